Source: an optimization exercise on an open RTL-to-GDS flow (aim: small area and a short achievable clock period). Production flows keep margins and buffers that such runs may drop. The RTL was checked by simulation tests, not by an equivalence proof against the original design. Order is by start time. A run may have started before the one above it ended, and the first run may already hold edits. Some runs may be left out. An edit can pass the tests and still lose a function that they never use. The clock cells of runs 4 to 8 come from the design's own scripts or RTL, not from TritonCTS. The clock port is modelled as an ideal driver, which makes a skipped or thinned clock tree look cheaper than it is; a real chip needs a root buffer or a tree. Power is estimated from default activity; no workload was simulated.

[flow/design.v]
module module_regfile (
    input logic            clk_i,  
    input logic            rst_i,  
    input logic            we3_i,  
    input logic   [4 : 0]  a1_i,   
    input logic   [4 : 0]  a2_i,   
    input logic   [4 : 0]  a3_i,   
    input logic   [31 : 0] wd3_i,  
    output logic  [31 : 0] rd1_o,  
    output logic  [31 : 0] rd2_o   
);
    typedef logic [31 : 0] register; 
    register      [31 : 0] rf_r;   
    always_ff @ (negedge clk_i) begin
        if (!rst_i)
            rf_r <= '0;
        else if (we3_i) 
            rf_r[a3_i] <= wd3_i;
        else
            rf_r[a3_i] <= rf_r[a3_i];
    end
    assign rd1_o = (a1_i != 0) ? rf_r[a1_i] : 0;  
    assign rd2_o = (a2_i != 0) ? rf_r[a2_i] : 0;  
endmodule
[flow/run.sh]
#!/bin/bash
# synth_recipe.tcl (not shown) runs the flow's synth.tcl, then flattens the netlist and writes it again
# the make line also repeats each setting of config.mk as NAME=value (left out here)
make -C /OpenROAD-flow-scripts/flow DESIGN_CONFIG=/design/flow/config.mk WORK_HOME=/design/flow/orfs CLKGATE_MAP_FILE= SYNTH_SCRIPT=/design/flow/synth_recipe.tcl finish
[flow/config.mk]
export PLATFORM = sky130hd
export DESIGN_NAME = module_regfile
export DESIGN_NICKNAME = module_regfile
export VERILOG_FILES = /design/flow/design.v
export SDC_FILE = /design/flow/constraint.sdc
export NUM_CORES = 4
export LEC_CHECK = 0
export CAP_MARGIN = 20
export CORE_MARGIN = 2
export CORE_UTILIZATION = 40
export SLEW_MARGIN = 20
[flow/constraint.sdc]
create_clock -name core_clock -period 12.0 [get_ports {clk_i}]
set_input_delay 2.4000 -clock core_clock [delete_from_list [all_inputs] [get_ports {clk_i}]]
set_output_delay 2.4000 -clock core_clock [all_outputs]
set_load 0.01 [all_outputs]
==> summary.md, run 1 <==
| Metric | Value |
|---|---|
| WL final | 253 mm |
| Vias per cell | 6.69 |
| Nets | 6329 |
| Seq/Total Area, Yosys | 36.0% |
| Distinct cells, synth | 51 |
| Setup violators final | 0 |
| Async SR Flop Fraction | 0% |
| DR iter-0 viols | 9120 |
| Syn-to-layout area delta | 20.9% |
| Yosys Warn Count | 1 |
| Place WS | 0.589 ns |
| Tightest Pin Transition | 1.23 ns |
| Antenna cells | 0 |
| Top reg by flops | rf_r |
| Maximum buffer depth of the clock tree | 3 |
| Max incr delay on CP | 0.73 ns |
| Share of post-route cells with drive strength above 1 | 23.0% |
| CTS tree | done |
| CP Class | flop to output port |
| Final HPWL DP | 146 mm |
| CP most frequent cell | mux4_2 |
| Routed Antenna Nets | 0 |
| Pin count of the biggest net entering global routing | 138 |
| Max FFs per register | 1024 |
| Vias in the first global route | 54784 |
| Register-to-Register Path Depth | 6 |
| Crit-path slowest cell | mux2i_1 |
| Ys flop type | dfxtp_1 |
| Die Ht | 381 µm |
| Clock latency on the worst-skew pair | 0.75 ns |
| TritonRoute pass-1 iters | 8 |
| Max H-tree Level | 3 |
| Crit-path max FO | 4 |
| Synthesized flop and latch total | 1024 |
| RSZ-0062 raised after global routing | no |
| Area of the core | 0.141 mm² |
| Rel. slew slack | 16.8% |
| Setup_tns | 0 ns |
| I/O pins | 114 |
| Global-route wire length before repair | 362 mm |
| Lkg Pwr | 27.1 nW |
| Clock transition at the registers of the reported paths | 0.04 ns |
| Status | complete, no violations |
| Cells after Synth | 5396 |
| Buffers on Ports | 113 |
| Worst setup EP type | output port |
| DRC viols | 0 |
| WL per Instance | 30.7 µm |
| Most frequent cells in the layout | inv_1 (1057), dfxtp_1 (1024), nand2_1 (838) |
| Worst path top cell family by delay | multiplexers |
| GRT Util Overall | 33.8% |
| Part of the power in registers | 36.1% |
| Worst vdd ir | 0.143 mV |
| Worst R2R End | rf_r[41] |
| CP cell instances | mux4_2 > mux4_2 > mux2i_1 > nor2_1 > clkdlybuf4s50_1 |
| Pint | 6.46 mW |
| Clock power frac | 52.1% |
| Combinational Power Share | 11.8% |
| Post-synthesis net count | 5451 |
| Setup Skew | 0.0311 ns |
| Sw Ratio | 33.9% |
| Grt ovf | 0 |
| Initial Utilization | 40.3% |
| CTS buffer count | 113 |
| PwrDens | 142 mW/mm² |
| Initial antenna violation count | 6 |
| Postcts setup bufs | 0 |
| PostCTS Resize Cnt | 0 |
| Largest registers | rf_r (1024) |
| Post-synth EDFFs | 0 |
| Hold violation count in the final report | 0 |
| Avg Cell Area, Syn | 10.6 µm² |
| CP bufs+invs | 1 |
| R2R setup slack | 9.55 ns |
| Arr. time, crit path | 9.46 ns |
| Max-slew violation count | 0 |
| Max cap viols | 0 |
| Routability Congestion | 0.935 |
| Most common cell after layout, fill and taps aside | inv_1 |
| Critical Path RT | 9.60 ns |
| Worst hold path type | flop to flop |
| Worst Setup Start Kind | flop |
| Synth Cell Area | 0.0570 mm² |
| Die X | 381 µm |
| Hold-fix buffers, CTS | 0 |
| Die area | 0.145 mm² |
| Total number of vias | 55259 |
| Row count | 138 |
| PnR worst setup slack | 0.135 ns |
| Worst hold path depth | 2 |
| RR Startpoint | rf_r[265] |
| Sw Pwr | 3.31 mW |
| Hold EP | rf_r[913] |
| TritonCTS Sinks | 1024 |
| Root Buffer | clkbuf_16 |
| Hold_sp | rf_r[913] |
-- tightest hold or removal path: stages (launching register included) --
cell,delay (ns)
dfxtp_1,0.31
nand2_1,0.05
o21ai_1,0.05
-- per-stage QoR --
step	instance area, µm²	hold WS [ns]	util (%)	instances	power, mW
finish	68900	0.470	48.7	8254	9.77
global route	68900	0.495	48.7	8254	10.3
CTS	68800	0.474	48.7	8252	9.79
detailed placement	61200	0.468	43.3	7024	5.18
global placement	61200	0.460	43.2	7024	5.18
floorplan	57000	0.447	-	5396	4.68
-- cells in the mapped netlist (2+ instances only) --
| cell | number | share of area, % |
|---|---|---|
| a31oi_1 | 17 | 0.19 |
| buf_4 | 11 | 0.14 |
| a41oi_1 | 10 | 0.15 |
| a221oi_1 | 31 | 0.48 |
| o2bb2ai_1 | 288 | 4.4 |
| o221ai_1 | 57 | 0.88 |
| nand2_1 | 845 | 5.6 |
| nor4_1 | 32 | 0.35 |
| nor3_1 | 59 | 0.52 |
| nand2b_1 | 4 | 0.044 |
| mux2_2 | 202 | 4.0 |
| o31ai_1 | 32 | 0.42 |
| nor2_1 | 83 | 0.55 |
| and3_1 | 8 | 0.088 |
| and2_1 | 4 | 0.044 |
| clkbuf_1 | 431 | 2.8 |
| mux4_2 | 684 | 27 |
| inv_1 | 10 | 0.066 |
| a211oi_1 | 104 | 1.4 |
| a21oi_2 | 2 | 0.031 |
| buf_6 | 8 | 0.16 |
| nor2b_1 | 98 | 1.1 |
| dfxtp_1 | 1024 | 36 |
| a21oi_1 | 109 | 0.96 |
| buf_2 | 159 | 1.4 |
| buf_1 | 26 | 0.17 |
| ha_1 | 5 | 0.11 |
| nand3_2 | 7 | 0.12 |
| nand3_1 | 18 | 0.16 |
| mux2i_1 | 117 | 2.1 |
| or4_1 | 2 | 0.026 |
| a211o_1 | 11 | 0.17 |
| inv_2 | 3 | 0.020 |
| o21ai_1 | 71 | 0.62 |
| o21ai_0 | 665 | 5.8 |
| o22ai_1 | 113 | 1.2 |
| o41ai_1 | 32 | 0.49 |
-- cell type report --
class | count | area [µm²]
fill | 12976 | 72500
clock buffer | 115 | 2880
timing repair buffer | 375 | 3660
tap | 1890 | 2360
clock inverter | 1114 | 4800
multi-input combinational | 3723 | 34600
sequential | 1024 | 20500
inverter | 13 | 56.3
-- cells by family after synthesis --
group	after synthesis	share of synthesized area, %
AO/OA/AOI/OAI	1546	17.4
AND/OR/NAND/NOR	1167	8.63
flip-flops	1024	36.0
multiplexers	1003	33.1
buffers and inverters	649	4.80
adder cells (fa/ha/maj)	5	0.110
XOR/XNOR	2	0.0439
-- layer usage --
layer / routed length, µm / global-route usage, % / up-vias
li1: - / - / 22525
met1: 90700 / 42.1 / 27113
met2: 105000 / 46.9 / 4643
met3: 37100 / 13.3 / 972
met4: 20100 / 25.5 / 6
met5: 42 / 0 / -
-- power groups by stage --
stage	combinational, mW	clock, mW	sequential (mW)
2_1_floorplan	0.614	0.514	3.56
3_3_place_gp	1.09	0.514	3.57
3_5_place_dp	1.10	0.514	3.57
4_1_cts	1.10	5.16	3.53
5_1_grt	1.16	5.57	3.53
6_report	1.15	5.09	3.53
-- worst max-delay path by stage --
stage,cells past startpoint,from,slack [ns],end
2_1_floorplan,19,a3_i[0],0.33,rf_r[544]
4_1_cts,5,rf_r[426],0.24,rd1_o[10]
6_report,5,rf_r[426],0.14,rd1_o[10]
5_1_grt,5,rf_r[426],0.1,rd1_o[10]
3_3_place_gp,7,a3_i[0],0.63,rf_r[539]
3_5_place_dp,8,a3_i[2],0.59,rf_r[370]
==> inputs of run 2 (changes only) <==
==> flow/design.v (replaced) <==
module rf_nand2 (input logic a, b, output logic y);
    assign y = ~(a & b);
endmodule
module rf_nand3 (input logic a, b, c, output logic y);
    assign y = ~(a & b & c);
endmodule
module rf_nand4 (input logic a, b, c, d, output logic y);
    assign y = ~(a & b & c & d);
endmodule
module rf_or3 (input logic a, b, c, output logic y);
    assign y = a | b | c;
endmodule
module rf_o21ai (input logic a1, a2, b1, output logic y);
    assign y = ~((a1 | a2) & b1);
endmodule
module rf_a222oi (input logic a1, a2, b1, b2, c1, c2, output logic y);
    assign y = ~((a1 & a2) | (b1 & b2) | (c1 & c2));
endmodule
module rf_rdbit (input logic [31 : 1] q, s, output logic y);
    logic [10 : 0] p;
    logic [2 : 0]  t;
    genvar g;
    generate
        for (g = 0; g < 10; g++) begin : grp
            rf_a222oi u (.a1(q[3*g+1]), .a2(s[3*g+1]), .b1(q[3*g+2]), .b2(s[3*g+2]),
                         .c1(q[3*g+3]), .c2(s[3*g+3]), .y(p[g]));
        end
    endgenerate
    rf_nand2 u31 (.a(q[31]), .b(s[31]), .y(p[10]));
    rf_nand4 un0 (.a(p[0]), .b(p[1]), .c(p[2]),  .d(p[3]), .y(t[0]));
    rf_nand4 un1 (.a(p[4]), .b(p[5]), .c(p[6]),  .d(p[7]), .y(t[1]));
    rf_nand3 un2 (.a(p[8]), .b(p[9]), .c(p[10]), .y(t[2]));
    rf_or3   uo  (.a(t[0]), .b(t[1]), .c(t[2]), .y(y));
endmodule
module module_regfile (
    input logic            clk_i,  
    input logic            rst_i,  
    input logic            we3_i,  
    input logic   [4 : 0]  a1_i,   
    input logic   [4 : 0]  a2_i,   
    input logic   [4 : 0]  a3_i,   
    input logic   [31 : 0] wd3_i,  
    output logic  [31 : 0] rd1_o,  
    output logic  [31 : 0] rd2_o   
);
    logic [31 : 0] rf_r [1 : 31];
    logic [31 : 0] rf_d [1 : 31];
    logic [31 : 1] hold;
    logic [31 : 0] wdn;
    assign wdn = ~(wd3_i & {32{rst_i}});
    always_comb begin
        for (int i = 1; i < 32; i++)
            hold[i] = rst_i && !(we3_i && (a3_i == i[4:0]));
    end
    logic [31 : 1] s1, s2;
    always_comb begin
        for (int i = 1; i < 32; i++) begin
            s1[i] = (a1_i == i[4:0]);
            s2[i] = (a2_i == i[4:0]);
        end
    end
    genvar r, b;
    generate
        for (r = 1; r < 32; r++) begin : row
            for (b = 0; b < 32; b++) begin : col
                logic n;
                rf_nand2  un (.a(rf_r[r][b]), .b(hold[r]), .y(n));
                rf_o21ai  uo (.a1(wdn[b]), .a2(hold[r]), .b1(n), .y(rf_d[r][b]));
            end
        end
        for (b = 0; b < 32; b++) begin : rdcol
            logic [31 : 1] q;
            for (r = 1; r < 32; r++) begin : rq
                assign q[r] = rf_r[r][b];
            end
            rf_rdbit u1 (.q(q), .s(s1), .y(rd1_o[b]));
            rf_rdbit u2 (.q(q), .s(s2), .y(rd2_o[b]));
        end
    endgenerate
    always_ff @ (negedge clk_i) begin
        for (int i = 1; i < 32; i++)
            rf_r[i] <= rf_d[i];
    end
endmodule
--- a/flow/config.mk
+++ b/flow/config.mk
@@ -11 +11,3 @@
 export SLEW_MARGIN = 20
+export SYNTH_HIERARCHICAL = 1
+export SYNTH_MINIMUM_KEEP_SIZE = 0
==> run 2 against run 1 <==
Compared with the run above: global-route usage up 1.1 points; hold slack about the same; still clean on timing, DRC and antenna; clock-buffer cell count is 6 lower; critical endpoint is now rd1_o[18]; largest power group unchanged; total power down 5.3%; critical path type unchanged; area after synthesis decreased by 34%; combinational power fell by about 30%.
==> summary.md, run 2 <==
| Metric | Value |
|---|---|
| Status | complete, no violations |
| Post-synth EDFFs | 0 |
| Most frequent cell after synthesis | nand2_1 |
| Share of post-route cells with drive strength above 1 | 7.11% |
| CTS tree | done |
| Routability Congestion | 0.909 |
| PostCTS Resize Cnt | 0 |
| Initial Utilization | 40.4% |
| Commonest cells post-synth | nand2_1 (1093), dfxtp_1 (992), o21ai_1 (992), a222oi_1 (640), nand4_1 (129) |
| Final HPWL DP | 99.9 mm |
| Max H-tree Level | 3 |
| Seq/Total Area, Yosys | 52.7% |
| GRT Util Overall | 35.0% |
| Rel. slew slack | 7.53% |
| Worst hold path type | flop to flop |
| Hold-fix buffers, CTS | 0 |
| Hold WS | 0.470 ns |
| Synthesized flop and latch total | 992 |
| CTS buffer count | 108 |
| Buffers on Ports | 113 |
| M3 GR Usage | 15.5% |
| Worst vdd ir | 0.134 mV |
| Initial antenna violation count | 12 |
| Vias per cell | 6.39 |
| Top reg by flops | rf_r |
| DR iter-0 viols | 9449 |
| Synth top area share | 52.7% |
| Worst path top cell family by delay | simple AND/OR/NAND/NOR gates |
| Ys flop type | dfxtp_1 |
| Max FFs per register | 992 |
| Yosys Warn Count | 10 |
| Setup Skew | 0 ns |
| Most frequent cells in the layout | nand2_1 (1091), inv_1 (1015), o21ai_1 (992), dfxtp_1 (992), a222oi_1 (640) |
| Max incr delay on CP | 0.86 ns |
| CP cell instances | a222oi_1 > nand4_1 > or3_1 > clkdlybuf4s50_1 |
| Worst setup EP type | output port |
| Cells after Synth | 4118 |
| Crit-path slowest cell | a222oi_1 |
| Max cap viols | 0 |
| Hold violation count in the final report | 0 |
| Root Buffer | clkbuf_16 |
| Tightest Pin Transition | 1.38 ns |
| PwrDens | 187 mW/mm² |
| Clock transition at the registers of the reported paths | 0.04 ns |
| Row count | 112 |
| Pin count of the biggest net entering global routing | 65 |
| Avg Cell Area, Syn | 9.15 µm² |
| Nets | 5498 |
| Postcts setup bufs | 0 |
| Die Ht | 311 µm |
| Global-route wire length before repair | 255 mm |
| Post-layout util | 52.9% |
| Worst Setup Start Kind | flop |
| WL per Instance | 26.4 µm |
| CP Class | flop to output port |
| GRT Max-Usage Layer | met2 |
| Area of the core | 0.0933 mm² |
| Grt met1 use | 42.0% |
| Met2 usage | 51.0% |
| I/O pins | 114 |
| Total power | 9.26 mW |
| Lkg Pwr | 21.6 nW |
| Largest registers | rf_r (992) |
| Most common cell after layout, fill and taps aside | nand2_1 |
| RSZ-0062 raised after global routing | no |
| DRC viols | 0 |
| Post-synthesis net count | 4168 |
| Die X | 311 µm |
| Crit-path max FO | 3 |
| Arr. time, crit path | 9.36 ns |
| Total number of vias | 43393 |
| Setup violators final | 0 |
| Area contributors post-synth | dfxtp_1 (53%), a222oi_1 (17%), o21ai_1 (13%), nand2_1 (11%), nand4_1 (2.1%) |
| Distinct cells, synth | 24 |
| CP bufs+invs | 1 |
| Routed Antenna Nets | 0 |
| Synth Cell Area | 0.0377 mm² |
| Clock latency on the worst-skew pair | 0.71 ns |
| Vias in the first global route | 41614 |
| Die area | 0.0967 mm² |
| Max-slew violation count | 0 |
| TritonCTS Sinks | 992 |
| Cell taking the most area after synthesis | dfxtp_1 |
| WL final | 179 mm |
| TritonRoute pass-1 iters | 17 |
| Async SR Flop Fraction | 0% |
| Syn-to-layout area delta | 31.1% |
| Grt ovf | 0 |
| Maximum buffer depth of the clock tree | 3 |
| Critical Path RT | 9.60 ns |
[run 2: changes by cell type after synthesis, sizes merged, moves of 248 or more]
cell | previous run | this run
mux4 | 684 | 0
a222oi | 0 | 640
clkbuf | 431 | 8
o2bb2ai | 288 | 0
o21ai | 736 | 992
nand2 | 845 | 1093
[run 2: metrics by stage]
| step | setup WS (ns) | std cells | cell area [µm²] | setup TNS, ns |
|---|---|---|---|---|
| 3_5_place_dp | 0.952 | 5598 | 42200 | 0 |
| 4_1_cts | 0.571 | 6775 | 49300 | 0 |
| 3_3_place_gp | 0.958 | 5591 | 42000 | 0 |
| 5_1_grt | 0.196 | 6780 | 49400 | 0 |
| 2_1_floorplan | -0.580 | 4118 | 37700 | -230.18 |
| 6_report | 0.239 | 6787 | 49400 | 0 |
[run 2: path summary, 6_finish.rpt]
kind                              startpoint  cells past startpoint  slack (ns)           end
worst max-delay path             rf_r[1][18]                      4        0.24     rd1_o[18]
worst min register to register    rf_r[3][4]                      2        0.47    rf_r[3][4]
worst min-delay path              rf_r[3][4]                      2        0.47    rf_r[3][4]
worst max register to register  rf_r[22][28]                      2       11.34  rf_r[22][28]
[run 2: layout make-up]
class	count	area, µm²
fill	9070	43900
antenna	9	22.5
timing repair buffer	244	2350
clock inverter	1069	4440
tap	1254	1570
clock buffer	109	2730
sequential	992	19900
multi-input combinational	3110	18400
[run 2: logic make-up after synthesis]
family	count (synthesis)	share of synthesized area, %
flip-flops	992	52.7
buffers and inverters	16	0.183
AND/OR/NAND/NOR	1447	16.3
AO/OA/AOI/OAI	1663	30.8
[run 2: power breakdown]
| part | switching (mW) | internal (mW) | total [mW] |
|---|---|---|---|
| Sequential | 0.222 | 3.61 | 3.83 |
| Combinational | 0.531 | 0.269 | 0.800 |
| Clock | 2.30 | 2.32 | 4.62 |
[run 2: Yosys stat by module, one instance, submodules excluded, excerpt]
module | times used | cells
module_regfile | 1 | 1174
rf_a222oi | 640 | 1
rf_nand4 | 128 | 1
rf_or3 | 64 | 1
rf_nand3 | 64 | 1
rf_o21ai | 992 | 1
rf_nand2 | 1056 | 1
[run 2: worst min-delay path: cells and delay by family (launching register included)]
kind / cells / cell delay, ns
simple gates: 1 / 0.06
flops: 1 / 0.31
compound gates: 1 / 0.05
[run 2: layer usage]
layer	routed length, µm	up-vias	share of wire [%]
met2	76000	3193	42
met4	9830	8	5.5
li1	-	19300	-
met5	197	-	0.11
met3	26200	602	15
met1	67200	20290	37
==> inputs of run 3 (changes only) <==
==> flow/flow/run.sh (new file) <==
#!/bin/bash
# The standard layout, with one change: the clock inverter that feeds the
# negative-edge registers is kept as one cell at the root of the clock tree
# (see pre_cts.tcl), instead of a copy next to every register.
set -euo pipefail
W=$PWD
bash standard.sh PRE_CTS_TCL=$W/flow/pre_cts.tcl finish > $W/standard.log 2>&1
==> flow/flow/pre_cts.tcl (new file) <==
# The negative-edge registers share one clock inverter at the root of the
# clock tree: do not clone it next to every register.
proc repair_clock_inverters {args} {
  puts "pre_cts.tcl: repair_clock_inverters skipped"
}
==> flow/standard.sh (new file) <==
#!/bin/bash
# synth_recipe.tcl (not shown) runs the flow's synth.tcl, then flattens the netlist and writes it again
# the make line also repeats each setting of config.mk as NAME=value (left out here)
make -C /OpenROAD-flow-scripts/flow DESIGN_CONFIG=/design/flow/config.mk WORK_HOME=/design/flow/orfs CLKGATE_MAP_FILE= SYNTH_SCRIPT=/design/flow/synth_recipe.tcl "${@:-finish}"
removed: flow/run.sh
==> run 3 against run 2 <==
Compared with the run above: clock-buffer cell count up 32; flip-flop and latch count unchanged; combinational power down 0.9%; final area down 7.3%; routed wire length down 4.0%; via count down 10%; highest routed layer unchanged.
==> summary.md, run 3 <==
| Metric | Value |
|---|---|
| Setup violators final | 0 |
| Status | complete, no violations |
| Tightest Pin Transition | 1.31 ns |
| Max-slew violation count | 0 |
| Share of post-route cells with drive strength above 1 | 8.94% |
| Initial Utilization | 40.4% |
| Distinct cells, synth | 24 |
| Die area | 0.0967 mm² |
| Clock latency on the worst-skew pair | 1.04 ns |
| Area contributors post-synth | dfxtp_1 (53%), a222oi_1 (17%), o21ai_1 (13%), nand2_1 (11%), nand4_1 (2.1%) |
| Grt ovf | 0 |
| Sw Ratio | 27.4% |
| Sw Pwr | 2.19 mW |
| WL per Instance | 29.7 µm |
| Row count | 112 |
| Syn-to-layout area delta | 21.6% |
| Clock transition at the registers of the reported paths | 0.06 ns |
| Most common cell after layout, fill and taps aside | nand2_1 |
| Top reg by flops | rf_r |
| Vias in the first global route | 35043 |
| CTS tree | done |
| Post-synthesis net count | 4168 |
| Crit-path max FO | 3 |
| Ys flop type | dfxtp_1 |
| Place WS | 0.952 ns |
| TritonCTS Sinks | 992 |
| Die Ht | 311 µm |
| PostCTS Resize Cnt | 0 |
| DRC viols | 0 |
| Part of the power in registers | 47.6% |
| Synth Cell Area | 0.0377 mm² |
| Largest registers | rf_r (992) |
| Routability Congestion | 0.909 |
| Worst setup EP type | output port |
| Vias per cell | 6.71 |
| Setup Skew | 0 ns |
| Postcts setup bufs | 0 |
| Final HPWL DP | 99.9 mm |
| Routed Antenna Nets | 0 |
| Avg Cell Area, Syn | 9.15 µm² |
| CTS buffer count | 105 |
| Seq/Total Area, Yosys | 52.7% |
| Most frequent cells in the layout | nand2_1 (1091), o21ai_1 (992), dfxtp_1 (992) |
| GRT Util Overall | 33.6% |
| CP Class | flop to output port |
| Lkg Pwr | 16.4 nW |
| CP Launch Point | rf_r[7][18] |
| RR Startpoint | rf_r[6][24] |
| Arr. time, crit path | 9.49 ns |
| Yosys Warn Count | 10 |
| Max cap viols | 0 |
| Synth top area share | 52.7% |
| Die X | 311 µm |
| Hold WS | 0.473 ns |
| Worst vdd ir | 0.122 mV |
| Cells after Synth | 4118 |
| TritonRoute pass-1 iters | 13 |
| Most frequent cell after synthesis | nand2_1 |
| Async SR Flop Fraction | 0% |
| Pint | 5.80 mW |
| Synthesized flop and latch total | 992 |
| Placed instance count | 5598 |
| # fillers | 8988 |
| RSZ-0062 raised after global routing | no |
| Hold violation count in the final report | 0 |
| Buffers on Ports | 113 |
| PwrDens | 174 mW/mm² |
| Global-route wire length before repair | 242 mm |
| Nets | 4504 |
| Worst Setup Start Kind | flop |
| I/O pins | 114 |
| Post-synth EDFFs | 0 |
| Pin count of the biggest net entering global routing | 65 |
| DR iter-0 viols | 9277 |
| Critical Path RT | 9.60 ns |
| Worst hold path type | flop to flop |
| PnR worst setup slack | 0.111 ns |
| Area of the core | 0.0933 mm² |
| Initial antenna violation count | 15 |
| Hold_sp | rf_r[3][4] |
| Combinational Power Share | 9.9% |
| Cell taking the most area after synthesis | dfxtp_1 |
| Rel. slew slack | 12.1% |
| Max FFs per register | 992 |
| Total number of vias | 38927 |
| Fin cells | 5805 |
| Commonest cells post-synth | nand2_1 (1093), dfxtp_1 (992), o21ai_1 (992), a222oi_1 (640), nand4_1 (129) |
| Clock power frac | 42.5% |
| WL final | 172 mm |
[run 3: cells by family after synthesis]
| family | count (synthesis) | synth area share [%] |
|---|---|---|
| compound gates | 1663 | 30.8 |
| simple gates | 1447 | 16.3 |
| buf+inv | 16 | 0.183 |
| flops | 992 | 52.7 |
[run 3: layout make-up]
class / instances / area [µm²] / share of cell area (%)
Multi-Input combinational cell: 3110 / 18400 / 40.2
Timing Repair Buffer: 244 / 2340 / 5.11
Tap cell: 1254 / 1570 / 3.42
Clock inverter: 52 / 627 / 1.37
Antenna cell: 11 / 27.5 / 0.0601
Clock buffer: 141 / 2950 / 6.44
Sequential cell: 992 / 19900 / 43.3
Inverter: 1 / 3.75 / 0.00819
[run 3: critical path, stage by stage, from the launching register on]
cell and delay (ns):
dfxtp_1 0.32, a222oi_1 0.72, nand4_1 0.40, or3_1 0.46, clkdlybuf4s50_1 0.53
[run 3: routing by layer]
metal / part of all wire (%) / vias to the layer above / GRT usage, %
met5: 0.26 / - / 2.27
met4: 5.0 / 17 / 16.3
met3: 14 / 510 / 11.0
met2: 42 / 2753 / 50.3
met1: 39 / 18324 / 43.2
li1: - / 17323 / -
[run 3: what timing repair did]
action,in CTS,in global routing
setup endpoints to repair,0,1
endpoints found under the hold margin,0,0
hold buffers,0,0
[run 3: stage by stage]
step | cell area (µm²) | utilization, % | power (mW) | TNS, ns
6_report | 45800 | 49.1 | 7.99 | 0
5_1_grt | 45800 | 49.1 | 8.23 | 0
4_1_cts | 45700 | 49.0 | 7.98 | 0
3_5_place_dp | 42200 | 45.2 | 5.12 | 0
3_3_place_gp | 42000 | 45.0 | 5.10 | 0
2_1_floorplan | 37700 | - | 4.72 | -230.18
[run 3: power groups by stage]
stage	Sequential (mW)	Combinational (mW)	Clock, mW
floorplan	3.80	0.416	0.498
global placement	3.85	0.750	0.498
detailed placement	3.85	0.766	0.498
CTS	3.79	0.769	3.42
global route	3.83	0.838	3.56
finish	3.80	0.793	3.39
[run 3: worst paths after layout]
check | end | slack [ns] | cells past startpoint
max | rd1_o[18] | 0.11 | 4
min | rf_r[3][4] | 0.47 | 2
max reg2reg | rf_r[6][24] | 11.33 | 2
min reg2reg | rf_r[3][4] | 0.47 | 2
[run 3: Yosys stat by module, one instance, submodules excluded, excerpt]
module,cells inside,cell area (µm²),times used,flops+latches
rf_nand4,1,6.26,128,0
rf_a222oi,1,10.0,640,0
module_regfile,1174,20800,1,992
rf_nand3,1,5.00,64,0
rf_o21ai,1,5.00,992,0
rf_or3,1,6.26,64,0
==> inputs of run 4 (changes only) <==
--- a/flow/design.v
+++ b/flow/design.v
@@ -6,7 +6,7 @@
 endmodule
-module rf_nand4 (input logic a, b, c, d, output logic y);
-    assign y = ~(a & b & c & d);
+module rf_and3 (input logic a, b, c, output logic y);
+    assign y = a & b & c;
 endmodule
-module rf_or3 (input logic a, b, c, output logic y);
-    assign y = a | b | c;
+module rf_and4 (input logic a, b, c, d, output logic y);
+    assign y = a & b & c & d;
 endmodule
@@ -29,6 +29,6 @@
     rf_nand2 u31 (.a(q[31]), .b(s[31]), .y(p[10]));
-    rf_nand4 un0 (.a(p[0]), .b(p[1]), .c(p[2]),  .d(p[3]), .y(t[0]));
-    rf_nand4 un1 (.a(p[4]), .b(p[5]), .c(p[6]),  .d(p[7]), .y(t[1]));
-    rf_nand3 un2 (.a(p[8]), .b(p[9]), .c(p[10]), .y(t[2]));
-    rf_or3   uo  (.a(t[0]), .b(t[1]), .c(t[2]), .y(y));
+    rf_and4  ua0 (.a(p[0]), .b(p[1]), .c(p[2]),  .d(p[3]), .y(t[0]));
+    rf_and4  ua1 (.a(p[4]), .b(p[5]), .c(p[6]),  .d(p[7]), .y(t[1]));
+    rf_and3  ua2 (.a(p[8]), .b(p[9]), .c(p[10]), .y(t[2]));
+    rf_nand3 uo  (.a(t[0]), .b(t[1]), .c(t[2]), .y(y));
 endmodule
==> flow/flow/run.sh (replaced) <==
#!/bin/bash
# The standard layout (standard.sh, all steps), with these changes:
# - clock tree: clock_tree.tcl builds it in place of TritonCTS (it is
#   sourced as the PRE_CTS hook and replaces clock_tree_synthesis). The clock
#   port drives 4 buf_16 roots, each root 16 inv_8 leaves, each leaf a
#   cluster of about 15 nearby negative-edge registers. The clock inverter
#   that synthesis makes is not cloned next to every register.
# - ports are buffered with buf_2 cells.
# The make output goes to standard.log; ORFS writes each step's log under
# orfs/logs.
set -euo pipefail
W=$PWD
bash standard.sh PRE_CTS_TCL=$W/flow/clock_tree.tcl \
  CTREE_LEAVES=64 CTREE_LEAF=sky130_fd_sc_hd__inv_8 CTREE_ROOT=sky130_fd_sc_hd__buf_16 CTREE_ROOTS=4 \
  "BUFFER_PORTS_ARGS=-buffer_cell sky130_fd_sc_hd__buf_2" \
  finish > $W/standard.log 2>&1
==> flow/flow/clock_tree.tcl (new file) <==
# Clock tree for the negative-edge registers, built here in place of
# TritonCTS (see run.sh). The clock port drives a few root cells; each root
# drives a set of leaf cells; each leaf drives a cluster of nearby registers
# of about the same size (recursive bisection of the placed registers), so
# that every register has the same path from the clock port and a similar
# load. The one clock
# inverter that synthesis makes is replaced by the tree: with the default
# cells the roots are buffers and the leaves inverters.

proc repair_clock_inverters {args} {
  puts "clock tree: repair_clock_inverters skipped"
}

proc ctree_env {name default} {
  if {[info exists ::env($name)] && $::env($name) ne ""} { return $::env($name) }
  return $default
}

proc ctree_inverts {master} {
  return [string match "*inv*" [$master getName]]
}

proc ctree_out {inst} {
  foreach it [$inst getITerms] {
    if {[$it getIoType] eq "OUTPUT"} { return $it }
  }
}

proc ctree_in {inst} {
  foreach it [$inst getITerms] {
    if {[$it getIoType] eq "INPUT" && [$it isInputSignal]} { return $it }
  }
}

# split items {obj x y} into k groups of about equal count and compact shape:
# cut across the longer side of their bounding box, recursively
proc ctree_bisect {items k} {
  if {$k <= 1} { return [list $items] }
  set xs [lsort -integer [lmap s $items {lindex $s 1}]]
  set ys [lsort -integer [lmap s $items {lindex $s 2}]]
  set idx [expr {([lindex $xs end] - [lindex $xs 0]) >= ([lindex $ys end] - [lindex $ys 0]) ? 1 : 2}]
  set items [lsort -integer -index $idx $items]
  set k1 [expr {$k / 2}]
  set m [expr {[llength $items] * $k1 / $k}]
  return [concat [ctree_bisect [lrange $items 0 [expr {$m - 1}]] $k1] \
                 [ctree_bisect [lrange $items $m end] [expr {$k - $k1}]]]
}

proc ctree_center {items} {
  set sx 0; set sy 0
  foreach s $items { incr sx [lindex $s 1]; incr sy [lindex $s 2] }
  set n [llength $items]
  return [list [expr {$sx / $n}] [expr {$sy / $n}]]
}

proc ctree_place {inst xy} {
  $inst setLocation [lindex $xy 0] [lindex $xy 1]
  $inst setPlacementStatus PLACED
}

proc clock_tree_synthesis {args} {
  set db [ord::get_db]
  set block [ord::get_db_block]
  set nleaves [ctree_env CTREE_LEAVES 48]
  set nroots [ctree_env CTREE_ROOTS 4]
  set leafm [$db findMaster [ctree_env CTREE_LEAF sky130_fd_sc_hd__inv_8]]
  set rootm [$db findMaster [ctree_env CTREE_ROOT sky130_fd_sc_hd__clkbuf_16]]

  # the synthesized clock inverter between clk_i and the registers
  set cnet [$block findNet clk_i]
  set loads {}
  foreach it [$cnet getITerms] { lappend loads $it }
  if {[llength $loads] != 1} { error "clock tree: clk_i drives [llength $loads] pins, expected 1" }
  set inv [[lindex $loads 0] getInst]
  if {![ctree_inverts [$inv getMaster]]} { error "clock tree: [$inv getName] is not an inverter" }
  set onet [[ctree_out $inv] getNet]
  set sinks {}
  foreach it [$onet getITerms] {
    if {[$it getIoType] ne "INPUT"} { continue }
    set bb [[$it getInst] getBBox]
    lappend sinks [list $it [expr {([$bb xMin] + [$bb xMax]) / 2}] [expr {([$bb yMin] + [$bb yMax]) / 2}]]
  }
  if {[ctree_inverts $leafm] == [ctree_inverts $rootm]} {
    error "clock tree: exactly one of root and leaf must invert"
  }
  puts "clock tree: [llength $sinks] sinks, $nleaves leaves ([$leafm getName]), $nroots roots ([$rootm getName])"
  foreach it [$inv getITerms] { $it disconnect }
  odb::dbInst_destroy $inv
  odb::dbNet_destroy $onet

  # leaves
  set leaves {}
  set k 0
  foreach grp [ctree_bisect $sinks $nleaves] {
    if {1} {
      if {[llength $grp] == 0} { continue }
      set b [odb::dbInst_create $block $leafm "ctree_leaf_$k"]
      set n [odb::dbNet_create $block "ctree_leaf_net_$k"]
      $n setSigType CLOCK
      [ctree_out $b] connect $n
      foreach s $grp {
        set it [lindex $s 0]
        $it disconnect
        $it connect $n
      }
      set xy [ctree_center $grp]
      ctree_place $b $xy
      lappend leaves [list $b {*}$xy]
      incr k
    }
  }
  # roots: the leaves split the same way into nroots groups
  set groups [ctree_bisect $leaves $nroots]
  set r 0
  foreach grp $groups {
    set b [odb::dbInst_create $block $rootm "ctree_root_$r"]
    set n [odb::dbNet_create $block "ctree_root_net_$r"]
    $n setSigType CLOCK
    [ctree_in $b] connect $cnet
    [ctree_out $b] connect $n
    foreach l $grp { [ctree_in [lindex $l 0]] connect $n }
    ctree_place $b [ctree_center $grp]
    incr r
  }
  $cnet setSigType CLOCK
  puts "clock tree: inserted $k leaves and $r roots"
  global_connect
  set_propagated_clock [all_clocks]
  estimate_parasitics -placement
  report_clock_latency
}
--- a/flow/config.mk
+++ b/flow/config.mk
@@ -9,3 +9,3 @@
 export CORE_MARGIN = 2
-export CORE_UTILIZATION = 40
+export CORE_UTILIZATION = 55
 export SLEW_MARGIN = 20
removed: flow/flow/pre_cts.tcl
==> run 4 against run 3 <==
Compared with the run above: clock power down 55%; flip-flop and latch count unchanged; clock skew unchanged; via count up 0.45%; first-iteration DRC count up 0.40%; utilization up 13 points; area after synthesis up 0.85%; die area down 26%; critical path depth unchanged; total power down 24%; final area down 7.8%; critical endpoint is now rd1_o[30].
==> summary.md, run 4 <==
| Metric | Value |
|---|---|
| Grt met1 use | 57.2% |
| Buffers on Ports | 113 |
| Synthesized flop and latch total | 992 |
| Worst Setup Start Kind | flop |
| WL per Instance | 31.9 µm |
| Routability Congestion | 0.908 |
| Most frequent cell after synthesis | nand2_1 |
| Ys flop type | dfxtp_1 |
| Avg Cell Area, Syn | 9.23 µm² |
| I/O pins | 114 |
| Nets | 4478 |
| RSZ-0062 raised after global routing | no |
| DRC viols | 0 |
| Die area | 0.0712 mm² |
| Status | complete, no violations |
| Yosys Warn Count | 10 |
| Hold violation count in the final report | 0 |
| Rel. slew slack | 12.8% |
| Max FFs per register | 992 |
| Post-synth EDFFs | 0 |
| Clock latency on the worst-skew pair | 0.41 ns |
| Seq/Total Area, Yosys | 52.2% |
| DR iter-0 viols | 9314 |
| Clock transition at the registers of the reported paths | 0.10 ns |
| Row count | 96 |
| Largest registers | rf_r (992) |
| Tightest Pin Transition | 1.31 ns |
| GRT Util Overall | 44.9% |
| Total number of vias | 39101 |
| Crit-path max FO | 3 |
| CP Class | flop to output port |
| TritonRoute pass-1 iters | 17 |
| Syn-to-layout area delta | 11.1% |
| Met2 usage | 67.1% |
| Worst vdd ir | 0.196 mV |
| Top reg by flops | rf_r |
| Most frequent cells in the layout | nand2_1 (1092), o21ai_1 (992), dfxtp_1 (992) |
| Max cap viols | 0 |
| WL final | 169 mm |
| CP cell instances | a222oi_1 > and4_1 > nand3_1 > buf_2 |
| Post-synthesis net count | 4168 |
| Cells after Synth | 4118 |
| Critical Path RT | 9.60 ns |
| Pin count of the biggest net entering global routing | 65 |
| Grt ovf | 0 |
| Vias per cell | 7.36 |
| Async SR Flop Fraction | 0% |
| Most common cell after layout, fill and taps aside | nand2_1 |
| Vias in the first global route | 34879 |
| # fillers | 6276 |
| Setup Skew | 0 ns |
| PwrDens | 144 mW/mm² |
| Worst path top cell family by delay | simple AND/OR/NAND/NOR gates |
| Post-layout util | 61.7% |
| M3 GR Usage | 12.6% |
| Total power | 6.09 mW |
| Routed Antenna Nets | 0 |
| Setup violators final | 0 |
| Die X | 267 µm |
| Synth Cell Area | 0.0380 mm² |
| Max incr delay on CP | 0.51 ns |
| Lkg Pwr | 14.3 nW |
| Crit-path slowest cell | a222oi_1 |
| Share of post-route cells with drive strength above 1 | 9.51% |
| Cell taking the most area after synthesis | dfxtp_1 |
| Hold-fix buffers, CTS | 0 |
| Initial Utilization | 55.5% |
| Initial antenna violation count | 4 |
| Die Ht | 267 µm |
| Max-slew violation count | 0 |
| Commonest cells post-synth | nand2_1 (1093), dfxtp_1 (992), o21ai_1 (992), a222oi_1 (640), and4_1 (128) |
| CP bufs+invs | 1 |
| Postcts setup bufs | 0 |
| Worst hold path type | flop to flop |
| Worst setup EP type | output port |
| Area contributors post-synth | dfxtp_1 (52%), a222oi_1 (17%), o21ai_1 (13%), nand2_1 (11%), and4_1 (2.9%) |
| Post-route cell area | 0.0422 mm² |
| Global-route wire length before repair | 237 mm |
| Synth top area share | 52.2% |
| Final HPWL DP | 101 mm |
| Distinct cells, synth | 26 |
| Area of the core | 0.0685 mm² |
| Post-Place Cell Area | 0.0413 mm² |
| Arr. time, crit path | 8.09 ns |
| PostCTS Resize Cnt | 0 |
| GRT Max-Usage Layer | met2 |
run 4: changes by cell type in the layout (fill, tap and decap cells not counted), moves of 19 or more:
cell             before  now
nand4_1             129    1
and4_1                0  128
clkbuf_16           105    0
buf_2                 1  113
buf_4               115  136
and3_1                0   64
clkinv_2             27    0
or3_1                68    4
inv_8                 0   64
clkdlybuf4s50_1     112    0
clkbuf_8             19    0
run 4: routing by layer:
metal  vias up  routed length [µm]
li1      17164                   -
met1     18230               62400
met2      3026               71200
met3       679               23500
met4         2               12100
met5         -                  41
run 4: final cells by class:
cell class / count / area [µm²] / area share (%)
antenna: 3 / 7.51 / 0.0178
buffer: 4 / 110 / 0.261
inverter: 64 / 721 / 1.71
multi-input combinational: 3110 / 18700 / 44.3
sequential: 992 / 19900 / 47.0
tap: 882 / 1100 / 2.61
timing repair buffer: 256 / 1740 / 4.12
run 4: Yosys stat by module (local to each module, per instance), excerpt:
module | flops+latches | cells inside
module_regfile | 992 | 1174
rf_a222oi | 0 | 1
rf_and4 | 0 | 1
rf_and3 | 0 | 1
rf_nand3 | 0 | 1
rf_o21ai | 0 | 1
rf_nand2 | 0 | 1
run 4: kinds of logic after synthesis:
| family | share of synthesized area [%] |
|---|---|
| compound gates | 30.5 |
| simple gates | 17.0 |
| buf+inv | 0.181 |
| flops | 52.2 |
run 4: tightest hold or removal path, delay by kind of cell (launching register included):
kind | cells | cell delay [ns]
DFF | 1 | 0.33
and+or+nand+nor | 1 | 0.06
AOI/OAI and AO/OA | 1 | 0.05
run 4: per-stage QoR:
step           instances  hold WS, ns  worst slack, ns  TNS [ns]
3_3_place_gp        5239        0.458             1.43         0
6_report            5311        0.479             1.51         0
3_5_place_dp        5239        0.464             1.40         0
2_1_floorplan       4118        0.451           -0.580   -230.18
5_1_grt             5308        0.494             1.54         0
4_1_cts             5306        0.478             1.62         0
run 4: power breakdown:
| part | internal [mW] | switching, mW | leakage [nW] |
|---|---|---|---|
| Sequential | 3.58 | 0.220 | 8.25 |
| Clock | 0.259 | 1.27 | 0.438 |
| Combinational | 0.228 | 0.531 | 5.67 |
| Total | 4.06 | 2.02 | 14.3 |
run 4: worst paths after layout:
check / start / endpoint / slack (ns) / cells after the start
worst min-delay path: rf_r[2][9] / rf_r[2][9] / 0.48 / 2
worst max register to register: rf_r[12][30] / rf_r[12][30] / 11.29 / 2
worst max-delay path: rf_r[13][30] / rd1_o[30] / 1.51 / 4
worst min register to register: rf_r[2][9] / rf_r[2][9] / 0.48 / 2
==> inputs of run 5 (changes only) <==
--- a/flow/flow/run.sh
+++ b/flow/flow/run.sh
@@ -4,5 +4,8 @@
 #   sourced as the PRE_CTS hook and replaces clock_tree_synthesis). The clock
-#   port drives 4 buf_16 roots, each root 16 inv_8 leaves, each leaf a
+#   port drives 4 inv_16 roots, each root 16 clkbuf_8 leaves, each leaf a
 #   cluster of about 15 nearby negative-edge registers. The clock inverter
 #   that synthesis makes is not cloned next to every register.
+# - right after the clock tree, repair_timing works on the paths from the
+#   inputs to the registers as if the inputs arrived 2 ns later; the
+#   constraint's input delay is then put back (see clock_tree.tcl).
 # - ports are buffered with buf_2 cells.
@@ -13,3 +16,4 @@
 bash standard.sh PRE_CTS_TCL=$W/flow/clock_tree.tcl \
-  CTREE_LEAVES=64 CTREE_LEAF=sky130_fd_sc_hd__inv_8 CTREE_ROOT=sky130_fd_sc_hd__buf_16 CTREE_ROOTS=4 \
+  CTREE_LEAVES=64 CTREE_LEAF=sky130_fd_sc_hd__clkbuf_8 CTREE_ROOT=sky130_fd_sc_hd__inv_16 CTREE_ROOTS=4 \
+  CTREE_INPUT_MARGIN=2.0 \
   "BUFFER_PORTS_ARGS=-buffer_cell sky130_fd_sc_hd__buf_2" \
--- a/flow/flow/clock_tree.tcl
+++ b/flow/flow/clock_tree.tcl
@@ -130,2 +130,22 @@
   report_clock_latency
+  ctree_repair_inputs [ctree_env CTREE_INPUT_MARGIN 0]
 }
+
+# The paths from the input ports to the registers (the reset and write
+# controls fan out to every register) have plenty of slack for repair_timing
+# to leave them alone, but not much more than the paths from the registers
+# to the outputs. Let repair_timing work on them alone, as if the inputs
+# arrived margin ns later than the constraint says, then put the
+# constraint's input delay back.
+proc ctree_repair_inputs {margin} {
+  if {$margin <= 0} { return }
+  set clk [lindex [all_clocks] 0]
+  set delay [expr {0.2 * [get_property $clk period]}]
+  set ins [delete_from_list [all_inputs] [get_ports clk_i]]
+  set_input_delay [expr {$delay + $margin}] -clock $clk $ins
+  puts "clock tree: repair_timing with input delay [expr {$delay + $margin}]"
+  report_worst_slack -max
+  repair_timing -setup -setup_margin 0 -skip_last_gasp
+  report_worst_slack -max
+  set_input_delay $delay -clock $clk $ins
+}
==> run 5 against run 4 <==
Compared with the run above: still clean; final area rose by 0.39%; first-iteration DRC count up 1.4%; global-route usage grew 0.057 points; final cell count is essentially flat; critical endpoint unchanged.
==> summary.md, run 5 <==
| Metric | Value |
|---|---|
| Placed instance count | 5239 |
| Pin count of the biggest net entering global routing | 65 |
| Initial Utilization | 55.5% |
| Share of post-route cells with drive strength above 1 | 9.53% |
| Most frequent cell after synthesis | nand2_1 |
| Synthesized flop and latch total | 992 |
| Max incr delay on CP | 0.53 ns |
| Hold EP | rf_r[5][24] |
| Hold_sp | rf_r[5][24] |
| PnR worst setup slack | 1.56 ns |
| Worst Setup Start Kind | flop |
| Setup violators final | 0 |
| RR Startpoint | rf_r[12][30] |
| Setup_tns | 0 ns |
| Worst setup EP type | output port |
| Top reg by flops | rf_r |
| Register area | 0.0199 mm² |
| Worst R2R End | rf_r[12][30] |
| Seq/Total Area, Yosys | 52.2% |
| Distinct cells, synth | 26 |
| Row count | 96 |
| Routability Congestion | 0.908 |
| RSZ-0062 raised after global routing | no |
| Synth top area share | 52.2% |
| Max cap viols | 0 |
| Worst hold path type | flop to flop |
| Crit-path max FO | 3 |
| PwrDens | 144 mW/mm² |
| Fin cells | 5315 |
| Die Ht | 267 µm |
| Critical Path RT | 9.60 ns |
| GRT Util Overall | 45.0% |
| Setup Skew | 0 ns |
| Most common cell after layout, fill and taps aside | nand2_1 |
| Cells after Synth | 4118 |
| Hold violation count in the final report | 0 |
| Post-synth EDFFs | 0 |
| Max FFs per register | 992 |
| DRC viols | 0 |
| Register-to-Register Path Depth | 2 |
| Tightest Pin Transition | 1.27 ns |
| Hold WS | 0.480 ns |
| Place WS | 1.40 ns |
| Rel. slew slack | 14.9% |
| Post-layout util | 61.9% |
| Clock transition at the registers of the reported paths | 0.10 ns |
| R2R setup slack | 11.29 ns |
| Grt ovf | 0 |
| Vias in the first global route | 34969 |
| Post-synthesis net count | 4168 |
| Area of the core | 0.0685 mm² |
| CP Class | flop to output port |
| DR iter-0 viols | 9443 |
| Die X | 267 µm |
| Most frequent cells in the layout | nand2_1 (1092), o21ai_1 (992), dfxtp_1 (992) |
| Worst vdd ir | 0.113 mV |
| Post-route cell area | 0.0424 mm² |
| # fillers | 6258 |
| Buffers on Ports | 113 |
| Clock latency on the worst-skew pair | 0.35 ns |
| Area of the multi-input gates | 0.0187 mm² |
| CP cell instances | a222oi_1 > and4_1 > nand3_1 > buf_2 |
| Arr. time, crit path | 8.04 ns |
| Area contributors post-synth | dfxtp_1 (52%), a222oi_1 (17%), o21ai_1 (13%), nand2_1 (11%), and4_1 (2.9%) |
| Global-route wire length before repair | 237 mm |
| Cell taking the most area after synthesis | dfxtp_1 |
| WL final | 169 mm |
| Avg Cell Area, Syn | 9.23 µm² |
| Lkg Pwr | 14.4 nW |
| Yosys Warn Count | 10 |
| Commonest cells post-synth | nand2_1 (1093), dfxtp_1 (992), o21ai_1 (992), a222oi_1 (640), and4_1 (128) |
| Final HPWL DP | 101 mm |
| Ys flop type | dfxtp_1 |
| I/O pins | 114 |
| Postcts setup bufs | 0 |
| TritonRoute pass-1 iters | 13 |
| Synth Cell Area | 0.0380 mm² |
| Total number of vias | 39197 |
| Worst hold path depth | 2 |
| Die area | 0.0712 mm² |
| Vias per cell | 7.37 |
| Total power | 6.09 mW |
| Initial antenna violation count | 5 |
| Max-slew violation count | 0 |
| Nets | 4479 |
| Routed Antenna Nets | 0 |
| Largest registers | rf_r (992) |
| Async SR Flop Fraction | 0% |
| WL per Instance | 31.8 µm |
| Crit-path slowest cell | a222oi_1 |
| Syn-to-layout area delta | 11.6% |
| Post-Place Cell Area | 0.0413 mm² |
| Status | complete, no violations |
## run 5: cells by family (layout without fill, tap and decap cells)
logic type / count (synthesis) / after routing / synth area share [%]
buf+inv: 16 / 325 / 0.181
simple gates: 1447 / 1447 / 17.0
flops: 992 / 992 / 52.2
other cells: 0 / 6 / 0
compound gates: 1663 / 1663 / 30.5
## run 5: how the worst max path moves through the flow
| stage | end | start | cells past startpoint | slack (ns) |
|---|---|---|---|---|
| after global routing | rd2_o[30] | rf_r[13][30] | 4 | 1.61 |
| after floorplan | rf_r[3][0] | rst_i | 4 | -0.58 |
| after CTS | rd1_o[30] | rf_r[13][30] | 4 | 1.68 |
| final | rd1_o[30] | rf_r[13][30] | 4 | 1.56 |
| after global placement | rf_r[31][5] | rst_i | 4 | 1.43 |
| after detailed placement | rf_r[30][14] | rst_i | 4 | 1.40 |
## run 5: repair_timing
action | in CTS | in global routing
setup endpoints to repair | 242 | 0
hold endpoints to repair | 0 | 0
resized for setup | 4 | 0
hold buffers | 0 | 0
## run 5: power breakdown
group / internal (mW) / switching [mW] / total, mW
sequential: 3.57 / 0.220 / 3.79
combinational: 0.228 / 0.530 / 0.758
clock: 0.507 / 1.03 / 1.54
total: 4.31 / 1.78 / 6.09
## run 5: worst max-delay path, delay by kind of cell (launching register included)
family	cells	cell delay, ns
AND/OR/NAND/NOR	2	0.59
AO/OA/AOI/OAI	1	0.53
flip-flops	1	0.34
buffers and inverters	1	0.21
## run 5: cell type report
| class | instances | area share [%] |
|---|---|---|
| sequential | 992 | 46.8 |
| multi-input combinational | 3110 | 44.1 |
| timing repair buffer | 257 | 4.16 |
| tap | 882 | 2.60 |
| buffer | 64 | 2.08 |
| inverter | 4 | 0.189 |
| antenna | 6 | 0.0354 |
## run 5: per-module statistics from Yosys (local to each module, per instance), a selection
module | flops+latches | area (µm²)
rf_nand3 | 0 | 5.00
rf_a222oi | 0 | 10.0
rf_and4 | 0 | 8.76
rf_and3 | 0 | 6.26
rf_nand2 | 0 | 3.75
module_regfile | 992 | 20800
rf_o21ai | 0 | 5.00
## run 5: per-layer routing
metal | global-route usage (%) | wire (µm)
met1 | 57.2 | 62400
met2 | 67.0 | 71100
met3 | 12.9 | 23400
met4 | 28.2 | 11900
met5 | 1.39 | 161
==> inputs of run 6 (changes only) <==
--- a/flow/flow/run.sh
+++ b/flow/flow/run.sh
@@ -10,3 +10,3 @@
 #   constraint's input delay is then put back (see clock_tree.tcl).
-# - ports are buffered with buf_2 cells.
+# - ports are buffered with buf_1 cells.
 # The make output goes to standard.log; ORFS writes each step's log under
@@ -18,3 +18,3 @@
   CTREE_INPUT_MARGIN=2.0 \
-  "BUFFER_PORTS_ARGS=-buffer_cell sky130_fd_sc_hd__buf_2" \
+  "BUFFER_PORTS_ARGS=-buffer_cell sky130_fd_sc_hd__buf_1" \
   finish > $W/standard.log 2>&1
==> run 6 against run 5 <==
Compared with the run above: register-to-register slack gained 0.06 ns; critical path depth is the same; first-iteration DRC count grew 6.5%; clock power is essentially flat; sequential share of layout area shrank 0.081 points; synthesized cell count is the same; critical path type unchanged; combinational power is essentially flat; sequential power is essentially flat; area after synthesis is the same; via count grew 0.72%; flip-flop and latch count is the same; final cell count is essentially flat.
==> summary.md, run 6 <==
| Metric | Value |
|---|---|
| R2R setup slack | 11.35 ns |
| Synthesized flop and latch total | 992 |
| Post-synth EDFFs | 0 |
| Routed Antenna Nets | 0 |
| Area contributors post-synth | dfxtp_1 (52%), a222oi_1 (17%), o21ai_1 (13%), nand2_1 (11%), and4_1 (2.9%) |
| Max-slew violation count | 0 |
| Rel. slew slack | 18.5% |
| I/O pins | 114 |
| Tightest Pin Transition | 1.22 ns |
| Most frequent cell after synthesis | nand2_1 |
| Synth Cell Area | 0.0380 mm² |
| Largest registers | rf_r (992) |
| CP Launch Point | rf_r[10][17] |
| Worst hold path depth | 2 |
| Hold violation count in the final report | 0 |
| Most frequent cells in the layout | nand2_1 (1091), o21ai_1 (992), dfxtp_1 (992) |
| Post-synthesis net count | 4168 |
| Register-to-Register Path Depth | 2 |
| Max FFs per register | 992 |
| CP Class | flop to output port |
| Global-route wire length before repair | 239 mm |
| CP bufs+invs | 1 |
| Vias per cell | 7.42 |
| Max cap viols | 0 |
| Worst Setup Start Kind | flop |
| Part of the power in registers | 62.2% |
| Place WS | 1.52 ns |
| DR iter-0 viols | 10055 |
| Crit-path max FO | 3 |
| Top reg by flops | rf_r |
| Total power | 6.10 mW |
| GRT Util Overall | 45.3% |
| RSZ-0062 raised after global routing | no |
| RR Startpoint | rf_r[2][7] |
| Cell taking the most area after synthesis | dfxtp_1 |
| Lkg Pwr | 14.1 nW |
| Seq/Total Area, Yosys | 52.2% |
| Syn-to-layout area delta | 11.8% |
| DRC viols | 0 |
| Setup_tns | 0 ns |
| Total number of vias | 39481 |
| Buffers on Ports | 113 |
| Commonest cells post-synth | nand2_1 (1093), dfxtp_1 (992), o21ai_1 (992), a222oi_1 (640), and4_1 (128) |
| Max incr delay on CP | 0.45 ns |
| Die X | 267 µm |
| TritonRoute pass-1 iters | 13 |
| Combinational Power Share | 12.4% |
| Vias in the first global route | 35472 |
| Initial Utilization | 55.5% |
| Sw Ratio | 29.4% |
| Cells after Synth | 4118 |
| Pin count of the biggest net entering global routing | 53 |
| PwrDens | 144 mW/mm² |
| Setup Skew | 0 ns |
| PnR worst setup slack | 1.68 ns |
| Placed instance count | 5242 |
| Synth top area share | 52.2% |
| Nets | 4486 |
| Share of post-route cells with drive strength above 1 | 7.17% |
| # fillers | 6295 |
| Distinct cells, synth | 26 |
| Async SR Flop Fraction | 0% |
| Initial antenna violation count | 4 |
| Clock power frac | 25.3% |
| Post-Place Cell Area | 0.0414 mm² |
| Worst setup endpoint | rd1_o[17] |
| Clock transition at the registers of the reported paths | 0.10 ns |
| Arr. time, crit path | 7.92 ns |
| Post-layout util | 62.1% |
| Crit-path slowest cell | a222oi_1 |
| Yosys Warn Count | 10 |
| Levels on crit path | 4 |
| Most common cell after layout, fill and taps aside | nand2_1 |
| Ys flop type | dfxtp_1 |
| Pint | 4.31 mW |
| Grt ovf | 0 |
| Area of the core | 0.0685 mm² |
| Post-route cell area | 0.0425 mm² |
| Fin cells | 5320 |
| Die area | 0.0712 mm² |
| Critical Path RT | 9.60 ns |
| Worst vdd ir | 0.100 mV |
| WL final | 170 mm |
| Worst path top cell family by delay | simple AND/OR/NAND/NOR gates |
| Clock latency on the worst-skew pair | 0.35 ns |
| WL per Instance | 32.0 µm |
| Worst setup EP type | output port |
| Worst hold path type | flop to flop |
| Worst R2R End | rf_r[2][7] |
| Hold WS | 0.479 ns |
| Die Ht | 267 µm |
| Avg Cell Area, Syn | 9.23 µm² |
| CP cell instances | a222oi_1 > and4_1 > nand3_1 > buf_1 |
| Final HPWL DP | 100 mm |
| Hold-fix buffers, CTS | 0 |
| Routability Congestion | 0.951 |
| Sw Pwr | 1.79 mW |
| Row count | 96 |
| Status | complete, no violations |
| Setup violators final | 0 |
run 6: cell types whose count changed in the layout (fill, tap and decap cells not counted), moves of 3 or more:
cell,before,now
buf_2,112,0
buf_4,136,132
buf_16,2,5
buf_1,0,112
buf_12,6,13
run 6: cell type report:
class | count | area (µm²) | share of cell area, %
Sequential cell | 992 | 19900 | 46.7
Tap cell | 882 | 1100 | 2.60
Buffer | 64 | 881 | 2.07
Inverter | 4 | 80.1 | 0.188
Timing Repair Buffer | 263 | 1810 | 4.27
Antenna cell | 4 | 10.0 | 0.0236
Multi-Input combinational cell | 3111 | 18700 | 44.1
run 6: kinds of logic after synthesis:
kind of cell	after synthesis	synth area share [%]
flip-flops	992	52.2
AO/OA/AOI/OAI	1663	30.5
AND/OR/NAND/NOR	1447	17.0
buffers and inverters	16	0.181
run 6: routing by layer:
| metal | vias to the layer above | track usage [%] | wire length, µm |
|---|---|---|---|
| met5 | - | 1.80 | 161 |
| met2 | 3116 | 65.4 | 69900 |
| met1 | 18506 | 58.3 | 63900 |
| met3 | 691 | 14.3 | 24300 |
| met4 | 6 | 28.8 | 12100 |
| li1 | 17162 | - | - |
run 6: worst register-to-register path, delay by kind of cell, from the launching register on:
kind               cells  cell delay (ns)
DFF                    1             0.44
and+or+nand+nor        1             0.08
AOI/OAI and AO/OA      1             0.07
run 6: Yosys stat by module, one instance, submodules excluded, excerpt:
module	copies in the design	flops+latches	cells	area (µm²)
rf_o21ai	992	0	1	5.00
rf_and3	64	0	1	6.26
rf_and4	128	0	1	8.76
module_regfile	1	992	1174	20800
rf_nand3	64	0	1	5.00
rf_nand2	1056	0	1	3.75
rf_a222oi	640	0	1	10.0
run 6: what timing repair did:
action                                  CTS  global route
resized for setup                         2             0
setup buffers                             3             0
endpoints found under the setup margin   47             0
hold endpoints to repair                  0             0
run 6: how the worst min path moves through the flow:
stage | start | endpoint | slack, ns
after detailed placement | rf_r[2][29] | rf_r[2][29] | 0.46
final | rf_r[25][12] | rf_r[25][12] | 0.48
after floorplan | rf_r[11][0] | rf_r[11][0] | 0.45
after CTS | rf_r[2][29] | rf_r[2][29] | 0.48
after global routing | rf_r[23][22] | rf_r[23][22] | 0.49
after global placement | rf_r[2][29] | rf_r[2][29] | 0.46
run 6: power groups by stage:
| stage | sequential, mW | clock, mW | combinational [mW] |
|---|---|---|---|
| finish | 3.79 | 1.54 | 0.758 |
| global route | 3.83 | 1.65 | 0.796 |
| detailed placement | 3.85 | 0.498 | 0.718 |
| CTS | 3.78 | 1.54 | 0.721 |
| global placement | 3.85 | 0.498 | 0.702 |
| floorplan | 3.80 | 0.498 | 0.416 |
==> inputs of run 7 (changes only) <==
--- a/flow/flow/run.sh
+++ b/flow/flow/run.sh
@@ -7,6 +7,8 @@
 #   that synthesis makes is not cloned next to every register.
-# - right after the clock tree, repair_timing works on the paths from the
-#   inputs to the registers as if the inputs arrived 2 ns later; the
-#   constraint's input delay is then put back (see clock_tree.tcl).
-# - ports are buffered with buf_1 cells.
+# - right after the clock tree (see clock_tree.tcl): repair_timing downsizes
+#   cells on paths with at least 1.75 ns of slack; then it works on the
+#   paths from the inputs to the registers as if the inputs arrived 2 ns
+#   later, and the constraint's input delay is put back; then it swaps
+#   commutative pins on paths with less than 3 ns of slack.
+# - ports are buffered with buf_2 cells.
 # The make output goes to standard.log; ORFS writes each step's log under
@@ -17,4 +19,4 @@
   CTREE_LEAVES=64 CTREE_LEAF=sky130_fd_sc_hd__clkbuf_8 CTREE_ROOT=sky130_fd_sc_hd__inv_16 CTREE_ROOTS=4 \
-  CTREE_INPUT_MARGIN=2.0 \
-  "BUFFER_PORTS_ARGS=-buffer_cell sky130_fd_sc_hd__buf_1" \
+  CTREE_RECOVER=1.75 CTREE_INPUT_MARGIN=2.0 CTREE_SWAP_MARGIN=3 \
+  "BUFFER_PORTS_ARGS=-buffer_cell sky130_fd_sc_hd__buf_2" \
   finish > $W/standard.log 2>&1
--- a/flow/flow/clock_tree.tcl
+++ b/flow/flow/clock_tree.tcl
@@ -5,5 +5,10 @@
 # that every register has the same path from the clock port and a similar
-# load. The one clock
-# inverter that synthesis makes is replaced by the tree: with the default
-# cells the roots are buffers and the leaves inverters.
+# load. The one clock inverter that synthesis makes is replaced by the tree
+# (one of root and leaf cells inverts).
+#
+# After the tree, three optional repair_timing passes (see the CTREE_*
+# variables in run.sh): downsizing of cells whose paths keep at least
+# CTREE_RECOVER ns of slack; upsizing on the paths from the inputs to the
+# registers (ctree_repair_inputs); and pin swaps alone on every path with
+# less than CTREE_SWAP_MARGIN ns of slack.
 
@@ -130,3 +135,16 @@
   report_clock_latency
+  set rp [ctree_env CTREE_RECOVER 0]
+  if {$rp > 0} {
+    report_design_area
+    repair_timing -recover_power 100 -slack_margin $rp -verbose
+    report_design_area
+    report_worst_slack -max
+  }
   ctree_repair_inputs [ctree_env CTREE_INPUT_MARGIN 0]
+  set sm [ctree_env CTREE_SWAP_MARGIN 0]
+  if {$sm > 0} {
+    report_worst_slack -max
+    repair_timing -setup -setup_margin $sm -sequence swap -skip_last_gasp
+    report_worst_slack -max
+  }
 }
==> run 7 against run 6 <==
Compared with the run above: sequential power barely moved; clock skew unchanged; critical endpoint is now rd1_o[30]; final cell count shrank 0.24%; largest power group unchanged; total power is 0.84% lower; synthesized cell count did not move.
==> summary.md, run 7 <==
| Metric | Value |
|---|---|
| Nets | 4472 |
| Routability Congestion | 0.908 |
| Die area | 0.0712 mm² |
| Cells after Synth | 4118 |
| Synth Cell Area | 0.0380 mm² |
| Share of synthesized area spent on multiplexers | 0% |
| Part of the power in registers | 62.8% |
| Area contributors post-synth | dfxtp_1 (52%), a222oi_1 (17%), o21ai_1 (13%), nand2_1 (11%), and4_1 (2.9%) |
| Yosys Warn Count | 10 |
| Distinct cells, synth | 26 |
| Register-to-Register Path Depth | 2 |
| DR iter-0 viols | 9265 |
| Post-synthesis net count | 4168 |
| Arr. time, crit path | 8.00 ns |
| WL per Instance | 31.8 µm |
| Most common cell after layout, fill and taps aside | nand2_1 |
| Largest registers | rf_r (992) |
| R2R setup slack | 11.27 ns |
| Sw Ratio | 29.2% |
| Final HPWL DP | 101 mm |
| GRT Util Overall | 44.9% |
| Share of post-route cells with drive strength above 1 | 7.65% |
| Status | complete, no violations |
| RR Startpoint | rf_r[12][30] |
| Postcts setup bufs | 0 |
| Async SR Flop Fraction | 0% |
| Post-synth EDFFs | 0 |
| Simple-gate area share of the yosys netlist | 17.0% |
| Most frequent cells in the layout | nand2_1 (1088), dfxtp_1 (992), o21ai_0 (890) |
| Worst hold path type | flop to flop |
| Synthesized flop and latch total | 992 |
| CP Launch Point | rf_r[13][30] |
| Initial Utilization | 55.5% |
| PnR worst setup slack | 1.60 ns |
| Ys flop type | dfxtp_1 |
| Vias per cell | 7.42 |
| Main combinational cell family by area after synthesis | compound AO/OA/AOI/OAI gates |
| Total power | 6.05 mW |
| Place WS | 1.40 ns |
| Fin cells | 5307 |
| Worst R2R End | rf_r[12][30] |
| Global-route wire length before repair | 237 mm |
| PwrDens | 144 mW/mm² |
| Clock transition at the registers of the reported paths | 0.10 ns |
| Crit-path max FO | 3 |
| Die X | 267 µm |
| Initial antenna violation count | 3 |
| Worst setup EP type | output port |
| Setup violators final | 0 |
| CP Class | flop to output port |
| Most frequent cell after synthesis | nand2_1 |
| Die Ht | 267 µm |
| Placed instance count | 5239 |
| Setup Skew | 0 ns |
| Hold-fix buffers, CTS | 0 |
| I/O pins | 114 |
| DRC viols | 0 |
| RSZ-0062 raised after global routing | no |
| Max cap viols | 0 |
| Commonest cells post-synth | nand2_1 (1093), dfxtp_1 (992), o21ai_1 (992), a222oi_1 (640), and4_1 (128) |
| Syn-to-layout area delta | 10.8% |
| Clock latency on the worst-skew pair | 0.34 ns |
| Critical Path RT | 9.60 ns |
| Seq/Total Area, Yosys | 52.2% |
| Vias in the first global route | 34976 |
| WL final | 169 mm |
| Grt ovf | 0 |
| Lkg Pwr | 14.1 nW |
| Pint | 4.28 mW |
| Sw Pwr | 1.76 mW |
| Worst Setup Start Kind | flop |
| Total number of vias | 39369 |
| Rel. slew slack | 14.9% |
| Avg Cell Area, Syn | 9.23 µm² |
| Max-slew violation count | 0 |
| Max FFs per register | 992 |
| Worst vdd ir | 0.113 mV |
| Combinational Power Share | 11.7% |
| Post-Synth XOR/XNOR Area | 0% |
| Area of the core | 0.0685 mm² |
| Cell taking the most area after synthesis | dfxtp_1 |
| Pin count of the biggest net entering global routing | 65 |
| TritonRoute pass-1 iters | 15 |
| Tightest Pin Transition | 1.27 ns |
| Adder-cell share of the synthesized area | 0% |
| Row count | 96 |
| Compound-gate portion of the synthesized area | 30.5% |
| Worst setup endpoint | rd1_o[30] |
| Buffers on Ports | 113 |
| Routed Antenna Nets | 0 |
| Hold violation count in the final report | 0 |
| Clock power frac | 25.6% |
| Synth top area share | 52.2% |
| Top reg by flops | rf_r |
-- run 7: changes by cell type in the layout (fill, tap and decap cells not counted), sizes merged --
| cell | before | now |
|---|---|---|
| a21boi | 16 | 15 |
| buf | 262 | 177 |
| clkbuf | 65 | 137 |
| diode | 4 | 5 |
-- run 7: layout make-up --
| class | instances | area (µm²) |
|---|---|---|
| fillers | 6321 | 26300 |
| flip-flops and latches | 992 | 19900 |
| multi-input cells | 3110 | 18600 |
| repair buffers | 250 | 1600 |
| well taps | 882 | 1100 |
| plain buffers | 64 | 881 |
| inverters | 4 | 80.1 |
| diodes | 5 | 12.5 |
-- run 7: how the worst min path moves through the flow --
stage / start / depth (start not counted) / end
3_5_place_dp: rf_r[31][16] / 2 / rf_r[31][16]
6_report: rf_r[23][6] / 2 / rf_r[23][6]
5_1_grt: rf_r[10][12] / 2 / rf_r[10][12]
4_1_cts: rf_r[23][6] / 2 / rf_r[23][6]
2_1_floorplan: rf_r[11][0] / 2 / rf_r[11][0]
3_3_place_gp: rf_r[5][31] / 2 / rf_r[5][31]
-- run 7: power by group through the flow --
stage	Sequential (mW)	Combinational (mW)	Clock [mW]
4_1_cts	3.78	0.670	1.53
5_1_grt	3.82	0.744	1.65
6_report	3.79	0.706	1.55
3_5_place_dp	3.85	0.722	0.498
3_3_place_gp	3.85	0.707	0.498
2_1_floorplan	3.80	0.416	0.498
-- run 7: cells by family (layout without fill, tap and decap cells) --
| group | Yosys count | count (layout) |
|---|---|---|
| flops | 992 | 992 |
| buf+inv | 16 | 318 |
| other cells | 0 | 5 |
| simple gates | 1447 | 1447 |
| compound gates | 1663 | 1663 |
-- run 7: per-stage QoR --
stage	TNS [ns]	utilization (%)	instance area, µm²	hold slack (ns)
global placement	0	60.4	41300	0.458
finish	0	61.5	42100	0.472
detailed placement	0	60.4	41300	0.464
CTS	0	61.4	42000	0.471
global route	0	61.5	42100	0.497
floorplan	-230.18	-	38000	0.451
-- run 7: per-layer routing --
layer,share of wire [%],track usage [%]
met3,14,12.7
met5,0.0077,0.832
met2,42,67.0
met1,37,57.1
met4,7.0,28.6
-- run 7: modules after synthesis (local to each module, per instance), excerpt --
module	times used	cells inside	flip-flops and latches	cell area, µm²
rf_and3	64	1	0	6.26
rf_nand3	64	1	0	5.00
rf_a222oi	640	1	0	10.0
rf_and4	128	1	0	8.76
rf_o21ai	992	1	0	5.00
rf_nand2	1056	1	0	3.75
module_regfile	1	1174	992	20800
-- run 7: worst max-delay path, cell delays in order (launching register included) --
cell and delay [ns]:
dfxtp_1 0.34, a222oi_1 0.51, and4_1 0.39, nand3_1 0.21, clkbuf_1 0.19
-- run 7: repair_timing --
item	in CTS	in global routing
endpoints found under the setup margin	992	0
hold endpoints to repair	0	0
gates resized for setup	29	0
==> inputs of run 8 (changes only) <==
--- a/flow/flow/run.sh
+++ b/flow/flow/run.sh
@@ -12,2 +12,5 @@
 #   commutative pins on paths with less than 3 ns of slack.
+# - global route (grt_hook.tcl, the PRE_GLOBAL_ROUTE hook): after the
+#   standard repair_timing on global-route parasitics, the same input-path
+#   repair (2 ns) and pin swaps (3 ns) again.
 # - ports are buffered with buf_2 cells.
@@ -20,2 +23,3 @@
   CTREE_RECOVER=1.75 CTREE_INPUT_MARGIN=2.0 CTREE_SWAP_MARGIN=3 \
+  PRE_GLOBAL_ROUTE_TCL=$W/flow/grt_hook.tcl GRT_INPUT_MARGIN=2.0 GRT_SWAP_MARGIN=3 \
   "BUFFER_PORTS_ARGS=-buffer_cell sky130_fd_sc_hd__buf_2" \
==> flow/flow/grt_hook.tcl (new file) <==
# PRE_GLOBAL_ROUTE hook: after the standard repair_timing on global-route
# parasitics, upsize on the paths from the inputs to the registers as if
# the inputs arrived GRT_INPUT_MARGIN ns later (the constraint's input delay
# is put back after), then swap commutative pins on the paths with less than
# GRT_SWAP_MARGIN ns of slack. The standard flow then legalizes and updates
# the global routes as it does after its own repair_timing.
rename repair_timing_helper grt_hook_repair_timing_helper
proc repair_timing_helper {args} {
  grt_hook_repair_timing_helper {*}$args
  set margin 0
  if {[info exists ::env(GRT_INPUT_MARGIN)]} { set margin $::env(GRT_INPUT_MARGIN) }
  if {$margin > 0} {
    set clk [lindex [all_clocks] 0]
    set delay [expr {0.2 * [get_property $clk period]}]
    set ins [delete_from_list [all_inputs] [get_ports clk_i]]
    set_input_delay [expr {$delay + $margin}] -clock $clk $ins
    puts "grt hook: repair_timing with input delay [expr {$delay + $margin}]"
    report_worst_slack -max
    repair_timing -setup -setup_margin 0 -skip_last_gasp
    report_worst_slack -max
    set_input_delay $delay -clock $clk $ins
  }
  set sm 0
  if {[info exists ::env(GRT_SWAP_MARGIN)]} { set sm $::env(GRT_SWAP_MARGIN) }
  if {$sm > 0} {
    repair_timing -setup -setup_margin $sm -sequence swap -skip_last_gasp
  }
  report_worst_slack -max
  report_design_area
}
==> run 8 against run 7 <==
Compared with the run above: still clean on timing, DRC and antenna; utilization is 0.16 points higher; total power decreased by 0.12%; area after synthesis stayed put; setup slack worse by 0.017 ns; hold slack worse by 0.0036 ns; die area unchanged; global-route usage is the same; largest power group unchanged.
==> summary.md, run 8 <==
| Metric | Value |
|---|---|
| CP Launch Point | rf_r[13][30] |
| Die X | 267 µm |
| Register area | 0.0199 mm² |
| Worst setup EP type | output port |
| Compound-gate portion of the synthesized area | 30.5% |
| Worst hold path depth | 2 |
| Hold EP | rf_r[21][8] |
| Simple-gate area share of the yosys netlist | 17.0% |
| Setup violators final | 0 |
| Commonest cells post-synth | nand2_1 (1093), dfxtp_1 (992), o21ai_1 (992), a222oi_1 (640), and4_1 (128) |
| Crit-path slowest cell | a222oi_1 |
| Hold-fix buffers, CTS | 0 |
| Initial Utilization | 55.5% |
| DR iter-0 viols | 9038 |
| Area contributors post-synth | dfxtp_1 (52%), a222oi_1 (17%), o21ai_1 (13%), nand2_1 (11%), and4_1 (2.9%) |
| Worst Setup Start Kind | flop |
| Clock latency on the worst-skew pair | 0.34 ns |
| Main combinational cell family by area after synthesis | compound AO/OA/AOI/OAI gates |
| Vias per cell | 7.36 |
| Share of synthesized area spent on multiplexers | 0% |
| PwrDens | 143 mW/mm² |
| Vias in the first global route | 34976 |
| TritonRoute pass-1 iters | 12 |
| Row count | 96 |
| Async SR Flop Fraction | 0% |
| Worst path top cell family by delay | simple AND/OR/NAND/NOR gates |
| Die area | 0.0712 mm² |
| Most common cell after layout, fill and taps aside | nand2_1 |
| WL final | 168 mm |
| Place WS | 1.40 ns |
| Routed Antenna Nets | 0 |
| I/O pins | 114 |
| Area of the multi-input gates | 0.0186 mm² |
| Register-to-Register Path Depth | 2 |
| Hold violation count in the final report | 0 |
| CP Class | flop to output port |
| Avg Cell Area, Syn | 9.23 µm² |
| Distinct cells, synth | 26 |
| Max cap viols | 0 |
| Area of the core | 0.0685 mm² |
| Yosys Warn Count | 10 |
| RR Startpoint | rf_r[12][30] |
| Critical Path RT | 9.60 ns |
| Most frequent cells in the layout | nand2_1 (1085), dfxtp_1 (992), o21ai_0 (890) |
| Setup Skew | 0 ns |
| Nets | 4477 |
| Lkg Pwr | 14.1 nW |
| Post-synth EDFFs | 0 |
| GRT Util Overall | 44.9% |
| Worst hold path type | flop to flop |
| Total number of vias | 39094 |
| Synth top area share | 52.2% |
| Arr. time, crit path | 8.01 ns |
| Synth Cell Area | 0.0380 mm² |
| Clock transition at the registers of the reported paths | 0.10 ns |
| Worst R2R End | rf_r[12][30] |
| Hold WS | 0.468 ns |
| Worst vdd ir | 0.112 mV |
| Initial antenna violation count | 2 |
| Total power | 6.04 mW |
| Share of post-route cells with drive strength above 1 | 7.89% |
| Global-route wire length before repair | 237 mm |
| Max incr delay on CP | 0.55 ns |
| Hold_sp | rf_r[21][8] |
| Max-slew violation count | 0 |
| WL per Instance | 31.6 µm |
| Cell taking the most area after synthesis | dfxtp_1 |
| Levels on crit path | 4 |
| Grt ovf | 0 |
| PnR worst setup slack | 1.59 ns |
| CP cell instances | a222oi_1 > and4_1 > nand3_1 > clkbuf_1 |
| Tightest Pin Transition | 1.25 ns |
| Crit-path max FO | 3 |
| Post-Synth XOR/XNOR Area | 0% |
| Top reg by flops | rf_r |
| Rel. slew slack | 16.2% |
| Max FFs per register | 992 |
| # fillers | 6303 |
| Seq/Total Area, Yosys | 52.2% |
| RSZ-0062 raised after global routing | yes |
| Pin count of the biggest net entering global routing | 65 |
| CP bufs+invs | 1 |
| Most frequent cell after synthesis | nand2_1 |
| Status | complete, no violations |
| Buffers on Ports | 113 |
| Adder-cell share of the synthesized area | 0% |
| R2R setup slack | 11.28 ns |
| Post-synthesis net count | 4168 |
| DRC viols | 0 |
| Die Ht | 267 µm |
| Synthesized flop and latch total | 992 |
| Routability Congestion | 0.908 |
| Cells after Synth | 4118 |
| Syn-to-layout area delta | 11.1% |
| Largest registers | rf_r (992) |
| Ys flop type | dfxtp_1 |
| Final HPWL DP | 101 mm |
## run 8: cell counts after synthesis
Identical to the previous run, type by type.
## run 8: how the worst max path moves through the flow
| stage | endpoint |
|---|---|
| 2_1_floorplan | rf_r[3][0] |
| 3_3_place_gp | rf_r[31][5] |
| 3_5_place_dp | rf_r[30][14] |
| 4_1_cts | rd1_o[30] |
| 5_1_grt | rd2_o[14] |
| 6_report | rd1_o[30] |
## run 8: modules after synthesis (local to each module, per instance), a selection
module          area [µm²]  cells inside
module_regfile       20800          1174
rf_a222oi             10.0             1
rf_and4               8.76             1
rf_and3               6.26             1
rf_nand3              5.00             1
rf_o21ai              5.00             1
rf_nand2              3.75             1
## run 8: repair_timing
item | CTS | global route
resized for setup | 29 | 19
hold endpoints to repair | 0 | 0
buffers inserted | 0 | 5
setup endpoints to repair | 992 | 311
pin swaps | 1150 | 417
## run 8: layout make-up
cell class / instances / area share (%)
Inverter: 4 / 0.190
Buffer: 64 / 2.09
Tap cell: 882 / 2.61
Antenna cell: 3 / 0.0178
Timing Repair Buffer: 255 / 3.99
Multi-Input combinational cell: 3110 / 44.1
Sequential cell: 992 / 47.0
## run 8: power by group
part / leakage [nW] / switching [mW] / internal [mW]
clock network: 0.499 / 1.03 / 0.508
logic: 5.40 / 0.506 / 0.201
registers: 8.25 / 0.219 / 3.57
## run 8: worst reg2reg max path, cell delays in order (launching register included)
cell	delay (ns)
dfxtp_1	0.46
nand2_1	0.08
o21ai_0	0.09
## run 8: routing by layer
layer  track usage (%)  share of wire, %
met1              57.1                37
met5             0.832                 0
met4              28.6               7.5
met2              67.0                42
met3              12.7                14
## run 8: logic make-up (layout without fill, tap and decap cells)
kind of cell	Yosys count	in the layout
simple gates	1447	1447
compound gates	1663	1663
other cells	0	3
flops	992	992
buf+inv	16	323
## run 8: stage by stage
stage / util (%) / cells / cell area, µm² / setup TNS [ns]
after floorplan: - / 4118 / 38000 / -230.18
after global placement: 60.4 / 5239 / 41300 / 0
after detailed placement: 60.4 / 5239 / 41300 / 0
after CTS: 61.4 / 5298 / 42000 / 0
after global routing: 61.7 / 5307 / 42200 / 0
final: 61.7 / 5310 / 42200 / 0
